This is an optimization exercise on Yosys and OpenROAD, whose aim is a short achievable clock period and few clock cycles, not a production implementation.
At most, simulation tests tie the RTL to the original design; equivalence was not proved.
Order is by start time. A run may have started before the one above it ended, and the first run may already hold edits.
Not every run is shown, and edits may drop behaviour that the tests do not exercise.
The RTL of run 1 was laid out without a check of its function.
No activity file was given, so power comes from the tool's default toggle rates.

**flow/config.mk**
```make
export PLATFORM = sky130hd
export DESIGN_NAME = hart
export DESIGN_NICKNAME = hart
export VERILOG_FILES = /design/flow/design.v
export SDC_FILE = /design/flow/constraint.sdc
export NUM_CORES = 4
export LEC_CHECK = 0
export CAP_MARGIN = 20
export CORE_MARGIN = 2
export CORE_UTILIZATION = 40
export SLEW_MARGIN = 20
```
**flow/constraint.sdc**
```tcl
create_clock -name core_clock -period 10.0 [get_ports {i_clk}]
set_input_delay 2.0000 -clock core_clock [delete_from_list [all_inputs] [get_ports {i_clk}]]
set_output_delay 2.0000 -clock core_clock [all_outputs]
set_load 0.01 [all_outputs]
```
**flow/design.v**
```verilog
`default_nettype none
module Control (
    input wire [6:0] i_opcode,
    output wire jal,   
    output wire jalr,   
    output wire branch,   
    output wire MemRead,
    output wire MemWrite,
    output wire ALUsrc2,
    output wire ALUsrc1,
    output wire RegWrite,
    output wire [1:0] Data_sel,
    output wire [2:0] ALUOp
);
  localparam R_type = 7'b0110011;
  localparam I_type = 7'b0010011;
  localparam Load = 7'b0000011;
  localparam S_type = 7'b0100011;
  localparam B_type = 7'b1100011;
  localparam LUI = 7'b0110111;   
  localparam auipc = 7'b0010111;   
  localparam Jump = 7'b1101111;   
  localparam JumpR = 7'b1100111;   
  assign jal = (i_opcode == Jump);   
  assign jalr = (i_opcode == JumpR);   
  assign branch = (i_opcode == B_type);   
  assign MemRead = (i_opcode == Load);   
  assign MemWrite = (i_opcode == S_type);   
  assign ALUsrc1 = (i_opcode == auipc);   
  assign ALUsrc2 = (i_opcode == I_type) || (i_opcode == Load) || (i_opcode == S_type) || (i_opcode==auipc) || (i_opcode == JumpR);
  assign RegWrite = (i_opcode == R_type) ||   
      (i_opcode == I_type) ||   
      (i_opcode == Load) ||   
      (i_opcode == Jump) ||   
      (i_opcode == JumpR)  ||   
      (i_opcode == LUI) || (i_opcode == auipc);
  assign ALUOp    =    (i_opcode == R_type) ? 3'b000 : 
                     (i_opcode == I_type) ? 3'b001 : 
                     (i_opcode == Load)   ? 3'b111 :  
      (i_opcode == S_type) ? 3'b010 :
                     (i_opcode == B_type) ? 3'b011 :
                     (i_opcode == LUI)    ? 3'b100 :  
      (i_opcode == auipc) ? 3'b100 :   
      (i_opcode == Jump)   ? 3'b101 : 
                     (i_opcode == JumpR)  ? 3'b001 : 3'b000;   
  assign Data_sel    = (i_opcode == R_type) ? 2'b10 : 
                     (i_opcode == I_type) ? 2'b10 : 
                     (i_opcode == Load)   ? 2'b11 : 
                     (i_opcode == auipc)  ? 2'b10 :
                     (i_opcode == LUI)    ? 2'b01 :
                     (i_opcode == Jump)   ? 2'b00 : 
                     (i_opcode == JumpR)  ? 2'b00 : 2'b10;
endmodule
`default_nettype wire
`default_nettype none
module imm_format(
    input wire [6:0] opcode,
    output wire [5:0] i_format
);
localparam R_type = 7'b0110011;
localparam I_type = 7'b0010011;
localparam Load   = 7'b0000011; 
localparam S_type = 7'b0100011; 
localparam B_type = 7'b1100011; 
localparam LUI    = 7'b0110111;  
localparam auipc  = 7'b0010111;  
localparam Jump   = 7'b1101111;  
localparam JumpR  = 7'b1100111;  
    assign i_format = (opcode == R_type) ? 6'b000001 :  
                      (opcode == Load || opcode == I_type || opcode == JumpR) ? 6'b000010 :  
                      (opcode ==  S_type) ? 6'b000100 :  
                      (opcode ==  B_type) ? 6'b001000 :  
                      (opcode == LUI || opcode == auipc) ? 6'b010000 :  
                      (opcode == Jump) ? 6'b100000 :  
                      6'b000001;  
endmodule
`default_nettype wire
`default_nettype none
module imm (
    input  wire [31:0] i_inst,
    input  wire [ 5:0] i_format,
    output wire [31:0] o_immediate
);
    assign o_immediate = i_format[1] ? {{20{i_inst[31]}}, i_inst[31:20]} :  
                         i_format[2] ? {{20{i_inst[31]}}, i_inst[31:25], i_inst[11:7]} :  
                         i_format[3] ? {{20{i_inst[31]}}, i_inst[7], i_inst[30:25], i_inst[11:8], 1'b0} :  
                         i_format[4] ? {i_inst[31:12], 12'b0} :  
                                       {{12{i_inst[31]}}, i_inst[19:12], i_inst[20], i_inst[30:21], 1'b0};  
endmodule
`default_nettype wire
`default_nettype none
module ID (
    input wire rst,            
    input wire clk,            
    input wire [31:0] i_instruct,  
    input wire [31:0] i_currentPC,  
    input wire [31:0] i_regData1, 
    input wire [31:0] i_regData2, 
    output wire o_jal,
    output wire o_jalr,     
    output wire o_branch,   
    output wire o_MemRead,  
    output wire [1:0] o_Data_sel,  
    output wire o_MemWrite,        
    output wire [31:0] o_op1,        
    output wire [31:0] o_op2,       
    output wire [2:0] o_ALUop,     
    output wire [31:0] o_imm,      
    output wire [31:0] o_Rdata2,  
    output wire o_RegWrite,       
    output wire [3:0] func,
    output wire [2:0] func3
);
    wire ALUmux1; 
    wire ALUmux2;
    wire [5:0] OneHotDecode; 
  Control decoder(
      .i_opcode(i_instruct[6:0]),
      .jal(o_jal),
      .jalr(o_jalr),
      .branch(o_branch),
      .MemRead(o_MemRead),
      .MemWrite(o_MemWrite),
      .ALUsrc1(ALUmux1),
      .ALUsrc2(ALUmux2),
      .RegWrite(o_RegWrite),
      .Data_sel(o_Data_sel),
      .ALUOp(o_ALUop)
  );
 imm_format OneHot(
   .opcode(i_instruct[6:0]),
   .i_format(OneHotDecode)     
);
   imm imm_gen(
      .i_inst(i_instruct),       
      .i_format(OneHotDecode),   
      .o_immediate(o_imm)        
  ); 
  assign func3 = {i_instruct[14:12]}; 
  assign func = {i_instruct[30], i_instruct[14:12] }; 
  assign o_Rdata2 = i_regData2; 
  assign o_op1 = (ALUmux1)? i_currentPC : i_regData1;  
  assign o_op2 = (ALUmux2)? o_imm : i_regData2;
endmodule
`default_nettype wire
`default_nettype none
module IF(
  input wire IF_EN,
  input wire i_clk,            
  input wire i_rst,            
  input wire [31:0] i_NextPC,       
  output reg [31:0] o_PC,           
  output wire [31:0] o_inc_pc   
);
always @(posedge i_clk) begin
    if (i_rst) begin
        o_PC <= 32'h00000000;   
    end else if (IF_EN) begin
        o_PC <= i_NextPC;       
    end else begin
        o_PC <= o_PC;            
    end
end
  assign o_inc_pc = o_PC + 32'd4;
endmodule
`default_nettype wire
`default_nettype none
module rf #(
    parameter BYPASS_EN = 1
) (
    input  wire        i_clk,
    input  wire        i_rst,
    input  wire [ 4:0] i_rs1_raddr,
    output wire [31:0] o_rs1_rdata,
    input  wire [ 4:0] i_rs2_raddr,
    output wire [31:0] o_rs2_rdata,
    input  wire        i_rd_wen,
    input  wire [ 4:0] i_rd_waddr,
    input  wire [31:0] i_rd_wdata
);
  reg [31:0] mem[31:0];   
  integer i;   
  always @(posedge i_clk) begin
    if (i_rst) begin   
      for (i = 0; i < 32; i = i + 1) begin
        mem[i] <= 32'd0;
      end
    end else if (i_rd_wen && (i_rd_waddr != 5'd0)) begin   
      mem[i_rd_waddr] <= i_rd_wdata;
    end
  end
  assign o_rs1_rdata = (BYPASS_EN && i_rd_wen && (i_rd_waddr == i_rs1_raddr) && (i_rd_waddr != 5'd0)) ? i_rd_wdata : mem[i_rs1_raddr];  
  assign o_rs2_rdata = (BYPASS_EN && i_rd_wen && (i_rd_waddr == i_rs2_raddr) && (i_rd_waddr != 5'd0)) ? i_rd_wdata : mem[i_rs2_raddr];  
endmodule
`default_nettype wire
module hazard (
    input wire [4:0] IF_ID_RS1,
    input wire [4:0] IF_ID_RS2,
    input wire valid_inst, 
    input wire [4:0] ID_EX_WriteReg,
    input wire ID_EX_RegWrite,
    input wire [4:0] EX_MEM_WriteReg,
    input wire EX_MEM_RegWrite,
    output wire PC_En,
    output wire IF_ID_En,
    output wire Mux_sel
);
 wire hazard;
assign hazard = valid_inst && (
                   (ID_EX_RegWrite && (ID_EX_WriteReg != 5'd0) &&
                        ((ID_EX_WriteReg == IF_ID_RS1) || (ID_EX_WriteReg == IF_ID_RS2))) ||
                   (EX_MEM_RegWrite && (EX_MEM_WriteReg != 5'd0) &&
                        ((EX_MEM_WriteReg == IF_ID_RS1) || (EX_MEM_WriteReg == IF_ID_RS2)))
                 );
  assign PC_En = (~hazard);
  assign IF_ID_En = (~hazard);
  assign Mux_sel = (hazard);
endmodule
`default_nettype none
module alu_control (
    input wire [3:0] instruction_bits,
    input wire [2:0] alu_op,
    output wire o_unsigned,
    output wire o_sub,
    output wire o_arith,
    output wire [2:0] o_opsel
);
  wire [2:0] sbuj_type;   
  wire [2:0] func3;
  assign func3 = instruction_bits[2:0];   
  assign o_arith = instruction_bits[3] && (alu_op == 3'b000 || alu_op == 3'b001);
  assign o_unsigned = (alu_op == 3'b000 && func3 == 3'b011) || 
                      (alu_op == 3'b001 && func3 == 3'b011) ||
                      (alu_op == 3'b011 && func3 == 3'b110) ||
                      (alu_op == 3'b011 && func3 == 3'b111);
  assign o_sub = instruction_bits[3] && (alu_op == 3'b000);
  assign sbuj_type = 3'b000;
  assign o_opsel =(alu_op==3'b111)?3'b000:((alu_op == 3'b000 || alu_op == 3'b001) ? func3 : sbuj_type);
endmodule
`default_nettype wire
`default_nettype none
module alu (
    input  wire [ 2:0] i_opsel,
    input  wire        i_sub,
    input  wire        i_unsigned,
    input  wire        i_arith,
    input  wire [31:0] i_op1,
    input  wire [31:0] i_op2,
    output wire [31:0] o_result,
    output wire        o_eq,
    output wire        o_slt
);
  assign o_eq = (i_op1 == i_op2);
  wire signed [31:0] signed_op1 = i_op1;
  wire signed [31:0] signed_op2 = i_op2;
  wire slt_signed = (signed_op1 < signed_op2);
  wire slt_unsigned = (i_op1 < i_op2);
  assign o_slt = i_unsigned ? slt_unsigned : slt_signed;
  wire [31:0] op2_mux = i_sub ? ~i_op2 + 1 : i_op2;
  wire [31:0] add_sub_result = i_op1 + op2_mux;
  wire [31:0] and_result = i_op1 & i_op2;
  wire [31:0] or_result = i_op1 | i_op2;
  wire [31:0] xor_result = i_op1 ^ i_op2;
  wire [31:0] shift_result;
  wire shift_left;
  assign shift_left = (i_opsel == 3'b001) ? 1'b1 : 1'b0;
  barrel_shifter shifter (
      .i_value(i_op1),
      .i_shift_amt(i_op2[4:0]),
      .i_left(shift_left),
      .i_arith(i_arith),
      .o_result(shift_result)
  );
  wire is_shift;
  assign is_shift = (i_opsel == 3'b001) | (i_opsel == 3'b101);
  assign o_result = (i_opsel == 3'b000) ? add_sub_result :   
      (i_opsel == 3'b111) ? and_result :   
      (i_opsel == 3'b110) ? or_result :   
      (i_opsel == 3'b100) ? xor_result :   
      (is_shift) ? shift_result :   
      {{31'b0}, o_slt};   
endmodule
module barrel_shifter (
    input wire [31:0] i_value,
    input wire [4:0] i_shift_amt,
    input wire i_left,
    input wire i_arith,
    output wire [31:0] o_result
);
  wire [31:0] stage[4:0];
  assign stage[0] = i_shift_amt[0] ? (i_left ? {i_value[30:0], 1'b0} :   
      (i_arith ? {i_value[31], i_value[31:1]} :   
      {1'b0, i_value[31:1]}))   
      : i_value;
  assign stage[1] = i_shift_amt[1] ? (i_left ? {stage[0][29:0], 2'b0} :   
      (i_arith) ? {{2{stage[0][31]}}, stage[0][31:2]} :   
      {2'b0, stage[0][31:2]}) :   
      stage[0];
  assign stage[2] = i_shift_amt[2] ? (i_left ? {stage[1][27:0], 4'b0} :   
      (i_arith ? {{4{stage[1][31]}}, stage[1][31:4]} :   
      {4'b0, stage[1][31:4]})) :   
      stage[1];
  assign stage[3] = i_shift_amt[3] ? (i_left ? {stage[2][23:0], 8'b0} :   
      (i_arith ? {{8{stage[2][31]}}, stage[2][31:8]} :   
      {8'b0, stage[2][31:8]})) :   
      stage[2];
  assign stage[4] = i_shift_amt[4] ? (i_left ? {stage[3][15:0], 16'b0} :   
      (i_arith ? {{16{stage[3][31]}}, stage[3][31:16]} :   
      {16'b0, stage[3][31:16]})) :   
      stage[3];
  assign o_result = stage[4];
endmodule
`default_nettype wire
`default_nettype none
module branch (
    input wire [2:0] func3,
    input wire jal,
    input wire jalr,
    input wire branch,
    input wire eq,
    input wire slt,
    output wire [1:0] out
);
  assign out=
    (jal)?(2'b11):
    (jalr)?(2'b01):  
    (branch & func3==3'b000)? (eq?  2'b11: 2'b00):
    (branch & func3==3'b001)? (~eq ? 2'b11: 2'b00):
    (branch & func3==3'b100)? (slt ? 2'b11: 2'b00):
    (branch & func3==3'b101)? ((~slt || eq) ? 2'b11:2'b00):
    (branch & func3==3'b110)? (slt ? 2'b11 : 2'b00) :
    (branch & func3==3'b111)? ((~slt||eq) ? 2'b11:2'b00):
    2'b00;
endmodule
`default_nettype wire
`default_nettype none
module EX (
    input wire[31:0] i_pc,     
    input wire [2:0] func3,   
    input wire i_jal,   
    input wire i_jalr,   
    input wire i_branch,   
    input wire [2:0] i_ALUOp,   
    input wire [31:0] i_op1,   
    input wire [31:0] i_op2,   
    input wire[31:0] i_imm, 
    input wire [3:0] func,   
    output wire [31:0] o_result,   
    output wire [1:0] o_PC_Select,   
    output wire [31:0] o_inc_pc   
);
  wire o_sub;
  wire o_unsigned;
  wire o_arith;
  wire [2:0] o_opsel;
  wire o_eq;   
  wire o_slt;   
  alu_control ALU_cntrl (
      .instruction_bits(func),
      .alu_op(i_ALUOp),
      .o_sub(o_sub),
      .o_unsigned(o_unsigned),
      .o_arith(o_arith),
      .o_opsel(o_opsel)
  );
  alu ALU (
      .i_opsel(o_opsel),
      .i_sub(o_sub),
      .i_unsigned(o_unsigned),
      .i_arith(o_arith),
      .i_op1(i_op1),
      .i_op2(i_op2),
      .o_result(o_result),
      .o_eq(o_eq),
      .o_slt(o_slt)
  );
  branch BRANCH (
      .func3(func3),
      .jal(i_jal),
      .jalr(i_jalr),
      .branch(i_branch),
      .eq(o_eq),
      .slt(o_slt),
      .out(o_PC_Select)
  );
  assign o_inc_pc = i_pc + i_imm; 
endmodule
`default_nettype wire
`default_nettype none
module S_extend(
  input wire [3:0] i_mask,         
  input wire i_unsign,
  input wire [3:0] i_old_mask,
  input wire i_old_unsign,
  input wire [31:0] i_Rs2Data,    
  output wire[31:0] o_Memdata,    
  input wire [31:0] i_WB,
  output wire [31:0] o_regData
);
assign o_Memdata = (i_mask == 4'b1111)?  i_Rs2Data :
                   (i_mask == 4'b1100)? { i_Rs2Data[15:0] , 16'h0}:
                   (i_mask == 4'b0011)? { {16{i_Rs2Data[15]}} ,i_Rs2Data[15:0] }:
                   (i_mask == 4'b0001)? { {24{i_Rs2Data[7]}} ,i_Rs2Data[7:0]  }:
                   (i_mask == 4'b0010)? { {16{i_Rs2Data[7]}} ,i_Rs2Data[7:0] , 8'h0 }:
                   (i_mask == 4'b0100)? { {8{i_Rs2Data[7]}} ,i_Rs2Data[7:0] , 16'h0 }:
                   (i_mask == 4'b1000)? { i_Rs2Data[7:0], 24'h0 }:
                   i_Rs2Data; 
wire [15:0] ld_half = i_old_mask[2] ? i_WB[31:16] : i_WB[15:0];
wire [7:0]  ld_byte = i_old_mask[3] ? i_WB[31:24] :
                      i_old_mask[2] ? i_WB[23:16] :
                      i_old_mask[1] ? i_WB[15:8]  : i_WB[7:0];
assign o_regData = ((i_old_mask == 4'b0011) || (i_old_mask == 4'b1100)) ?
                     {{16{~i_old_unsign & ld_half[15]}}, ld_half} :
                   ((i_old_mask == 4'b0001) || (i_old_mask == 4'b0010) ||
                    (i_old_mask == 4'b0100) || (i_old_mask == 4'b1000)) ?
                     {{24{~i_old_unsign & ld_byte[7]}}, ld_byte} :
                   i_WB; 
endmodule
`default_nettype wire
module mask_gen (
    input wire [31:0] address,
    input wire [2:0] func3,
    input wire [6:0] opcode,
    output wire [31:0] aligned_address,
    output wire o_unsigned,
    output wire [3:0] mask
);
  wire[1:0] lsb;
  assign lsb = address[1:0];
  assign aligned_address = {address[31:2], 2'b0};
  assign mask = (opcode==7'b0000011 || opcode==7'b0100011)?((func3 == 3'b000 || func3 == 3'b100) ?   
      (lsb == 2'b00 ? 4'b0001 :
         lsb == 2'b01 ? 4'b0010 :
         lsb == 2'b10 ? 4'b0100 :
                        4'b1000 ) :
    (func3 == 3'b001 || func3 == 3'b101) ?   
      (lsb[1] == 1'b1 ? 4'b1100 : 4'b0011) : 4'b1111) : 4'b1111;   
  assign o_unsigned = (func3 == 3'b100 || func3 == 3'b101);
endmodule
`default_nettype none
module WB(
  input wire[31:0] i_MemData,   
  input wire[31:0] i_AluRslt,    
  input wire[31:0] i_imm,         
  input wire[31:0] i_PC4,        
  input wire [1:0] i_MUXsel,     
  output wire [31:0] o_dataSel  
  );
  assign o_dataSel = 
   (i_MUXsel == 2'b00) ? i_PC4 
  :(i_MUXsel == 2'b01) ? i_imm
  :(i_MUXsel == 2'b10) ? i_AluRslt : i_MemData;
endmodule
`default_nettype wire
`default_nettype none
module hart #(
    parameter RESET_ADDR = 32'h00000000
) (
    input  wire        i_clk,
    input  wire        i_rst,
    output wire [31:0] o_imem_raddr,
    input  wire [31:0] i_imem_rdata,
    output wire [31:0] o_dmem_addr,
    output wire        o_dmem_ren,
    output wire        o_dmem_wen,
    output wire [31:0] o_dmem_wdata,
    output wire [ 3:0] o_dmem_mask,
    input  wire [31:0] i_dmem_rdata,
    output wire        o_retire_valid,
    output wire [31:0] o_retire_inst,
    output wire        o_retire_trap,
    output wire        o_retire_halt,
    output wire [ 4:0] o_retire_rs1_raddr,
    output wire [ 4:0] o_retire_rs2_raddr,
    output wire [31:0] o_retire_rs1_rdata,
    output wire [31:0] o_retire_rs2_rdata,
    output wire [ 4:0] o_retire_rd_waddr,
    output wire [31:0] o_retire_rd_wdata,
    output wire [31:0] o_retire_dmem_addr,
    output wire [ 3:0] o_retire_dmem_mask,
    output wire        o_retire_dmem_ren,
    output wire        o_retire_dmem_wen,
    output wire [31:0] o_retire_dmem_rdata,
    output wire [31:0] o_retire_dmem_wdata,
    output wire [31:0] o_retire_pc,
    output wire [31:0] o_retire_next_pc
);
  wire [31:0] JB_PC;
  wire [31:0] current_PC;   
  wire [31:0] next_PC;   
  wire [31:0] PC_plus4;   
  wire        jal_C;   
  wire        jalr_C;   
  wire        branch_C;   
  wire        MemRead_C;   
  wire        MemWrite_C;   
  wire [ 1:0] Data_sel_C;   
  wire [ 2:0] ALUop_C;   
  wire [31:0] ALU_operand1;   
  wire [31:0] ALU_operand2;   
  wire [31:0] immediate_val;   
  wire [31:0] Mem_WD;   
  wire [ 2:0] func3_val;   
  wire [ 3:0] func_val;   
  wire [31:0] ALU_result;   
  wire [ 1:0] PC_MUX_SEL;   
  wire [31:0] PC_offset;   
  wire [31:0] MEM_DATA;   
  wire [31:0] WB_DATA;   
  wire IF_ID_En;  
  reg reg2_regWrite;
  reg [31:0] reg3_curr_instruct;
  assign next_PC = (PC_MUX_SEL[0]) ? JB_PC : PC_plus4;
  wire taken = PC_MUX_SEL[0];
  reg  taken_d;
  always @(posedge i_clk) begin
    if (i_rst)
      taken_d <= 1'b0;
    else
      taken_d <= taken;
  end
  wire[31:0] current_PC_w;
  IF fetch_inst (
      .IF_EN(IF_ID_En | taken),
      .i_clk   (i_clk),    
      .i_rst   (i_rst),    
      .i_NextPC(next_PC),  
      .o_PC(current_PC_w),             
      .o_inc_pc(PC_plus4)   
  );
  assign current_PC=(IF_ID_En)?(current_PC_w):(current_PC_w-32'd4);
  assign o_imem_raddr = current_PC;   
  reg[31:0] PC_plus4_flop;
  reg rst_reg;
  always@(posedge i_clk)begin
    if(i_rst)
      rst_reg<=1'b1;
    else
      rst_reg<=1'b0;
  end
reg [31:0] flopped_current_PC;
  always @(posedge i_clk) begin
    if (i_rst || rst_reg)begin
      flopped_current_PC      <= 32'd0;
    PC_plus4_flop<=32'd4;
  end
  else if (IF_ID_En)begin
      flopped_current_PC      <= current_PC;
    PC_plus4_flop<=PC_plus4;
  end
  else begin
      flopped_current_PC      <= flopped_current_PC; 
      PC_plus4_flop<=PC_plus4_flop;
    end
  end
  reg [31:0] reg0_PC_plus4;
  reg [31:0] reg0_current_PC;
  reg [31:0] reg0_curr_instruct;
  reg reg0_retire_valid; 
  always @(posedge i_clk) begin
    if (i_rst || rst_reg || taken || taken_d) begin
      reg0_PC_plus4      <= 32'd0;
      reg0_current_PC    <= 32'd0;
      reg0_curr_instruct <= 32'd0;
      reg0_retire_valid  <= 1'd0; 
    end else if (IF_ID_En) begin
      reg0_PC_plus4      <= PC_plus4_flop;
      reg0_current_PC    <= flopped_current_PC;
      reg0_curr_instruct <= i_imem_rdata;
      reg0_retire_valid  <= 1'd1;
    end else begin 
      reg0_PC_plus4      <= reg0_PC_plus4;
      reg0_current_PC    <= reg0_current_PC;
      reg0_curr_instruct <= reg0_curr_instruct;
      reg0_retire_valid  <= reg0_retire_valid; 
    end
  end
  wire [4:0] IF_ID_RS1;
  wire [4:0] IF_ID_RS2;
  wire [4:0] ID_EX_WriteReg;
  wire ID_EX_RegWrite;
  wire [4:0] EX_MEM_WriteReg;
  wire EX_MEM_RegWrite;
  reg reg0_regWrite;
  reg [31:0] reg1_curr_instruct;
  reg [31:0] reg2_curr_instruct;
  reg reg1_regWrite; 
  wire PC_En;
  wire Mux_sel;
  hazard haz (
      .IF_ID_RS1(reg0_curr_instruct[19:15]),
      .IF_ID_RS2(reg0_curr_instruct[24:20]),
      .ID_EX_RegWrite(reg0_regWrite),
      .EX_MEM_RegWrite(reg1_regWrite), 
      .ID_EX_WriteReg(reg1_curr_instruct[11:7]),
      .EX_MEM_WriteReg(reg2_curr_instruct[11:7]),
      .valid_inst(reg0_retire_valid),
      .PC_En(PC_En),
      .IF_ID_En(IF_ID_En),
      .Mux_sel(Mux_sel)
  );
  wire [31:0] regData1;
  wire [31:0] regData2;
  wire regWrite;
  ID decode_I (
      .rst        (i_rst),                
      .clk        (i_clk),                
      .i_instruct (reg0_curr_instruct),   
      .i_currentPC(reg0_current_PC),      
      .o_RegWrite (regWrite),
      .i_regData1 (regData1),
      .i_regData2 (regData2),
      .o_jal     (jal_C),           
      .o_jalr    (jalr_C),          
      .o_branch  (branch_C),        
      .o_MemRead (MemRead_C),       
      .o_Data_sel(Data_sel_C),      
      .o_MemWrite(MemWrite_C),      
      .o_op1     (ALU_operand1),    
      .o_op2     (ALU_operand2),    
      .o_ALUop   (ALUop_C),         
      .o_imm     (immediate_val),   
      .o_Rdata2  (Mem_WD),          
      .func      (func_val),        
      .func3     (func3_val)        
  );
  wire [4:0] rf_writeAddress;
  assign rf_writeAddress = (reg2_regWrite) ? reg3_curr_instruct[11:7] : 5'b00000;
  wire [31:0] WriteDataReg;
  rf rf (
      .i_clk(i_clk),
      .i_rst(i_rst),
      .i_rs1_raddr(reg0_curr_instruct[19:15]),
      .i_rs2_raddr(reg0_curr_instruct[24:20]),
      .o_rs1_rdata(regData1),
      .o_rs2_rdata(regData2),
      .i_rd_waddr(rf_writeAddress),
      .i_rd_wen  (reg2_regWrite),
      .i_rd_wdata(WriteDataReg)
  );
  reg [31:0] reg1_PC_plus4;
  reg [31:0] reg1_current_PC;
  reg [31:0] reg0_immediate_val;
  reg [2:0] reg0_func3_val;
  reg reg0_jal_C;
  reg reg0_jalr_C;
  reg reg0_branch_C;
  reg reg0_MemRead_C;
  reg [1:0] reg0_Data_sel_C;
  reg reg0_MemWrite_C;
  reg [31:0] reg0_ALU_operand1;
  reg [31:0] reg0_ALU_operand2;
  reg [31:0] reg0_Mem_WD;
  reg [2:0] reg0_ALUop_C;
  reg [3:0] reg0_func_val;
  reg [6:0] reg0_OP;
  reg reg1_retire_valid; 
reg [31:0] reg0_regData1;
reg [31:0] reg0_regData2;
  always @(posedge i_clk) begin
    if (i_rst || Mux_sel || taken) begin
      reg1_current_PC    <= 32'd0;
      reg1_PC_plus4      <= 32'd0;
      reg0_immediate_val <= 32'd0;
      reg0_func3_val     <= 3'd0;
      reg0_jal_C         <= 1'd0;
      reg0_jalr_C        <= 1'd0;
      reg0_branch_C      <= 1'd0;
      reg0_regWrite      <= 1'd0;
      reg0_MemRead_C     <= 1'd0; 
      reg0_Data_sel_C    <= 2'd0; 
      reg0_MemWrite_C    <= 1'd0;
      reg0_ALU_operand1  <= 32'd0;
      reg0_ALU_operand2  <= 32'd0;
      reg0_Mem_WD        <= 32'd0;
      reg0_ALUop_C       <= 3'd0;
      reg0_func_val      <= 4'd0;
      reg0_OP            <= 7'd0;
      reg1_curr_instruct <= 32'd0;
      reg1_retire_valid  <= 1'd0;
      reg0_regData1      <= 32'd0;
      reg0_regData2      <=32'd0;
    end else begin
      reg1_current_PC    <= reg0_current_PC;
      reg1_PC_plus4      <= reg0_PC_plus4;
      reg0_immediate_val <= immediate_val;
      reg0_func3_val     <= func3_val;
      reg0_jal_C         <= jal_C;
      reg0_jalr_C        <= jalr_C;
      reg0_branch_C      <= branch_C;
      reg0_regWrite      <= regWrite;
      reg0_MemRead_C     <= MemRead_C;
      reg0_Data_sel_C    <= Data_sel_C;
      reg0_MemWrite_C    <= MemWrite_C;
      reg0_ALU_operand1  <= ALU_operand1;
      reg0_ALU_operand2  <= ALU_operand2;
      reg0_Mem_WD        <= Mem_WD;
      reg0_ALUop_C       <= ALUop_C;
      reg0_func_val      <= func_val;
      reg0_OP            <= reg0_curr_instruct[6:0];
      reg1_curr_instruct <= reg0_curr_instruct; 
      reg1_retire_valid  <= reg0_retire_valid;
      reg0_regData1      <= regData1;
      reg0_regData2      <= regData2;      
    end 
 end
  EX execute_I (
      .i_pc(reg1_current_PC),       
      .func3(reg0_func3_val),   
      .i_jal(reg0_jal_C),   
      .i_jalr(reg0_jalr_C),   
      .i_branch(reg0_branch_C),   
      .i_ALUOp(reg0_ALUop_C),   
      .i_op1(reg0_ALU_operand1),   
      .i_op2(reg0_ALU_operand2),   
      .i_imm(reg0_immediate_val),         
      .func(reg0_func_val),   
      .o_result(ALU_result),   
      .o_PC_Select(PC_MUX_SEL),      
      .o_inc_pc(PC_offset)           
  );
assign JB_PC = (PC_MUX_SEL[1]) ? PC_offset :  ALU_result;
wire byte_hw_unsigned;
wire [3:0] mask;
wire [31:0] WriteDataMem;
reg [3:0]  reg1_mask;
reg reg1_byte_hw_unsigned;
S_extend dataEXT(
  .i_mask(mask),         
  .i_unsign(byte_hw_unsigned),
  .i_old_mask(reg1_mask),
  .i_old_unsign(reg1_byte_hw_unsigned), 
  .i_Rs2Data(reg0_Mem_WD),             
  .o_Memdata(WriteDataMem),            
  .i_WB(WB_DATA),
  .o_regData(WriteDataReg)
);
wire [31:0] aligned_address;
  mask_gen mask_gen (
      .address(ALU_result),
      .func3(reg0_func3_val),
      .aligned_address(aligned_address),
      .o_unsigned(byte_hw_unsigned),
      .mask(mask),
      .opcode(reg0_OP)
  );
  reg [31:0] reg2_PC_plus4;
  reg [31:0] reg0_alu_result;
  reg [31:0] reg0_aligned_address; 
  reg [3:0] reg0_mask;
  reg reg0_byte_hw_unsigned;
  reg [31:0] reg0_ALU_result;
  reg [31:0] reg1_immediate_val; 
  reg reg1_MemRead_C;
  reg [1:0] reg1_Data_sel_C; 
  reg reg1_MemWrite_C; 
  reg [31:0] reg0_WriteDataMem; 
  reg reg2_retire_valid;
  reg [31:0] reg2_current_PC;
  reg [31:0] reg2_next_PC;
  reg [31:0] reg1_regData1;
  reg [31:0] reg1_regData2;
  always @(posedge i_clk) begin
    if (i_rst) begin
      reg2_PC_plus4 <= 32'b0;
      reg0_aligned_address <= 32'b0;
      reg0_mask <= 4'b0;
      reg0_byte_hw_unsigned <= 1'b0;
      reg0_ALU_result <= 32'b0;
      reg1_immediate_val <= 32'd0;
      reg1_regWrite <= 1'd0;
      reg1_MemRead_C <= 1'd0;
      reg1_Data_sel_C <= 2'd0;
      reg1_MemWrite_C <= 1'd0;
      reg0_WriteDataMem <= 32'd0;
      reg2_curr_instruct <= 32'd0;
      reg2_retire_valid  <= 1'd0;
      reg2_current_PC    <= 32'd0;
      reg2_next_PC       <= 32'd0;
      reg1_regData2     <= 32'd0;
      reg1_regData1     <= 32'd0;   
    end else begin
      reg2_PC_plus4 <= reg1_PC_plus4;
      reg0_aligned_address <= aligned_address;
      reg0_mask <= mask;
      reg0_byte_hw_unsigned <= byte_hw_unsigned;
      reg0_ALU_result <= ALU_result;
      reg1_immediate_val <= reg0_immediate_val;
      reg1_regWrite <= reg0_regWrite;
      reg1_MemRead_C <= reg0_MemRead_C;
      reg1_Data_sel_C <= reg0_Data_sel_C;
      reg1_MemWrite_C <= reg0_MemWrite_C;
      reg0_WriteDataMem <= WriteDataMem;
      reg2_curr_instruct <= reg1_curr_instruct;
      reg2_retire_valid  <= reg1_retire_valid;
      reg2_current_PC    <= reg1_current_PC;
      reg2_next_PC       <= taken ? JB_PC : reg1_PC_plus4;
      reg1_regData2     <= reg0_regData2;
      reg1_regData1     <= reg0_regData1;       
    end
  end
  assign o_dmem_addr = reg0_aligned_address;   
  assign o_dmem_ren  = reg1_MemRead_C;    
  assign o_dmem_wen  = reg1_MemWrite_C;   
  assign o_dmem_wdata = reg0_WriteDataMem;      
  assign MEM_DATA = i_dmem_rdata;     
reg [1:0]  reg2_Data_sel_C;
reg [31:0] reg0_MEM_DATA;
reg [31:0] reg1_ALU_result;
reg [31:0] reg2_immediate_val;
reg [31:0] reg3_PC_plus4; 
reg reg3_retire_valid;
reg [31:0] reg3_current_PC;
reg [31:0] reg3_next_PC;
reg [31:0] reg1_aligned_address;
reg reg2_MemRead_C;
reg reg2_MemWrite_C;
reg [31:0] reg1_WriteDataMem;
reg [31:0] reg2_regData1;
reg [31:0] reg2_regData2;
always @(posedge i_clk) begin
    if (i_rst)begin
      reg2_regWrite         <= 1'd0;
      reg2_Data_sel_C       <= 2'd0;
      reg0_MEM_DATA         <= 32'd0; 
      reg1_ALU_result       <= 32'd0;
      reg2_immediate_val    <= 32'd0;
      reg3_PC_plus4         <= 32'd0;
      reg1_mask             <= 4'd0;
      reg1_byte_hw_unsigned <= 1'd0;
      reg3_curr_instruct    <= 32'd0; 
      reg3_retire_valid     <= 1'd0;
      reg3_current_PC       <= 32'd0;  
      reg3_next_PC          <= 32'd0;
      reg1_aligned_address  <= 32'd0;
      reg2_MemRead_C        <= 1'd0; 
      reg2_MemWrite_C       <= 1'd0;
      reg1_WriteDataMem     <= 32'd0;
      reg2_regData1         <= 32'd0;
      reg2_regData2         <= 32'd0;   
    end else begin
      reg2_regWrite         <= reg1_regWrite;
      reg2_Data_sel_C       <= reg1_Data_sel_C; 
      reg0_MEM_DATA         <= MEM_DATA;
      reg1_ALU_result       <= reg0_ALU_result;
      reg2_immediate_val    <= reg1_immediate_val; 
      reg3_PC_plus4         <= reg2_PC_plus4;
      reg1_mask             <= reg0_mask;
      reg1_byte_hw_unsigned <= reg0_byte_hw_unsigned;
      reg3_curr_instruct    <= reg2_curr_instruct; 
      reg3_retire_valid     <= reg2_retire_valid;
      reg3_current_PC       <= reg2_current_PC;
      reg3_next_PC          <= reg2_next_PC;
      reg1_aligned_address  <= reg0_aligned_address;
      reg2_MemRead_C        <= reg1_MemRead_C;
      reg2_MemWrite_C       <= reg1_MemWrite_C;
      reg1_WriteDataMem     <= reg0_WriteDataMem; 
      reg2_regData1         <= reg1_regData1;
      reg2_regData2         <= reg1_regData2;
    end 
 end
  WB writeback (
      .i_MemData(MEM_DATA),   
      .i_AluRslt(reg1_ALU_result),   
      .i_imm(reg2_immediate_val),   
      .i_PC4(reg3_PC_plus4),   
      .i_MUXsel(reg2_Data_sel_C),   
      .o_dataSel(WB_DATA)         
  );
  assign o_dmem_mask = reg0_mask;  
  assign o_retire_valid = reg3_retire_valid &  ~i_rst;  
  assign o_retire_inst = reg3_curr_instruct;
  assign o_retire_trap = 1'b0;   
  assign o_retire_halt = (reg3_curr_instruct == 32'h00100073);   
  assign o_retire_rs1_raddr = reg3_curr_instruct[19:15];
  assign o_retire_rs2_raddr = reg3_curr_instruct[24:20];
  assign o_retire_rd_waddr = rf_writeAddress;
  assign o_retire_rs1_rdata = reg2_regData1;
  assign o_retire_rs2_rdata = reg2_regData2;
  assign o_retire_rd_wdata = WriteDataReg;
  assign o_retire_pc = reg3_current_PC;
  assign o_retire_next_pc = reg3_next_PC;
  assign o_retire_dmem_addr = reg1_aligned_address; 
  assign o_retire_dmem_ren = reg2_MemRead_C;
  assign o_retire_dmem_wen = reg2_MemWrite_C;
  assign o_retire_dmem_mask = reg1_mask; 
  assign o_retire_dmem_wdata = reg1_WriteDataMem; 
  assign o_retire_dmem_rdata = MEM_DATA; 
endmodule
`default_nettype wire
```
**flow/run.sh**
```bash
#!/bin/bash
# synth_recipe.tcl (not shown) runs the flow's synth.tcl, then flattens the netlist and writes it again
# the make line also repeats each setting of config.mk as NAME=value (left out here)
make -C /OpenROAD-flow-scripts/flow DESIGN_CONFIG=/design/flow/config.mk WORK_HOME=/design/flow/orfs CLKGATE_MAP_FILE= SYNTH_SCRIPT=/design/flow/synth_recipe.tcl finish
```
==> impl_results.md, run 1 <==
* Number of warnings reported in the yosys synthesis log at 4
* Internal reg-to-reg setup slack at roughly 3.5 ns
* Synthesized netlist cell count at between 8000 and 9000
* Global-route usage over all layers at 0.329
* Worst path buffer plus inverter count at 3
* Adder-cell share of the synthesized area at 0.0207
* Number of buffers added for setup after CTS at 0
* Final Setup Violations at 0
* Areal power density over the cells at between 150 and 200 nW/um^2
* Highest-count cells in the layout ignoring fill and taps: sky130_fd_sc_hd__nor2_1, sky130_fd_sc_hd__dfxtp_1, sky130_fd_sc_hd__edfxtp_1, sky130_fd_sc_hd__mux4_2, sky130_fd_sc_hd__nor2b_1
* Total die area at 252000 um^2
* Starting density of the core at 0.403
* Count of flip-flops with a built-in enable after synthesis at ~1000
* Async set-or-reset flop fraction in the synthesized netlist at 0
* Die Y at between 500 and 600 um
* Highest net fanout along the worst path at 33
* Half-perimeter wire length after detailed placement at 280 mm
* CTS Sinks at ~2100
* Syn_area_per_cell at roughly 12 um^2
* Worst Setup End Kind: output pin
* Transition at the pin with the smallest max-transition slack at between 1 and 1.5 ns
* Count of pins on the block boundary at 480
* Vias in the first global route at about 73000
* Drt total wl at about 420 mm
* Fraction of post-synthesis cell area in the top cell type by area at 0.310
* Input/output buffers at 474
* Path type of the worst min-delay path: reg -> reg
* Inserted Clock Buffers at 216
* Tcrit/Tclk final at 0.794
* Multiplexer area fraction after synthesis at 0.170
* Number of unique standard cell types used by synthesis at approximately 110
* Number of nets with antenna violations after routing at 0
* Count of instances resized after the clock tree is built at 0
* Met2 demand-to-capacity share in global routing at 0.509
* Overall power consumption at around 21 mW
* Number of hold violations in the final report at 0
* Number of iterations in the first detailed-routing pass at 8
* Layer carrying the most global-route usage: met2
* CTS root buffer: sky130_fd_sc_hd__clkbuf_16
* Initial DRC Count at 10900
* Largest family of logic cells by synthesized area: multiplexers
* Beginning of the worst hold path: reg0_regData1[5]
* Number of cell rows at roughly 180
* Worst hold path endpoint: reg1_regData1[5]
* Floorplan Core Area at 246000 um^2
* Critical path startpoint category: primary input
* Worst-path clk slew at around 0.06 ns
* Fraction of final layout cells with drive strength greater than 1 at 0.164
* #FFs+latches synth at 2082
* Largest net degree at the start of global routing at between 150 and 200
* Worst reg2reg path startpoint: reg0_ALU_operand2[1]
* Worst Hold Path Cells at 1
* Stage delay of the slowest cell on the critical path at ~0.95 ns
* Area of the mapped netlist at between 90000 and 100000 um^2
* Layout Skew at 0.0974 ns
* Routed wirelength normalized by instance count at between 30 and 40 um
* Arrival time reported for the critical path endpoint at around 5.9 ns
* Met1 GRT Util at 0.411
* Longest Clk Path Bufs at 3
* Number of max-slew violations in the final report at 0
* Unrepaired setup endpoints after global routing: no
* Antenna violations before repair at 30
* Reg-to-Reg End: fetch_inst.o_PC[31]
* Vias after detailed routing at roughly 76000
* Result of the run: complete, no violations
* Area share of and/or/nand/nor cells after synthesis at 0.143
* Register area share after synthesis at 0.524
* CTS tree: yes
* Final nets at 8888
* Maximum level of the CTS H-tree at 4
* Top flip-flop cell by instance count after synthesis: sky130_fd_sc_hd__dfxtp_1
* Most area-hungry cell type in the Yosys netlist: sky130_fd_sc_hd__edfxtp_1
* Total gr overflow at 0
* Required time of the critical path at about 8 ns
* Cell at the slowest stage of the critical path: sky130_fd_sc_hd__a211oi_4
* Cell repeated most along the worst path: sky130_fd_sc_hd__clkdlybuf4s50_1
* Sequence of cells on the critical path: clkdlybuf4s50_1 > mux4_2 > nand2_1 > a311o_1 > a211oi_4 > a211oi_1 > a31o_2 > inv_2 > clkdlybuf4s50_1
* Hold-fix buffers at CTS at 0
* Clock Latency Late Sink at ~0.92 ns
* Final min period at slightly below 8 ns
* Residual DRC count at 0
* Worst hold margin at 0.422 ns
* Compound-cell area share of the yosys netlist at 0.0843
* Die width at 502 um
* Largest cells by area after synthesis: sky130_fd_sc_hd__edfxtp_1, sky130_fd_sc_hd__dfxtp_1, sky130_fd_sc_hd__mux4_2
* Timing-limited maximum frequency at roughly 130 MHz
* Largest vdd supply drop at 0.194 mV
* Final TNS setup at 0 ns
* Wire length of the first global-routing pass at slightly below 600 mm
* Fraction of met3 tracks used by global routing at 0.0704
* Commonest non-fill, non-tap cell in the layout: sky130_fd_sc_hd__nor2_1
* Max FFs per register at just over 1000
* Post-Synth XOR/XNOR Area at 0.0162
* Depth of the most critical reg-to-reg path at 17
* Weighted congestion at the end of routability-driven global placement at 1.03
* Largest register by flop count: rf.mem
* Worst slew slack as a fraction of its limit at 0.150
* CP top delay family: compound AO/OA/AOI/OAI gates
* Reported max-cap violation count at 0
* Static leakage at around 40 nW
* Critical path start-end classification: in -> out
* Via density per instance at around 6.2
* Area growth, synth to finish at 15.3%
metrics by stage:
| stage | setup WS, ns | std cells | cell area [um^2] | utilization |
|---|---|---|---|---|
| final | 2.06 | 12200 | 114000 | 0.464 |
| after global routing | 1.92 | 12200 | 114000 | 0.464 |
| after CTS | 2.12 | 12200 | 114000 | 0.464 |
| after detailed placement | 2.15 | 11800 | 107000 | 0.434 |
| after global placement | 2.14 | 11800 | 107000 | 0.434 |
| after floorplan | 3.87 | 8591 | 99200 | - |
how the worst max path moves through the flow:
stage	cells past startpoint	startpoint	end
floorplan	10	i_dmem_rdata[7]	o_retire_rd_wdata[10]
global placement	9	i_dmem_rdata[7]	o_retire_rd_wdata[12]
detailed placement	9	i_dmem_rdata[7]	o_retire_rd_wdata[12]
CTS	9	i_dmem_rdata[23]	o_retire_rd_wdata[12]
global route	9	i_dmem_rdata[23]	o_retire_rd_wdata[13]
finish	9	i_dmem_rdata[7]	o_retire_rd_wdata[9]
where the power goes:
| part | leakage (nW) | internal [mW] | switching (mW) | total [mW] |
|---|---|---|---|---|
| logic | 17.0 | 0.972 | 1.75 | 2.72 |
| registers | 19.2 | 9.23 | 0.323 | 9.55 |
| clock network | 3.60 | 4.78 | 3.62 | 8.41 |
| total | 39.8 | 15.0 | 5.70 | 20.7 |
worst reg2reg max path, delay by kind of cell, from the launching register on:
family | cells | cell delay (ns)
AO/OA/AOI/OAI | 6 | 2.30
buffers and inverters | 2 | 0.97
adder cells (fa/ha/maj) | 2 | 0.68
flip-flops | 1 | 0.47
AND/OR/NAND/NOR | 6 | 1.80
XOR/XNOR | 1 | 0.24
cell usage after synthesis, drive strengths merged (31+ instances only):
cell and instances:
nor2 1443, dfxtp 1058, edfxtp 1024, mux4 678, clkbuf 560, nand2 548, nor2b 518, a21oi 343
buf 273, o21ai 215, ha 160, and2 150, inv 142, a211oi 125, xnor2 103, mux2i 99
nor3 98, nand3 89, xor2 80, a31oi 67, a21o 54, o211ai 50, mux2 48, o21a 45
a22oi 44, and3 32, nand2b 32, nor4 32, or3 31
logic make-up after synthesis:
group / count (synthesis)
other cells: 1
fa+ha+maj: 163
mux: 825
simple gates: 3073
flops: 2082
buf+inv: 980
xor+xnor: 183
compound gates: 1248
area by class of cell:
| type | count | area (um^2) |
|---|---|---|
| diodes | 13 | 32.5 |
| clock buffers | 292 | 6040 |
| clock inverters | 113 | 1380 |
| fillers | 22300 | 132000 |
| inverters | 147 | 553 |
| multi-input cells | 5529 | 43700 |
| flip-flops and latches | 2082 | 52000 |
| well taps | 3312 | 4140 |
| repair buffers | 684 | 6480 |
layer usage:
metal  wire length [um]  up-vias
met5                 80        -
met4              35300       12
met3              44200     1251
met2             190000     5351
met1             153000    38000
li1                   -    31000
==> run 2, diff against run 1 <==
==> flow/design.v (replaced) <==
`default_nettype none
module hart #(
    parameter RESET_ADDR = 32'h00000000
) (
    input  wire        i_clk,
    input  wire        i_rst,
    output wire [31:0] o_imem_raddr,
    input  wire [31:0] i_imem_rdata,
    output wire [31:0] o_dmem_addr,
    output wire        o_dmem_ren,
    output wire        o_dmem_wen,
    output wire [31:0] o_dmem_wdata,
    output wire [ 3:0] o_dmem_mask,
    input  wire [31:0] i_dmem_rdata,
    output wire        o_retire_valid,
    output wire [31:0] o_retire_inst,
    output wire        o_retire_trap,
    output wire        o_retire_halt,
    output wire [ 4:0] o_retire_rs1_raddr,
    output wire [ 4:0] o_retire_rs2_raddr,
    output wire [31:0] o_retire_rs1_rdata,
    output wire [31:0] o_retire_rs2_rdata,
    output wire [ 4:0] o_retire_rd_waddr,
    output wire [31:0] o_retire_rd_wdata,
    output wire [31:0] o_retire_dmem_addr,
    output wire [ 3:0] o_retire_dmem_mask,
    output wire        o_retire_dmem_ren,
    output wire        o_retire_dmem_wen,
    output wire [31:0] o_retire_dmem_rdata,
    output wire [31:0] o_retire_dmem_wdata,
    output wire [31:0] o_retire_pc,
    output wire [31:0] o_retire_next_pc
);
  reg [31:0] pc;   
  reg        d_valid;
  reg [31:0] d_pc;
  reg        d_pred;
  reg [31:0] d_pred_tgt;
  reg        e_valid;
  reg [31:0] e_inst;
  reg [31:0] e_pc;
  reg [31:0] e_pc4;
  reg        e_pred;
  reg [31:0] e_opa, e_opb, e_ops;
  reg        e_am, e_bm, e_sm;   
  reg [31:0] e_opbx;             
  reg        e_pp, e_mp, e_pm, e_mm;   
  reg        e_spp, e_smp, e_spma, e_spms, e_smma;   
  reg        e_rpp, e_rmp, e_rpma, e_rpms, e_rmma;   
  reg [31:0] e_brimm;        
  reg        e_tgt_ok;       
  reg [31:0] e_passval;  
  reg        e_pass;
  reg        e_sub, e_arith, e_ltu;
  reg        e_sel_add, e_sel_sll, e_sel_slt, e_sel_xor, e_sel_sr, e_sel_or, e_sel_and;   
  reg        e_j_add, e_j_sll, e_j_slt, e_j_xor, e_j_sr, e_j_or, e_j_and;   
  reg        e_br_eq, e_br_ne, e_br_lt, e_br_ge, e_jal, e_jalr, e_br;
  reg        e_ld, e_st;
  reg [4:0]  e_rdw;      
  reg        e_isld;
  reg        m_valid;
  reg [31:0] m_inst, m_pc, m_npc, m_res;
  reg [4:0]  m_rdw;
  reg        m_ld, m_st;
  reg [31:0] m_addr, m_wdata;
  reg [3:0]  m_mask;
  reg        m_uns;
  reg        w_valid;
  reg [31:0] w_inst, w_pc, w_npc, w_res;
  reg [4:0]  w_rdw;
  reg        w_ld, w_st;
  reg [31:0] w_addr, w_wdata;
  reg [3:0]  w_mask;
  reg        w_uns;
  reg        r_valid;
  reg [31:0] r_inst, r_pc, r_npc, r_wdata;
  reg [4:0]  r_rdw;
  reg [31:0] r_rs1v, r_rs2v;
  reg        r_ld, r_st;
  reg [31:0] r_addr, r_mdata, r_mrdata;
  reg [3:0]  r_mask;
  reg        r_halt;
  reg [31:0] rf [0:31];
  reg [31:0] btb_v;
  reg [6:0]  btb_tag [0:31];
  reg [11:0] btb_tgt [0:31];
  reg        bw_en, bw_v, bw_data;
  reg [4:0]  bw_idx;
  reg [6:0]  bw_tag;
  reg [11:0] bw_tgt;
  wire [6:0]  f_tag = {pc[11:7], pc[1:0]};
  reg         f_hit;
  reg  [11:0] f_tgt;
  integer k;
  always @(*) begin
    f_hit = 1'b0;
    f_tgt = 12'd0;
    for (k = 0; k < 32; k = k + 1) begin
      if (btb_v[k] && (pc[6:2] == k[4:0]) && (btb_tag[k] == f_tag)) begin
        f_hit = 1'b1;
        f_tgt = f_tgt | btb_tgt[k];
      end
    end
  end
  wire [31:0] inst = i_imem_rdata;
  wire [6:0]  op   = inst[6:0];
  wire [2:0]  f3   = inst[14:12];
  wire [4:0]  rd   = inst[11:7];
  wire [4:0]  rs1  = inst[19:15];
  wire [4:0]  rs2  = inst[24:20];
  wire is_r     = (op == 7'b0110011);
  wire is_i     = (op == 7'b0010011);
  wire is_ld    = (op == 7'b0000011);
  wire is_st    = (op == 7'b0100011);
  wire is_br    = (op == 7'b1100011);
  wire is_lui   = (op == 7'b0110111);
  wire is_auipc = (op == 7'b0010111);
  wire is_jal   = (op == 7'b1101111);
  wire is_jalr  = (op == 7'b1100111);
  wire regwrite = is_r | is_i | is_ld | is_jal | is_jalr | is_lui | is_auipc;
  wire [4:0] d_rdw = regwrite ? rd : 5'd0;
  wire use1 = is_r | is_i | is_ld | is_st | is_br | is_jalr;
  wire use2 = is_r | is_st | is_br;
  wire [31:0] imm_i = {{20{inst[31]}}, inst[31:20]};
  wire [31:0] imm_s = {{20{inst[31]}}, inst[31:25], inst[11:7]};
  wire [31:0] imm_b = {{20{inst[31]}}, inst[7], inst[30:25], inst[11:8], 1'b0};
  wire [31:0] imm_u = {inst[31:12], 12'b0};
  wire [31:0] imm_j = {{12{inst[31]}}, inst[19:12], inst[20], inst[30:21], 1'b0};
  wire [31:0] d_imm = is_st ? imm_s : is_auipc ? imm_u : imm_i;
  wire b_imm = is_i | is_ld | is_st | is_auipc | is_jalr;
  wire f3op  = is_r | is_i | is_jalr;
  wire d_sel_add = ~(is_lui | is_jal | is_jalr) & (~f3op | (f3 == 3'b000));
  wire [4:0] e_rdq = e_valid ? e_rdw : 5'd0;
  wire [4:0] m_rdq = m_valid ? m_rdw : 5'd0;
  wire [4:0] w_rdq = w_valid ? w_rdw : 5'd0;
  wire [4:0] e_ldq = (e_valid & e_isld) ? e_rdw : 5'd0;
  wire [4:0] m_ldq = (m_valid & m_ld) ? m_rdw : 5'd0;
  wire haz1 = use1 & (rs1 != 5'd0) & ((rs1 == e_ldq) | (rs1 == m_ldq));
  wire haz2 = use2 & (rs2 != 5'd0) & ((rs2 == e_ldq) | (rs2 == m_ldq));
  wire d_stall = d_valid & (haz1 | haz2);
  wire [31:0] d_pred_off = d_pred_tgt - d_pc;
  wire d_tgt_ok = (is_br | is_jal) & (d_pred_off == (is_jal ? imm_j : imm_b));
  wire a_m = (rs1 != 5'd0) & (rs1 == e_rdq);
  wire a_w = (rs1 != 5'd0) & (rs1 == m_rdq) & ~a_m;
  wire a_r = (rs1 != 5'd0) & (rs1 == w_rdq) & ~a_m & ~a_w;
  wire a_f = ~a_m & ~a_w & ~a_r;
  wire b_m = (rs2 != 5'd0) & (rs2 == e_rdq);
  wire b_w = (rs2 != 5'd0) & (rs2 == m_rdq) & ~b_m;
  wire b_r = (rs2 != 5'd0) & (rs2 == w_rdq) & ~b_m & ~b_w;
  wire [31:0] w_wb;
  wire [31:0] rf1 = rf[rs1];
  wire [31:0] rf2 = rf[rs2];
  wire [31:0] d_opa = is_auipc ? d_pc : a_w ? m_res : a_r ? w_wb : rf1;
  wire [31:0] d_opb = b_imm ? d_imm : b_w ? m_res : b_r ? w_wb : rf2;
  wire [31:0] d_ops = b_w ? m_res : b_r ? w_wb : rf2;
  wire [31:0] ea = e_am ? m_res : e_opa;
  wire [31:0] eb = e_bm ? m_res : e_opb;
  wire [31:0] es = e_sm ? m_res : e_ops;
  wire [31:0] sum_pp  = e_opa + e_opbx + {31'd0, e_sub};
  wire [31:0] sum_mp  = m_res + e_opbx + {31'd0, e_sub};
  wire [31:0] sum_pma = e_opa + m_res;
  wire [31:0] sum_pms = e_opa - m_res;
  wire [31:0] sum_mma = {m_res[30:0], 1'b0};
  wire [31:0] sum = ({32{e_spp}} & sum_pp) | ({32{e_smp}} & sum_mp) |
                    ({32{e_spma}} & sum_pma) | ({32{e_spms}} & sum_pms) |
                    ({32{e_smma}} & sum_mma);
  wire        eq_pp = (e_opa == e_opb);
  wire        eq_mp = (m_res == e_opb);
  wire        eq_pm = (e_opa == m_res);
  wire [31:0] ca = {e_opa[31] ^ ~e_ltu, e_opa[30:0]};
  wire [31:0] cb = {e_opb[31] ^ ~e_ltu, e_opb[30:0]};
  wire [31:0] cm = {m_res[31] ^ ~e_ltu, m_res[30:0]};
  wire        lt_pp = (ca < cb);
  wire        lt_mp = (cm < cb);
  wire        lt_pm = (ca < cm);
  wire        lt  = (e_pp & lt_pp) | (e_mp & lt_mp) | (e_pm & lt_pm);
  wire [31:0] sll = ea << eb[4:0];
  wire signed [32:0] sr_in = {e_arith & ea[31], ea};
  wire signed [32:0] sr  = sr_in >>> eb[4:0];
  wire [31:0] res_other = ({32{e_sel_sll}} & sll) |
                      ({32{e_sel_slt}} & {31'd0, lt}) | ({32{e_sel_xor}} & (ea ^ eb)) |
                      ({32{e_sel_sr}} & sr[31:0]) | ({32{e_sel_or}} & (ea | eb)) |
                      ({32{e_sel_and}} & (ea & eb)) | ({32{e_pass}} & e_passval);
  wire [31:0] e_res = ({32{e_rpp}} & sum_pp) | ({32{e_rmp}} & sum_mp) |
                      ({32{e_rpma}} & sum_pma) | ({32{e_rpms}} & sum_pms) |
                      ({32{e_rmma}} & sum_mma) | res_other;
  wire [31:0] e_pcimm = e_pc + e_brimm;
  wire [31:0] tgt_other = ({32{e_j_sll}} & sll) |
                      ({32{e_j_slt}} & {31'd0, lt}) | ({32{e_j_xor}} & (ea ^ eb)) |
                      ({32{e_j_sr}} & sr[31:0]) | ({32{e_j_or}} & (ea | eb)) |
                      ({32{e_j_and}} & (ea & eb)) | ({32{~e_jalr}} & e_pcimm);
  wire [31:0] tgt = ({32{e_j_add}} & sum) | tgt_other;
  wire jmp = e_jal | e_jalr;
  wire tk_pp = jmp | (e_br_eq & eq_pp) | (e_br_ne & ~eq_pp) | (e_br_lt & lt_pp) | (e_br_ge & ~lt_pp);
  wire tk_mp = jmp | (e_br_eq & eq_mp) | (e_br_ne & ~eq_mp) | (e_br_lt & lt_mp) | (e_br_ge & ~lt_mp);
  wire tk_pm = jmp | (e_br_eq & eq_pm) | (e_br_ne & ~eq_pm) | (e_br_lt & lt_pm) | (e_br_ge & ~lt_pm);
  wire tk_mm = jmp | e_br_eq | e_br_ge;
  wire taken = (e_pp & tk_pp) | (e_mp & tk_mp) | (e_pm & tk_pm) | (e_mm & tk_mm);
  wire [31:0] e_npc = taken ? tgt : e_pc4;
  wire pred_ok = e_pred ? (taken & e_tgt_ok) : ~taken;
  wire redirect = e_valid & ~pred_ok;
  wire [1:0] lsb = sum[1:0];
  wire [2:0] ef3 = e_inst[14:12];
  wire [3:0] e_mask = (ef3[1:0] == 2'b00) ? (4'b0001 << lsb) :
                      (ef3[1:0] == 2'b01) ? (lsb[1] ? 4'b1100 : 4'b0011) : 4'b1111;
  wire [31:0] e_mdata = (ef3[1:0] == 2'b00) ? {4{es[7:0]}} :
                        (ef3[1:0] == 2'b01) ? {2{es[15:0]}} : es;
  wire [31:0] ld = i_dmem_rdata;
  wire [15:0] ld_half = w_mask[2] ? ld[31:16] : ld[15:0];
  wire [7:0]  ld_byte = w_mask[3] ? ld[31:24] : w_mask[2] ? ld[23:16] : w_mask[1] ? ld[15:8] : ld[7:0];
  wire [31:0] ld_ext = ((w_mask == 4'b0011) || (w_mask == 4'b1100)) ? {{16{~w_uns & ld_half[15]}}, ld_half} :
                       ((w_mask == 4'b0001) || (w_mask == 4'b0010) || (w_mask == 4'b0100) || (w_mask == 4'b1000)) ?
                         {{24{~w_uns & ld_byte[7]}}, ld_byte} : ld;
  wire [4:0] w_rs1 = w_inst[19:15];
  wire [4:0] w_rs2 = w_inst[24:20];
  assign w_wb = w_ld ? ld_ext : w_res;
  integer i;
  always @(posedge i_clk) begin
    if (i_rst) begin
      pc      <= RESET_ADDR;
      d_valid <= 1'b0;
    end else if (redirect) begin
      pc      <= e_npc;
      d_valid <= 1'b0;
    end else if (d_stall) begin
      pc      <= d_pc;
      d_valid <= 1'b0;
    end else begin
      pc      <= f_hit ? {pc[31:12], f_tgt} : pc + 32'd4;
      d_valid <= 1'b1;
    end
    d_pc       <= pc;
    d_pred     <= f_hit;
    d_pred_tgt <= {pc[31:12], f_tgt};
    e_valid    <= ~i_rst & d_valid & ~d_stall & ~redirect;
    e_inst     <= inst;
    e_pc       <= d_pc;
    e_pc4      <= d_pc + 32'd4;
    e_pred     <= d_pred;
    e_tgt_ok   <= d_tgt_ok;
    e_opa      <= d_opa;
    e_opb      <= d_opb;
    e_ops      <= d_ops;
    e_am       <= ~is_auipc & a_m;
    e_bm       <= ~b_imm & b_m;
    e_opbx     <= (is_r & inst[30]) ? ~d_opb : d_opb;
    e_pp       <= ~(~is_auipc & a_m) & ~(~b_imm & b_m);
    e_mp       <=  (~is_auipc & a_m) & ~(~b_imm & b_m);
    e_pm       <= ~(~is_auipc & a_m) &  (~b_imm & b_m);
    e_mm       <=  (~is_auipc & a_m) &  (~b_imm & b_m);
    e_spp      <= ~(~is_auipc & a_m) & ~(~b_imm & b_m);
    e_smp      <=  (~is_auipc & a_m) & ~(~b_imm & b_m);
    e_spma     <= ~(~is_auipc & a_m) &  (~b_imm & b_m) & ~(is_r & inst[30]);
    e_spms     <= ~(~is_auipc & a_m) &  (~b_imm & b_m) &  (is_r & inst[30]);
    e_smma     <=  (~is_auipc & a_m) &  (~b_imm & b_m) & ~(is_r & inst[30]);
    e_rpp      <= d_sel_add & ~(~is_auipc & a_m) & ~(~b_imm & b_m);
    e_rmp      <= d_sel_add &  (~is_auipc & a_m) & ~(~b_imm & b_m);
    e_rpma     <= d_sel_add & ~(~is_auipc & a_m) &  (~b_imm & b_m) & ~(is_r & inst[30]);
    e_rpms     <= d_sel_add & ~(~is_auipc & a_m) &  (~b_imm & b_m) &  (is_r & inst[30]);
    e_rmma     <= d_sel_add &  (~is_auipc & a_m) &  (~b_imm & b_m) & ~(is_r & inst[30]);
    e_sm       <= b_m;
    e_brimm    <= is_jal ? imm_j : imm_b;
    e_passval  <= is_lui ? imm_u : d_pc + 32'd4;
    e_pass     <= is_lui | is_jal | is_jalr;
    e_sub      <= is_r & inst[30];
    e_arith    <= inst[30];
    e_ltu      <= is_br ? f3[1] : f3[0];
    e_sel_add  <= d_sel_add;
    e_sel_sll  <= (is_r | is_i) & (f3 == 3'b001);
    e_sel_slt  <= (is_r | is_i) & (f3[2:1] == 2'b01);
    e_sel_xor  <= (is_r | is_i) & (f3 == 3'b100);
    e_sel_sr   <= (is_r | is_i) & (f3 == 3'b101);
    e_sel_or   <= (is_r | is_i) & (f3 == 3'b110);
    e_sel_and  <= (is_r | is_i) & (f3 == 3'b111);
    e_j_add    <= is_jalr & (f3 == 3'b000);
    e_j_sll    <= is_jalr & (f3 == 3'b001);
    e_j_slt    <= is_jalr & (f3[2:1] == 2'b01);
    e_j_xor    <= is_jalr & (f3 == 3'b100);
    e_j_sr     <= is_jalr & (f3 == 3'b101);
    e_j_or     <= is_jalr & (f3 == 3'b110);
    e_j_and    <= is_jalr & (f3 == 3'b111);
    e_br_eq    <= is_br & (f3 == 3'b000);
    e_br_ne    <= is_br & (f3 == 3'b001);
    e_br_lt    <= is_br & ((f3 == 3'b100) | (f3 == 3'b110));
    e_br_ge    <= is_br & ((f3 == 3'b101) | (f3 == 3'b111));
    e_br       <= is_br;
    e_jal      <= is_jal;
    e_jalr     <= is_jalr;
    e_ld       <= is_ld;
    e_st       <= is_st;
    e_isld     <= is_ld;
    e_rdw      <= d_rdw;
    m_valid <= ~i_rst & e_valid;
    m_inst  <= e_inst;
    m_pc    <= e_pc;
    m_npc   <= e_npc;
    m_res   <= e_res;
    m_rdw   <= e_rdw;
    m_ld    <= ~i_rst & e_valid & e_ld;
    m_st    <= ~i_rst & e_valid & e_st;
    m_addr  <= {sum[31:2], 2'b00};
    m_mask  <= (e_ld | e_st) ? e_mask : 4'b1111;
    m_wdata <= e_mdata;
    m_uns   <= ef3[2];
    w_valid <= ~i_rst & m_valid;
    w_inst  <= m_inst;
    w_pc    <= m_pc;
    w_npc   <= m_npc;
    w_res   <= m_res;
    w_rdw   <= m_rdw;
    w_ld    <= m_ld;
    w_st    <= m_st;
    w_addr  <= m_addr;
    w_mask  <= m_mask;
    w_wdata <= m_wdata;
    w_uns   <= m_uns;
    r_valid  <= ~i_rst & w_valid;
    r_inst   <= w_inst;
    r_halt   <= (w_inst == 32'h00100073);
    r_pc     <= w_pc;
    r_npc    <= w_npc;
    r_wdata  <= w_wb;
    r_rdw    <= w_rdw;
    r_ld     <= w_ld;
    r_st     <= w_st;
    r_addr   <= w_addr;
    r_mask   <= w_mask;
    r_mdata  <= w_wdata;
    r_mrdata <= ld;
    r_rs1v   <= rf[w_rs1];
    r_rs2v   <= rf[w_rs2];
    if (i_rst) begin
      for (i = 0; i < 32; i = i + 1) rf[i] <= 32'd0;
    end else if (w_valid && (w_rdw != 5'd0)) begin
      rf[w_rdw] <= w_wb;
    end
    bw_en   <= ~i_rst & e_valid & (e_br | e_jal | e_pred);
    bw_v    <= (e_br | e_jal) & taken;
    bw_data <= e_valid & (e_br | e_jal);
    bw_idx  <= e_pc[6:2];
    bw_tag  <= {e_pc[11:7], e_pc[1:0]};
    bw_tgt  <= e_pcimm[11:0];
    if (i_rst) begin
      btb_v <= 32'd0;
    end else if (bw_en) begin
      btb_v[bw_idx] <= bw_v;
    end
    if (bw_data) begin
      btb_tag[bw_idx] <= bw_tag;
      btb_tgt[bw_idx] <= bw_tgt;
    end
  end
  assign o_imem_raddr = pc;
  assign o_dmem_addr  = m_addr;
  assign o_dmem_ren   = m_ld;
  assign o_dmem_wen   = m_st;
  assign o_dmem_wdata = m_wdata;
  assign o_dmem_mask  = m_mask;
  assign o_retire_valid      = r_valid;
  assign o_retire_inst       = r_inst;
  assign o_retire_trap       = 1'b0;
  assign o_retire_halt       = r_halt;
  assign o_retire_rs1_raddr  = r_inst[19:15];
  assign o_retire_rs2_raddr  = r_inst[24:20];
  assign o_retire_rs1_rdata  = r_rs1v;
  assign o_retire_rs2_rdata  = r_rs2v;
  assign o_retire_rd_waddr   = r_rdw;
  assign o_retire_rd_wdata   = r_wdata;
  assign o_retire_dmem_addr  = r_addr;
  assign o_retire_dmem_mask  = r_mask;
  assign o_retire_dmem_ren   = r_ld;
  assign o_retire_dmem_wen   = r_st;
  assign o_retire_dmem_rdata = r_mrdata;
  assign o_retire_dmem_wdata = r_mdata;
  assign o_retire_pc         = r_pc;
  assign o_retire_next_pc    = r_npc;
endmodule
`default_nettype wire
==> flow/flow/run.sh (new file) <==
#!/bin/bash
# The standard layout, with timing repair aimed below the clock period: the
# clock, its period and the constraints are the standard flow's; only the repair margin
# differs from the standard flow.
set -uo pipefail
export SETUP_SLACK_MARGIN=7
bash standard.sh > standard.log 2>&1
==> flow/standard.sh (new file) <==
#!/bin/bash
# synth_recipe.tcl (not shown) runs the flow's synth.tcl, then flattens the netlist and writes it again
# the make line also repeats each setting of config.mk as NAME=value (left out here)
make -C /OpenROAD-flow-scripts/flow DESIGN_CONFIG=/design/flow/config.mk WORK_HOME=/design/flow/orfs CLKGATE_MAP_FILE= SYNTH_SCRIPT=/design/flow/synth_recipe.tcl "${@:-finish}"
--- a/flow/config.mk
+++ b/flow/config.mk
@@ -6,6 +6,8 @@
 export NUM_CORES = 4
 export LEC_CHECK = 0
+export ABC_CLOCK_PERIOD_IN_PS = 2500
 export CAP_MARGIN = 20
 export CORE_MARGIN = 2
-export CORE_UTILIZATION = 40
+export CORE_UTILIZATION = 35
+export PLACE_DENSITY = 0.45
 export SLEW_MARGIN = 20
removed: flow/run.sh
==> impl_results.md, run 2 <==
* Arrival time reported for the critical path endpoint at 4.97 ns (-0.97 ns)
* Largest registers: rf: 1024 flops, btb_tgt: 352 flops, btb_tag: 224 flops
* Largest register by flop count: rf
* Largest net degree at the start of global routing at 96 (-40%)
* Inserted Clock Buffers at 327 (+51%)
* Vias after detailed routing at 121000 (+60%)
* Total gr overflow at 0 (unchanged)
* Highest-count cells in the layout ignoring fill and taps: sky130_fd_sc_hd__edfxtp_1, sky130_fd_sc_hd__mux4_2, sky130_fd_sc_hd__nor2_1, sky130_fd_sc_hd__buf_4, sky130_fd_sc_hd__dfxtp_1
* Maximum level of the CTS H-tree at 5 (+1)
* #FFs+latches synth at 2742 (+32%)
* Longest Clk Path Bufs at 4 (+1)
* CTS Sinks at 2742 (+32%)
* Most frequent cells after synthesis: sky130_fd_sc_hd__edfxtp_1, sky130_fd_sc_hd__nor2_1, sky130_fd_sc_hd__mux4_2
* Initial DRC Count at 19100 (+76%)
* Number of unique standard cell types used by synthesis at 94 (-11%)
* Starting density of the core at 0.352 (-0.0505)
* Synthesized netlist cell count at 11100 (+30%)
* P_int at 27.0 mW (+80%)
* Area growth, synth to finish at 39.2%
* Input/output buffers at 474 (unchanged)
* Transition at the pin with the smallest max-transition slack at 1.24 ns (+0.000833 ns)
* Global-route usage over all layers at 0.388 (+0.0588)
* Number of cell rows at 233 (+28%)
* Clock Power Share at 0.288 (-0.118)
* Weighted congestion at the end of routability-driven global placement at 1.02 (-0.23%)
* Required time of the critical path at 10.87 ns (+2.87 ns)
* Static leakage at 71.8 nW (+80%)
* Total die area at 411000 um^2 (+63%)
* Reported max-cap violation count at 0 (unchanged)
* CP top delay family: compound AO/OA/AOI/OAI gates
* Via density per instance at 6.56 (+5.7%)
* Most area-hungry cell type in the Yosys netlist: sky130_fd_sc_hd__edfxtp_1
* Number of warnings reported in the yosys synthesis log at 1 (-3)
* Most common cell in the netlist: sky130_fd_sc_hd__edfxtp_1
* Share of total power consumed by net switching at 0.375 (+0.0995)
* Wire length of the first global-routing pass at 1070 mm (+84%)
* Final min period at 4.11 ns (-3.83 ns)
* Drt total wl at 825 mm (+95%)
* Register area share after synthesis at 0.499 (-0.0249)
* Fraction of final layout cells with drive strength greater than 1 at 0.463 (+0.300)
* Cell at the slowest stage of the critical path: sky130_fd_sc_hd__o41ai_4
* CTS tree: yes
* Tcrit/Tclk final at 0.411 (-0.383)
* Worst path buffer plus inverter count at 2 (-1)
* Min setup slack post-route at 5.89 ns (+3.83 ns)
* Combinational share of power at 0.389 (+0.257)
* Unrepaired setup endpoints after global routing: yes
* Final TNS setup at 0 ns (unchanged)
* Worst Hold Path Cells at 0 (-1)
* Critical path startpoint category: flop
* Top flip-flop cell by instance count after synthesis: sky130_fd_sc_hd__edfxtp_1
* Highest net fanout along the worst path at 11 (-67%)
* Floorplan Core Area at 403000 um^2 (+64%)
* Final Setup Violations at 0 (unchanged)
* Syn_area_per_cell at 12.8 um^2 (+11%)
* Vias in the first global route at 113000 (+55%)
* Area of the mapped netlist at 142000 um^2 (+43%)
* Number of nets with antenna violations after routing at 0 (unchanged)
* Count of flip-flops with a built-in enable after synthesis at 1600 (+56%)
* Fraction of post-synthesis cell area in the top cell type by area at 0.338 (+0.0279)
* Routed wirelength normalized by instance count at 44.8 um (+29%)
* Depth of the most critical reg-to-reg path at 13 (-4)
* Max FFs per register at 1024 (unchanged)
* Path type of the worst min-delay path: reg -> reg
* Layout Skew at 0.0703 ns (-0.0271 ns)
* Post-placement setup slack at 3.37 ns (+1.22 ns)
* Die width at 641 um (+28%)
* Worst slew slack as a fraction of its limit at 0.171 (+0.0203)
* Timing-limited maximum frequency at 244 MHz (+93%)
* Worst Setup End Kind: flop
* Residual DRC count at 0 (unchanged)
* Worst-path clk slew at 0.06 ns (about the same)
* Commonest non-fill, non-tap cell in the layout: sky130_fd_sc_hd__edfxtp_1
* Largest vdd supply drop at 0.144 mV (-26%)
* Critical path start-end classification: reg -> reg
* Sequential power share at 0.323 (-0.139)
* Die Y at 641 um (+28%)
* Result of the run: complete, no violations
* Clock Latency Late Sink at 1.00 ns (+0.08 ns)
* Antenna violations before repair at 83 (+180%)
* Areal power density over the cells at 218 nW/um^2 (+21%)
* Number of max-slew violations in the final report at 0 (unchanged)
* Logic depth of the worst path, buffers included at 13 (+4)
* Number of iterations in the first detailed-routing pass at 7 (-1)
* Count of pins on the block boundary at 480 (unchanged)
* Overall power consumption at 43.2 mW (+110%)
* Sequence of cells on the critical path: buf_4 > buf_12 > ha_2 > a21oi_4 > o21bai_1 > a21oi_1 > o31ai_4 > xor2_2 > a221o_1 > o41ai_4 > a41oi_4 > nand2_1 > o21ai_1
* Number of hold violations in the final report at 0 (unchanged)
* CTS root buffer: sky130_fd_sc_hd__clkbuf_16
* Stage delay of the slowest cell on the critical path at 0.78 ns (-0.17 ns)
* Largest cells by area after synthesis: sky130_fd_sc_hd__edfxtp_1, sky130_fd_sc_hd__mux4_2, sky130_fd_sc_hd__dfxtp_1
* Switching component of the power at 16.2 mW (+180%)
* Half-perimeter wire length after detailed placement at 462 mm (+65%)
* Final nets at 13100 (+47%)
* Async set-or-reset flop fraction in the synthesized netlist at 0 (unchanged)
run 2: changes by cell type in the layout (fill, tap and decap cells not counted), moves of 275 or more:
cell and delta:
sky130_fd_sc_hd__buf_12 +363, sky130_fd_sc_hd__buf_4 +570, sky130_fd_sc_hd__buf_6 +572, sky130_fd_sc_hd__clkdlybuf4s50_1 -452
sky130_fd_sc_hd__dfxtp_1 -302, sky130_fd_sc_hd__dfxtp_2 +275, sky130_fd_sc_hd__edfxtp_1 +576, sky130_fd_sc_hd__mux4_2 +613
sky130_fd_sc_hd__nor2_1 -390, sky130_fd_sc_hd__nor2_4 +327, sky130_fd_sc_hd__nor2b_1 -493, sky130_fd_sc_hd__xnor2_1 +286
run 2: what timing repair did:
item | CTS | global route
setup buffers | 897 | 251
resized for setup | 4502 | 1122
pin swaps | 392 | 272
hold buffers | 0 | 0
gates cloned | 216 | 27
setup endpoints to repair | 2892 | 2179
run 2: final timing paths:
path,startpoint,end,slack (ns)
min,w_wdata[17],r_mdata[17],0.31
max reg2reg,m_res[23],pc[26],5.89
min reg2reg,w_wdata[17],r_mdata[17],0.31
max,m_res[23],pc[26],5.89
run 2: stage by stage:
stage / instances / utilization / hold WS, ns / area (um^2)
floorplan: 11100 / - / 0.310 / 147000
global placement: 16400 / 0.384 / 0.311 / 155000
detailed placement: 16400 / 0.384 / 0.312 / 155000
CTS: 18100 / 0.472 / 0.290 / 190000
global route: 18400 / 0.490 / 0.281 / 198000
finish: 18400 / 0.490 / 0.307 / 198000
run 2: area by class of cell:
| class | count | area (um^2) |
|---|---|---|
| antenna | 41 | 103 |
| clock buffer | 433 | 9140 |
| clock inverter | 164 | 1830 |
| fill | 34900 | 206000 |
| inverter | 320 | 1390 |
| multi-input combinational | 7171 | 78400 |
| sequential | 2742 | 71700 |
| tap | 5405 | 6760 |
| timing repair buffer | 2158 | 28300 |
| timing repair inverter | 1 | 8.76 |
run 2: per-layer routing:
| layer | global-route usage | up-vias | wire (um) |
|---|---|---|---|
| met5 | 0.000473 | - | 552 |
| li1 | - | 46200 | - |
| met2 | 0.556 | 9958 | 344000 |
| met3 | 0.138 | 2559 | 111000 |
| met1 | 0.482 | 62200 | 296000 |
| met4 | 0.280 | 54 | 74300 |
run 2: cell families after synthesis:
family / share of synthesized area
AND/OR/NAND/NOR: 0.0869
flip-flops: 0.499
AO/OA/AOI/OAI: 0.0856
multiplexers: 0.236
buffers and inverters: 0.0355
XOR/XNOR: 0.0293
adder cells (fa/ha/maj): 0.0279
other: 0.0000264
run 2: power by group through the flow:
stage	logic, mW	registers, mW	clock network [mW]
6_report	16.8	13.9	12.4
5_1_grt	17.0	14.0	12.9
4_1_cts	14.9	13.9	12.5
3_5_place_dp	10.6	14.0	0
3_3_place_gp	10.6	14.0	0
2_1_floorplan	6.32	13.6	0
Testbench counts for the RTL of run 2, summed over its fixed seeds: cycles 62,966.
==> run 3, diff against run 2 <==
--- a/flow/design.v
+++ b/flow/design.v
@@ -44,13 +44,12 @@
   reg [31:0] e_opa, e_opb, e_ops;
   reg        e_am, e_bm, e_sm;   
-  reg [31:0] e_opbx;             
   reg        e_pp, e_mp, e_pm, e_mm;   
   reg        e_spp, e_smp, e_spma, e_spms, e_smma;   
-  reg        e_rpp, e_rmp, e_rpma, e_rpms, e_rmma;   
+  reg        e_rppa, e_rpps, e_rmpa, e_rmps, e_rpma, e_rpms, e_rmma;   
   reg [31:0] e_brimm;        
   reg        e_tgt_ok;       
   reg [31:0] e_passval;  
   reg        e_pass;
-  reg        e_sub, e_arith, e_ltu;
+  reg        e_arith, e_ltu;
   reg        e_sel_add, e_sel_sll, e_sel_slt, e_sel_xor, e_sel_sr, e_sel_or, e_sel_and;   
   reg        e_j_add, e_j_sll, e_j_slt, e_j_xor, e_j_sr, e_j_or, e_j_and;   
@@ -60,5 +59,8 @@
   reg        e_isld;
   reg        m_valid;
-  reg [31:0] m_inst, m_pc, m_npc, m_res;
+  reg [31:0] m_inst, m_pc, m_res;
+  reg        m_taken;            
+  reg        m_jr;               
+  reg [31:0] m_tgt, m_pc4;
   reg [4:0]  m_rdw;
   reg        m_ld, m_st;
@@ -131,4 +133,5 @@
   wire f3op  = is_r | is_i | is_jalr;
   wire d_sel_add = ~(is_lui | is_jal | is_jalr) & (~f3op | (f3 == 3'b000));
+  wire       ev = e_valid & ~m_jr;
   wire [4:0] e_rdq = e_valid ? e_rdw : 5'd0;
   wire [4:0] m_rdq = m_valid ? m_rdw : 5'd0;
@@ -151,18 +154,22 @@
   wire [31:0] rf1 = rf[rs1];
   wire [31:0] rf2 = rf[rs2];
-  wire [31:0] d_opa = is_auipc ? d_pc : a_w ? m_res : a_r ? w_wb : rf1;
-  wire [31:0] d_opb = b_imm ? d_imm : b_w ? m_res : b_r ? w_wb : rf2;
-  wire [31:0] d_ops = b_w ? m_res : b_r ? w_wb : rf2;
+  wire [31:0] d_opa_o = is_auipc ? d_pc : a_w ? m_res : w_wb;
+  wire [31:0] d_opb_o = b_imm ? d_imm : b_w ? m_res : w_wb;
+  wire [31:0] d_ops_o = b_w ? m_res : w_wb;
+  wire [31:0] d_opa = (~is_auipc & ~a_w & ~a_r) ? rf1 : d_opa_o;
+  wire [31:0] d_opb = (~b_imm & ~b_w & ~b_r) ? rf2 : d_opb_o;
+  wire [31:0] d_ops = (~b_w & ~b_r) ? rf2 : d_ops_o;
   wire [31:0] ea = e_am ? m_res : e_opa;
   wire [31:0] eb = e_bm ? m_res : e_opb;
   wire [31:0] es = e_sm ? m_res : e_ops;
-  wire [31:0] sum_pp  = e_opa + e_opbx + {31'd0, e_sub};
-  wire [31:0] sum_mp  = m_res + e_opbx + {31'd0, e_sub};
+  wire [31:0] sum_ppa = e_opa + e_opb;
+  wire [31:0] sum_pps = e_opa - e_opb;
+  wire [31:0] sum_mpa = m_res + e_opb;
+  wire [31:0] sum_mps = m_res - e_opb;
   wire [31:0] sum_pma = e_opa + m_res;
   wire [31:0] sum_pms = e_opa - m_res;
   wire [31:0] sum_mma = {m_res[30:0], 1'b0};
-  wire [31:0] sum = ({32{e_spp}} & sum_pp) | ({32{e_smp}} & sum_mp) |
-                    ({32{e_spma}} & sum_pma) | ({32{e_spms}} & sum_pms) |
-                    ({32{e_smma}} & sum_mma);
+  wire [31:0] sum = ({32{e_spp}} & sum_ppa) | ({32{e_smp}} & sum_mpa) |
+                    ({32{e_spma}} & sum_pma) | ({32{e_smma}} & sum_mma);
   wire        eq_pp = (e_opa == e_opb);
   wire        eq_mp = (m_res == e_opb);
@@ -182,5 +189,6 @@
                       ({32{e_sel_sr}} & sr[31:0]) | ({32{e_sel_or}} & (ea | eb)) |
                       ({32{e_sel_and}} & (ea & eb)) | ({32{e_pass}} & e_passval);
-  wire [31:0] e_res = ({32{e_rpp}} & sum_pp) | ({32{e_rmp}} & sum_mp) |
+  wire [31:0] e_res = ({32{e_rppa}} & sum_ppa) | ({32{e_rpps}} & sum_pps) |
+                      ({32{e_rmpa}} & sum_mpa) | ({32{e_rmps}} & sum_mps) |
                       ({32{e_rpma}} & sum_pma) | ({32{e_rpms}} & sum_pms) |
                       ({32{e_rmma}} & sum_mma) | res_other;
@@ -197,7 +205,12 @@
   wire tk_mm = jmp | e_br_eq | e_br_ge;
   wire taken = (e_pp & tk_pp) | (e_mp & tk_mp) | (e_pm & tk_pm) | (e_mm & tk_mm);
-  wire [31:0] e_npc = taken ? tgt : e_pc4;
   wire pred_ok = e_pred ? (taken & e_tgt_ok) : ~taken;
-  wire redirect = e_valid & ~pred_ok;
+  wire redirect = ev & ~e_jalr & ~pred_ok;
+  wire [31:0] pc_seq  = d_stall ? d_pc : f_hit ? {pc[31:12], f_tgt} : pc + 32'd4;
+  wire        rd_t    = ev & ~e_jalr & ~(e_pred & e_tgt_ok);   
+  wire        rd_n    = ev & ~e_jalr & e_pred;                 
+  wire [31:0] pc_if_t = rd_t ? e_pcimm : pc_seq;
+  wire [31:0] pc_if_n = rd_n ? e_pc4 : pc_seq;
+  wire [31:0] pc_next = m_jr ? m_tgt : taken ? pc_if_t : pc_if_n;
   wire [1:0] lsb = sum[1:0];
   wire [2:0] ef3 = e_inst[14:12];
@@ -217,21 +230,11 @@
   integer i;
   always @(posedge i_clk) begin
-    if (i_rst) begin
-      pc      <= RESET_ADDR;
-      d_valid <= 1'b0;
-    end else if (redirect) begin
-      pc      <= e_npc;
-      d_valid <= 1'b0;
-    end else if (d_stall) begin
-      pc      <= d_pc;
-      d_valid <= 1'b0;
-    end else begin
-      pc      <= f_hit ? {pc[31:12], f_tgt} : pc + 32'd4;
-      d_valid <= 1'b1;
-    end
+    if (i_rst) pc <= RESET_ADDR;
+    else       pc <= pc_next;
+    d_valid <= ~i_rst & ~redirect & ~d_stall & ~m_jr;
     d_pc       <= pc;
     d_pred     <= f_hit;
     d_pred_tgt <= {pc[31:12], f_tgt};
-    e_valid    <= ~i_rst & d_valid & ~d_stall & ~redirect;
+    e_valid    <= ~i_rst & d_valid & ~d_stall & ~redirect & ~m_jr;
     e_inst     <= inst;
     e_pc       <= d_pc;
@@ -244,5 +247,4 @@
     e_am       <= ~is_auipc & a_m;
     e_bm       <= ~b_imm & b_m;
-    e_opbx     <= (is_r & inst[30]) ? ~d_opb : d_opb;
     e_pp       <= ~(~is_auipc & a_m) & ~(~b_imm & b_m);
     e_mp       <=  (~is_auipc & a_m) & ~(~b_imm & b_m);
@@ -254,6 +256,8 @@
     e_spms     <= ~(~is_auipc & a_m) &  (~b_imm & b_m) &  (is_r & inst[30]);
     e_smma     <=  (~is_auipc & a_m) &  (~b_imm & b_m) & ~(is_r & inst[30]);
-    e_rpp      <= d_sel_add & ~(~is_auipc & a_m) & ~(~b_imm & b_m);
-    e_rmp      <= d_sel_add &  (~is_auipc & a_m) & ~(~b_imm & b_m);
+    e_rppa     <= d_sel_add & ~(~is_auipc & a_m) & ~(~b_imm & b_m) & ~(is_r & inst[30]);
+    e_rpps     <= d_sel_add & ~(~is_auipc & a_m) & ~(~b_imm & b_m) &  (is_r & inst[30]);
+    e_rmpa     <= d_sel_add &  (~is_auipc & a_m) & ~(~b_imm & b_m) & ~(is_r & inst[30]);
+    e_rmps     <= d_sel_add &  (~is_auipc & a_m) & ~(~b_imm & b_m) &  (is_r & inst[30]);
     e_rpma     <= d_sel_add & ~(~is_auipc & a_m) &  (~b_imm & b_m) & ~(is_r & inst[30]);
     e_rpms     <= d_sel_add & ~(~is_auipc & a_m) &  (~b_imm & b_m) &  (is_r & inst[30]);
@@ -263,5 +267,4 @@
     e_passval  <= is_lui ? imm_u : d_pc + 32'd4;
     e_pass     <= is_lui | is_jal | is_jalr;
-    e_sub      <= is_r & inst[30];
     e_arith    <= inst[30];
     e_ltu      <= is_br ? f3[1] : f3[0];
@@ -291,12 +294,15 @@
     e_isld     <= is_ld;
     e_rdw      <= d_rdw;
-    m_valid <= ~i_rst & e_valid;
+    m_valid <= ~i_rst & ev;
+    m_jr    <= ~i_rst & ev & e_jalr;
     m_inst  <= e_inst;
     m_pc    <= e_pc;
-    m_npc   <= e_npc;
+    m_taken <= taken;
+    m_tgt   <= tgt;
+    m_pc4   <= e_pc4;
     m_res   <= e_res;
     m_rdw   <= e_rdw;
-    m_ld    <= ~i_rst & e_valid & e_ld;
-    m_st    <= ~i_rst & e_valid & e_st;
+    m_ld    <= ~i_rst & ev & e_ld;
+    m_st    <= ~i_rst & ev & e_st;
     m_addr  <= {sum[31:2], 2'b00};
     m_mask  <= (e_ld | e_st) ? e_mask : 4'b1111;
@@ -306,5 +312,5 @@
     w_inst  <= m_inst;
     w_pc    <= m_pc;
-    w_npc   <= m_npc;
+    w_npc   <= m_taken ? m_tgt : m_pc4;
     w_res   <= m_res;
     w_rdw   <= m_rdw;
@@ -335,7 +341,7 @@
       rf[w_rdw] <= w_wb;
     end
-    bw_en   <= ~i_rst & e_valid & (e_br | e_jal | e_pred);
+    bw_en   <= ~i_rst & ev & (e_br | e_jal | e_pred);
     bw_v    <= (e_br | e_jal) & taken;
-    bw_data <= e_valid & (e_br | e_jal);
+    bw_data <= ev & (e_br | e_jal);
     bw_idx  <= e_pc[6:2];
     bw_tag  <= {e_pc[11:7], e_pc[1:0]};
==> impl_results.md, run 3 <==
* Result of the run: complete, no violations
* Count of flip-flops with a built-in enable after synthesis at 1600 (unchanged)
* Total die area at 418000 um^2 (+1.7%)
* Critical path startpoint category: flop
* Critical path start-end classification: reg -> reg
* Area growth, synth to finish at 39.9%
* Reg-to-Reg End: pc[10]
* Areal power density over the cells at 219 nW/um^2 (+0.38%)
* Top flip-flop cell by instance count after synthesis: sky130_fd_sc_hd__edfxtp_1
* Tcrit/Tclk final at 0.400 (-0.0105)
* Clock Latency Late Sink at 1.02 ns (+0.02 ns)
* Die width at 647 um (+0.86%)
* Final Setup Violations at 0 (unchanged)
* Area of the mapped netlist at 145000 um^2 (+1.7%)
* Worst slew slack as a fraction of its limit at 0.0997 (-0.0710)
* Wire length of the first global-routing pass at 1060 mm (-0.64%)
* Most common cell in the netlist: sky130_fd_sc_hd__edfxtp_1
* Input/output buffers at 474 (unchanged)
* Initial DRC Count at 19200 (+0.69%)
* Number of hold violations in the final report at 0 (unchanged)
* Required time of the critical path at 10.88 ns (about the same)
* Placed Instances at 17000 (+3.3%)
* Worst Setup End Kind: flop
* Largest register by flop count: rf
* Hold-fix buffers at CTS at 0 (unchanged)
* First element of the critical path: m_res[24]
* Post-placement setup slack at 3.71 ns (+0.347 ns)
* Synthesized netlist cell count at 11600 (+4.7%)
* Transition at the pin with the smallest max-transition slack at 1.35 ns (+0.111 ns)
* Inserted Clock Buffers at 325 (-0.61%)
* Half-perimeter wire length after detailed placement at 473 mm (+2.3%)
* Utilization after layout at 0.493 (+0.00272)
* Async set-or-reset flop fraction in the synthesized netlist at 0 (unchanged)
* Layout Skew at 0.0999 ns (+0.0296 ns)
* Number of cells in the finished layout apart from fillers at 19000 (+3.1%)
* Reported max-cap violation count at 0 (unchanged)
* #FFs+latches synth at 2742 (unchanged)
* Total gr overflow at 0 (unchanged)
* Routed wirelength normalized by instance count at 43.5 um (-2.8%)
* Arrival time reported for the critical path endpoint at 4.88 ns (-0.09 ns)
* Most frequent cells after synthesis: sky130_fd_sc_hd__edfxtp_1, sky130_fd_sc_hd__nor2_1, sky130_fd_sc_hd__mux4_2
* Depth of the most critical reg-to-reg path at 17 (+4)
* Most area-hungry cell type in the Yosys netlist: sky130_fd_sc_hd__edfxtp_1
* Fraction of post-synthesis cell area in the top cell type by area at 0.332 (-0.00578)
* Weighted congestion at the end of routability-driven global placement at 0.996 (-2.8%)
* Min setup slack post-route at 6.00 ns (+0.105 ns)
* Largest registers: rf: 1024 flops, btb_tgt: 352 flops, btb_tag: 224 flops
* Highest-count cells in the layout ignoring fill and taps: sky130_fd_sc_hd__edfxtp_1, sky130_fd_sc_hd__mux4_2, sky130_fd_sc_hd__nor2_1, sky130_fd_sc_hd__buf_4, sky130_fd_sc_hd__dfxtp_1
* CTS Sinks at 2742 (unchanged)
* Beginning of the worst hold path: m_inst[15]
* Timing-limited maximum frequency at 250 MHz (+2.6%)
* CTS tree: yes
* Number of max-slew violations in the final report at 0 (unchanged)
* Vias after detailed routing at 124000 (+2.7%)
* Drt total wl at 827 mm (+0.20%)
* Number of nets with antenna violations after routing at 0 (unchanged)
* Largest cells by area after synthesis: sky130_fd_sc_hd__edfxtp_1, sky130_fd_sc_hd__mux4_2, sky130_fd_sc_hd__dfxtp_1
* Largest net degree at the start of global routing at 112 (+17%)
* Number of cell rows at 235 (+0.86%)
* Residual DRC count at 0 (unchanged)
* Count of pins on the block boundary at 480 (unchanged)
* Via density per instance at 6.54 (-0.38%)
* Internal reg-to-reg setup slack at 6.00 ns (+0.11 ns)
* Global-route usage over all layers at 0.374 (-0.0134)
* Worst-path clk slew at 0.07 ns (about the same)
* Max FFs per register at 1024 (unchanged)
* Longest Clk Path Bufs at 4 (unchanged)
* Worst hold path endpoint: w_inst[15]
* Starting density of the core at 0.352 (about the same)
* Unrepaired setup endpoints after global routing: yes
* Fraction of final layout cells with drive strength greater than 1 at 0.471 (+0.00796)
* Worst reg2reg path startpoint: m_res[24]
* Path type of the worst min-delay path: reg -> reg
* Static leakage at 74.5 nW (+3.8%)
* Final TNS setup at 0 ns (unchanged)
* Final min period at 4.00 ns (-0.105 ns)
* Worst Hold Path Cells at 0 (unchanged)
* Final nets at 13600 (+4.1%)
* Number of iterations in the first detailed-routing pass at 10 (+3)
* Die Y at 647 um (+0.86%)
* Number of unique standard cell types used by synthesis at 104 (+11%)
* Highest net fanout along the worst path at 11 (unchanged)
* Floorplan Core Area at 410000 um^2 (+1.7%)
* Number of warnings reported in the yosys synthesis log at 1 (unchanged)
* Maximum level of the CTS H-tree at 5 (unchanged)
* Commonest non-fill, non-tap cell in the layout: sky130_fd_sc_hd__edfxtp_1
* Syn_area_per_cell at 12.5 um^2 (-2.8%)
* Vias in the first global route at 116000 (+2.9%)
* Register area share after synthesis at 0.491 (-0.00853)
* CTS root buffer: sky130_fd_sc_hd__clkbuf_16
* Largest vdd supply drop at 0.151 mV (+5.0%)
* Antenna violations before repair at 78 (-6.0%)
-- run 3: changes by cell type after synthesis, sizes merged, moves of 38 or more --
cell / previous run / this run
clkbuf: 644 / 717
mux2i: 299 / 261
xnor2: 408 / 245
nand2b: 31 / 98
a22oi: 263 / 195
xor2: 68 / 235
nand2: 582 / 666
buf: 294 / 243
a21oi: 368 / 449
o21ai: 255 / 383
mux2: 120 / 158
and3: 43 / 100
nor2: 1493 / 1598
nand3: 203 / 123
-- run 3: cell type report --
| class | count | area [um^2] |
|---|---|---|
| Multi-Input combinational cell | 7607 | 81600 |
| Sequential cell | 2742 | 71700 |
| Clock inverter | 159 | 1930 |
| Tap cell | 5451 | 6820 |
| Antenna cell | 37 | 92.6 |
| Timing Repair Buffer | 2221 | 29600 |
| Fill cell | 35400 | 208000 |
| Clock buffer | 442 | 8990 |
| Timing Repair inverter | 1 | 11.3 |
| Inverter | 353 | 1540 |
-- run 3: worst max-delay path by stage --
stage          slack [ns]  cells past startpoint   endpoint
6_report             6.00                     17     pc[10]
5_1_grt              6.02                     17     pc[31]
4_1_cts              6.13                     13  m_tgt[29]
3_5_place_dp         3.71                     10   e_opb[4]
3_3_place_gp         3.72                     10   e_opb[4]
2_1_floorplan        5.80                      9  e_opb[15]
-- run 3: repair_timing --
| item | 4_1_cts | 5_1_grt |
|---|---|---|
| cloned | 211 | 67 |
| endpoints found under the hold margin | 0 | 0 |
| pin swaps | 385 | 342 |
| endpoints found under the setup margin | 2822 | 2108 |
| buffers inserted | 786 | 361 |
| gates resized for setup | 4756 | 1547 |
-- run 3: where the power goes --
part / internal, mW / total (mW) / switching, mW
registers: 12.9 / 14.0 / 1.10
clock network: 7.12 / 12.4 / 5.30
logic: 7.65 / 17.9 / 10.3
total: 27.7 / 44.3 / 16.7
-- run 3: metrics by stage --
step / hold WS [ns] / area [um^2] / power (mW)
finish: 0.265 / 202000 / 44.3
global route: 0.269 / 202000 / 45.2
CTS: 0.256 / 191000 / 41.8
detailed placement: 0.312 / 157000 / 24.8
global placement: 0.310 / 157000 / 24.8
floorplan: 0.310 / 149000 / 20.2
-- run 3: critical path: stages, from the launching register on --
cell and delay [ns]:
sky130_fd_sc_hd__dfxtp_1 0.32, sky130_fd_sc_hd__buf_6 0.21, sky130_fd_sc_hd__inv_1 0.20, sky130_fd_sc_hd__ha_4 0.39, sky130_fd_sc_hd__and3_1 0.20, sky130_fd_sc_hd__and4_2 0.30, sky130_fd_sc_hd__and3_2 0.26, sky130_fd_sc_hd__nand4_1 0.23
sky130_fd_sc_hd__mux2_2 0.32, sky130_fd_sc_hd__o221ai_2 0.09, sky130_fd_sc_hd__a221o_2 0.40, sky130_fd_sc_hd__buf_12 0.17, sky130_fd_sc_hd__buf_16 0.14, sky130_fd_sc_hd__nand2_8 0.12, sky130_fd_sc_hd__buf_12 0.13, sky130_fd_sc_hd__buf_16 0.11
sky130_fd_sc_hd__a21oi_1 0.05, sky130_fd_sc_hd__a211o_1 0.25
-- run 3: cells by family (layout without fill, tap and decap cells) --
group / Yosys count / in the layout / synth area share
multiplexers: 1700 / 1701 / 0.230
flip-flops: 2742 / 2742 / 0.491
AND/OR/NAND/NOR: 3121 / 3130 / 0.0953
XOR/XNOR: 480 / 480 / 0.0291
AO/OA/AOI/OAI: 1929 / 1946 / 0.0910
other: 1 / 74 / 0.0000259
buffers and inverters: 1313 / 3176 / 0.0364
adder cells (fa/ha/maj): 313 / 313 / 0.0276
-- run 3: metal layers --
layer | track usage | vias to the layer above | wire (um)
met5 | 0 | - | 530
met4 | 0.249 | 42 | 71900
met3 | 0.118 | 2377 | 113000
met2 | 0.546 | 10000 | 347000
met1 | 0.475 | 64000 | 295000
li1 | - | 47900 | -
Testbench counts for the RTL of run 3, summed over its fixed seeds: cycles 63,212.
==> run 4, diff against run 3 <==
--- a/flow/config.mk
+++ b/flow/config.mk
@@ -9,5 +9,5 @@
 export CAP_MARGIN = 20
 export CORE_MARGIN = 2
-export CORE_UTILIZATION = 35
-export PLACE_DENSITY = 0.45
+export CORE_UTILIZATION = 40
+export PLACE_DENSITY = 0.5
 export SLEW_MARGIN = 20
==> impl_results.md, run 4 <==
* Number of cell rows at 220 (-6.4%)
* Most area-hungry cell type in the Yosys netlist: sky130_fd_sc_hd__edfxtp_1
* Maximum level of the CTS H-tree at 5 (unchanged)
* Number of iterations in the first detailed-routing pass at 10 (unchanged)
* Antenna violations before repair at 84 (+7.7%)
* Number of filler cells placed in the layout at 29300 (-17%)
* Commonest non-fill, non-tap cell in the layout: sky130_fd_sc_hd__edfxtp_1
* Most common cell in the netlist: sky130_fd_sc_hd__edfxtp_1
* Transition at the pin with the smallest max-transition slack at 1.31 ns (-0.0434 ns)
* Initial DRC Count at 21900 (+14%)
* Area growth, synth to finish at 38.7%
* Stage delay of the slowest cell on the critical path at 0.51 ns (+0.11 ns)
* Number of warnings reported in the yosys synthesis log at 1 (unchanged)
* CTS tree: yes
* Reported max-cap violation count at 0 (unchanged)
* Final TNS setup at 0 ns (unchanged)
* Wire length of the first global-routing pass at 1070 mm (+1.1%)
* Fraction of post-synthesis cell area in the top cell type by area at 0.332 (unchanged)
* Final Setup Violations at 0 (unchanged)
* Die width at 605 um (-6.4%)
* Half-perimeter wire length after detailed placement at 480 mm (+1.5%)
* Layout Skew at 0.0563 ns (-0.0436 ns)
* Syn_area_per_cell at 12.5 um^2 (unchanged)
* Count of flip-flops with a built-in enable after synthesis at 1600 (unchanged)
* Highest net fanout along the worst path at 6 (-5)
* Worst slew slack as a fraction of its limit at 0.126 (+0.0268)
* Required time of the critical path at 10.85 ns (-0.03 ns)
* Routed wirelength normalized by instance count at 45.6 um (+4.8%)
* Die Y at 605 um (-6.4%)
* Cell at the slowest stage of the critical path: sky130_fd_sc_hd__mux4_2
* Critical path startpoint category: primary input
* Beginning of the worst hold path: w_addr[29]
* Unrepaired setup endpoints after global routing: yes
* Drt total wl at 833 mm (+0.69%)
* Number of unique standard cell types used by synthesis at 104 (unchanged)
* CTS root buffer: sky130_fd_sc_hd__clkbuf_16
* Weighted congestion at the end of routability-driven global placement at 0.984 (-1.2%)
* Vias in the first global route at 118000 (+1.3%)
* Path type of the worst min-delay path: reg -> reg
* Result of the run: complete, no violations
* Fraction of final layout cells with drive strength greater than 1 at 0.470 (-0.00127)
* Worst Setup End Kind: flop
* CTS Sinks at 2742 (unchanged)
* Inserted Clock Buffers at 318 (-2.2%)
* Vias after detailed routing at 127000 (+1.9%)
* Areal power density over the cells at 221 nW/um^2 (+0.73%)
* Largest register by flop count: rf
* Highest-count cells in the layout ignoring fill and taps: sky130_fd_sc_hd__edfxtp_1, sky130_fd_sc_hd__mux4_2, sky130_fd_sc_hd__nor2_1, sky130_fd_sc_hd__buf_4, sky130_fd_sc_hd__dfxtp_1
* Number of nets with antenna violations after routing at 0 (unchanged)
* Count of pins on the block boundary at 480 (unchanged)
* Synthesized netlist cell count at 11600 (unchanged)
* Input/output buffers at 474 (unchanged)
* Static leakage at 74.1 nW (-0.61%)
* Longest Clk Path Bufs at 4 (unchanged)
* Global-route usage over all layers at 0.434 (+0.0602)
* Largest net degree at the start of global routing at 80 (-29%)
* Area of the mapped netlist at 145000 um^2 (unchanged)
* Largest vdd supply drop at 0.151 mV (+0.13%)
* Register area share after synthesis at 0.491 (unchanged)
* Async set-or-reset flop fraction in the synthesized netlist at 0 (unchanged)
* Sequence of cells on the critical path: buf_16 > buf_12 > buf_6 > buf_8 > buf_16 > buf_12 > mux4_2 > mux4_2 > mux2i_4 > nor2_4 > a21oi_2 > o21ai_2 > mux2_4
* Largest cells by area after synthesis: sky130_fd_sc_hd__edfxtp_1, sky130_fd_sc_hd__mux4_2, sky130_fd_sc_hd__dfxtp_1
* Total die area at 366000 um^2 (-12%)
* #FFs+latches synth at 2742 (unchanged)
* Floorplan Core Area at 359000 um^2 (-12%)
* Total gr overflow at 0 (unchanged)
* Number of hold violations in the final report at 0 (unchanged)
* Max FFs per register at 1024 (unchanged)
* First element of the critical path: i_imem_rdata[20]
* Utilization after layout at 0.558 (+0.0650)
* Worst hold margin at 0.310 ns (+0.0450 ns)
* Starting density of the core at 0.402 (+0.0499)
* Top flip-flop cell by instance count after synthesis: sky130_fd_sc_hd__edfxtp_1
* Clock Latency Late Sink at 0.96 ns (-0.06 ns)
* Number of max-slew violations in the final report at 0 (unchanged)
* Tcrit/Tclk final at 0.406 (+0.00571)
* Final min period at 4.06 ns (+0.0571 ns)
* Critical path start-end classification: in -> reg
* Most frequent cells after synthesis: sky130_fd_sc_hd__edfxtp_1, sky130_fd_sc_hd__nor2_1, sky130_fd_sc_hd__mux4_2
* Residual DRC count at 0 (unchanged)
* Worst-path clk slew at 0.06 ns (about the same)
* Final Instance Area at 201000 um^2 (-0.86%)
* Arrival time reported for the critical path endpoint at 4.91 ns (+0.03 ns)
* Final nets at 13600 (-0.46%)
* Timing-limited maximum frequency at 246 MHz (-1.4%)
* Via density per instance at 6.93 (+6.1%)
* Worst reg2reg path startpoint: m_res[24]
* Largest registers: rf: 1024 flops, btb_tgt: 352 flops, btb_tag: 224 flops
* Total cell area at the placement stage at 156000 um^2 (-0.53%)
==> run 4: worst paths after layout <==
kind,cells after the start,slack [ns],end
setup / recovery,13,5.94,e_opb[2]
hold / removal,0,0.31,r_addr[29]
setup reg to reg,16,5.97,pc[21]
hold reg to reg,0,0.31,r_addr[29]
==> run 4: report_power, final <==
group | internal (mW) | switching, mW
Combinational | 7.72 | 10.3
Sequential | 12.9 | 1.20
Clock | 6.87 | 5.25
Total | 27.5 | 16.8
==> run 4: logic make-up after synthesis <==
| family | count (synthesis) | synth area share |
|---|---|---|
| AO/OA/AOI/OAI | 1929 | 0.0910 |
| multiplexers | 1700 | 0.230 |
| AND/OR/NAND/NOR | 3121 | 0.0953 |
| XOR/XNOR | 480 | 0.0291 |
| other | 1 | 0.0000259 |
| adder cells (fa/ha/maj) | 313 | 0.0276 |
| flip-flops | 2742 | 0.491 |
| buffers and inverters | 1313 | 0.0364 |
==> run 4: critical path: cells and delay by family <==
kind / cells / cell delay, ns
compound gates: 2 / 0.26
buf+inv: 6 / 0.84
mux: 4 / 1.66
simple gates: 1 / 0.11
==> run 4: cell type report <==
cell class                      count  area, um^2  area share
Multi-Input combinational cell   7615       81400       0.406
Sequential cell                  2742       71800       0.358
Timing Repair Buffer             2158       29100       0.145
Clock buffer                      431        9010      0.0449
Tap cell                         4773        5970      0.0298
Clock inverter                    152        1550     0.00775
Inverter                          353        1510     0.00751
Antenna cell                       47         118    0.000587
==> run 4: metrics by stage <==
step                total power, mW  std cells  setup slack (ns)
floorplan                      20.2      11600              5.80
global placement               24.8      16300              3.55
detailed placement             24.9      16300              3.56
CTS                            41.5      17800              6.06
global route                   45.0      18200              5.94
finish                         44.3      18300              5.94
==> run 4: layer usage <==
metal,wire length (um),up-vias,global-route usage
met1,287000,64600,0.535
met3,127000,2870,0.174
met2,343000,11400,0.620
li1,-,47800,-
met4,74700,70,0.305
met5,1370,-,0
==> run 4: repair_timing <==
action                                   CTS  global route
hold buffers                               0             0
cloned                                   216            55
resized for setup                       4634          1628
pin swaps                                324           399
buffers inserted                         763           333
endpoints found under the setup margin  2815          2192
==> run 5, diff against run 4 <==
--- a/flow/flow/run.sh
+++ b/flow/flow/run.sh
@@ -4,4 +4,4 @@
 # differs from the standard flow.
 set -uo pipefail
-export SETUP_SLACK_MARGIN=7
+export SETUP_SLACK_MARGIN=6
 bash standard.sh > standard.log 2>&1
--- a/flow/config.mk
+++ b/flow/config.mk
@@ -9,5 +9,5 @@
 export CAP_MARGIN = 20
 export CORE_MARGIN = 2
-export CORE_UTILIZATION = 40
-export PLACE_DENSITY = 0.5
+export CORE_UTILIZATION = 35
+export PLACE_DENSITY = 0.45
 export SLEW_MARGIN = 20
==> impl_results.md, run 5 <==
* Result of the run: complete, no violations
* Highest net fanout along the worst path at 6 (unchanged)
* Number of unique standard cell types used by synthesis at 104 (unchanged)
* Floorplan Core Area at 410000 um^2 (+14%)
* Via density per instance at 6.42 (-7.4%)
* Critical path start-end classification: reg -> reg
* Combinational share of power at 0.327 (-0.081)
* Number of nets with antenna violations after routing at 0 (unchanged)
* Tcrit/Tclk final at 0.412 (+0.00592)
* Layout Skew at 0.0975 ns (+0.0412 ns)
* CTS tree: yes
* Final TNS setup at 0 ns (unchanged)
* Input/output buffers at 474 (unchanged)
* Switching component of the power at 14.3 mW (-15%)
* CTS Sinks at 2742 (unchanged)
* Unrepaired setup endpoints after global routing: yes
* Starting density of the core at 0.352 (-0.0499)
* Area of the mapped netlist at 145000 um^2 (unchanged)
* Commonest non-fill, non-tap cell in the layout: sky130_fd_sc_hd__edfxtp_1
* Most area-hungry cell type in the Yosys netlist: sky130_fd_sc_hd__edfxtp_1
* Routed wirelength normalized by instance count at 41.6 um (-8.7%)
* Number of warnings reported in the yosys synthesis log at 1 (unchanged)
* Clock Power Share at 0.317 (+0.043)
* Maximum level of the CTS H-tree at 5 (unchanged)
* Number of cell rows at 235 (+6.8%)
* Total die area at 418000 um^2 (+14%)
* Path type of the worst min-delay path: reg -> reg
* Min setup slack post-route at 5.88 ns (-0.0592 ns)
* Final min period at 4.12 ns (+0.0592 ns)
* Largest register by flop count: rf
* Most common cell in the netlist: sky130_fd_sc_hd__edfxtp_1
* Required time of the critical path at 10.88 ns (+0.03 ns)
* Share of total power consumed by net switching at 0.365 (-0.0143)
* Transition at the pin with the smallest max-transition slack at 1.30 ns (-0.00630 ns)
* Largest net degree at the start of global routing at 109 (+36%)
* Overall power consumption at 39.1 mW (-12%)
* Worst-path clk slew at 0.06 ns (about the same)
* Largest registers: rf: 1024 flops, btb_tgt: 352 flops, btb_tag: 224 flops
* Fraction of final layout cells with drive strength greater than 1 at 0.279 (-0.192)
* Hold-fix buffers at CTS at 0 (unchanged)
* Areal power density over the cells at 222 nW/um^2 (+0.40%)
* Placed Instances at 16900 (+4.1%)
* Final Instance Area at 176000 um^2 (-12%)
* Final Setup Violations at 0 (unchanged)
* Half-perimeter wire length after detailed placement at 468 mm (-2.6%)
* Longest Clk Path Bufs at 4 (unchanged)
* CTS root buffer: sky130_fd_sc_hd__clkbuf_16
* Utilization after layout at 0.429 (-0.128)
* Top flip-flop cell by instance count after synthesis: sky130_fd_sc_hd__edfxtp_1
* Die Y at 647 um (+6.9%)
* Max FFs per register at 1024 (unchanged)
* Final nets at 12500 (-7.6%)
* P_int at 24.8 mW (-9.7%)
* Number of hold violations in the final report at 0 (unchanged)
* Residual DRC count at 0 (unchanged)
* Worst Setup End Kind: flop
* Antenna violations before repair at 88 (+4.8%)
* Number of filler cells placed in the layout at 37900 (+29%)
* Register area share after synthesis at 0.491 (unchanged)
* Global-route usage over all layers at 0.345 (-0.0892)
* Inserted Clock Buffers at 325 (+2.2%)
* Number of cells in the finished layout apart from fillers at 18000 (-1.4%)
* Largest vdd supply drop at 0.153 mV (+1.4%)
* Worst hold margin at 0.312 ns (+0.00153 ns)
* Post-placement setup slack at 3.74 ns (+0.179 ns)
* Arrival time reported for the critical path endpoint at 5.00 ns (+0.09 ns)
* Weighted congestion at the end of routability-driven global placement at 0.984 (about the same)
* Wire length of the first global-routing pass at 984 mm (-8.1%)
* Syn_area_per_cell at 12.5 um^2 (unchanged)
* Most frequent cells after synthesis: sky130_fd_sc_hd__edfxtp_1, sky130_fd_sc_hd__nor2_1, sky130_fd_sc_hd__mux4_2
* Reported max-cap violation count at 0 (unchanged)
* Critical path startpoint category: flop
* Total cell area at the placement stage at 156000 um^2 (about the same)
* Vias after detailed routing at 116000 (-8.7%)
* Fraction of post-synthesis cell area in the top cell type by area at 0.332 (unchanged)
* Count of flip-flops with a built-in enable after synthesis at 1600 (unchanged)
* Total gr overflow at 0 (unchanged)
* #FFs+latches synth at 2742 (unchanged)
* Count of pins on the block boundary at 480 (unchanged)
* Static leakage at 64.8 nW (-12%)
* Worst slew slack as a fraction of its limit at 0.132 (+0.00558)
* Area growth, synth to finish at 21.9%
* Vias in the first global route at 110000 (-6.8%)
* Largest cells by area after synthesis: sky130_fd_sc_hd__edfxtp_1, sky130_fd_sc_hd__mux4_2, sky130_fd_sc_hd__dfxtp_1
* Sequential power share at 0.356 (+0.038)
* Drt total wl at 750 mm (-10%)
* Clock Latency Late Sink at 1.00 ns (+0.04 ns)
* Synthesized netlist cell count at 11600 (unchanged)
* Initial DRC Count at 17200 (-22%)
* Number of iterations in the first detailed-routing pass at 9 (-1)
* Highest-count cells in the layout ignoring fill and taps: sky130_fd_sc_hd__edfxtp_1, sky130_fd_sc_hd__nor2_1, sky130_fd_sc_hd__mux4_2, sky130_fd_sc_hd__dfxtp_1, sky130_fd_sc_hd__nand2_1
* Async set-or-reset flop fraction in the synthesized netlist at 0 (unchanged)
* Timing-limited maximum frequency at 243 MHz (-1.4%)
* Die width at 647 um (+6.9%)
* Number of max-slew violations in the final report at 0 (unchanged)
## run 5: cell types whose count changed in the layout (fill, tap and decap cells not counted), moves of 86 or more
cell and change:
sky130_fd_sc_hd__nor2_1 +568, sky130_fd_sc_hd__buf_6 -466, sky130_fd_sc_hd__buf_16 -190, sky130_fd_sc_hd__buf_12 -261
sky130_fd_sc_hd__clkdlybuf4s50_1 +366, sky130_fd_sc_hd__buf_2 -103, sky130_fd_sc_hd__diode_2 +95, sky130_fd_sc_hd__o21ai_0 +147
sky130_fd_sc_hd__buf_4 -340, sky130_fd_sc_hd__nor2_2 -86, sky130_fd_sc_hd__a21oi_1 +100, sky130_fd_sc_hd__nor2_4 -482
sky130_fd_sc_hd__dfxtp_1 +280, sky130_fd_sc_hd__dfxtp_2 -220
## run 5: worst max-delay path, stage by stage, from the launching register on
cell	delay [ns]
sky130_fd_sc_hd__dfxtp_4	0.35
sky130_fd_sc_hd__buf_12	0.15
sky130_fd_sc_hd__clkinvlp_4	0.19
sky130_fd_sc_hd__ha_4	0.33
sky130_fd_sc_hd__nand4_1	0.18
sky130_fd_sc_hd__nor2_2	0.19
sky130_fd_sc_hd__and3_4	0.26
sky130_fd_sc_hd__nand4_1	0.51
sky130_fd_sc_hd__mux2_4	0.49
sky130_fd_sc_hd__o221ai_1	0.18
sky130_fd_sc_hd__a221o_2	0.26
sky130_fd_sc_hd__buf_12	0.17
sky130_fd_sc_hd__buf_4	0.12
sky130_fd_sc_hd__nor2_4	0.05
sky130_fd_sc_hd__buf_6	0.14
sky130_fd_sc_hd__nand2_2	0.06
sky130_fd_sc_hd__a21oi_2	0.04
sky130_fd_sc_hd__a2111oi_1	0.36
## run 5: power by group through the flow
stage / clock (mW) / sequential, mW / combinational (mW)
after global placement: 0 / 13.9 / 10.6
final: 12.4 / 13.9 / 12.8
after detailed placement: 0 / 14.0 / 10.7
after global routing: 12.9 / 13.9 / 13.2
after CTS: 12.5 / 13.9 / 11.7
after floorplan: 0 / 13.6 / 5.91
## run 5: cell type report
type,count,area [um^2],share of cell area
multi-input combinational,7603,73000,0.414
inverter,353,1420,0.00808
clock buffer,444,9270,0.0526
antenna,142,355,0.00202
sequential,2742,71300,0.404
timing repair buffer,1126,12400,0.0702
tap,5451,6820,0.0387
clock inverter,148,1670,0.00949
## run 5: cells by family after synthesis
kind of cell / after synthesis / share of synthesized area
adders and majority gates: 313 / 0.0276
xor gates and xnor gates: 480 / 0.0291
muxes: 1700 / 0.230
buffers and inverters: 1313 / 0.0364
AOI/OAI and AO/OA: 1929 / 0.0910
and+or+nand+nor: 3121 / 0.0953
DFF: 2742 / 0.491
other: 1 / 0.0000259
## run 5: what timing repair did
item	CTS	global route
buffers inserted	122	135
cloned	52	24
pin swaps	71	119
endpoints found under the setup margin	1523	799
endpoints found under the hold margin	0	0
resized for setup	891	406
## run 5: final timing paths
path | startpoint | endpoint | slack [ns] | cells past startpoint
setup / recovery | m_res[20] | pc[13] | 5.88 | 17
hold / removal | e_inst[18] | m_inst[18] | 0.31 | 0
setup reg to reg | m_res[20] | pc[13] | 5.88 | 17
hold reg to reg | e_inst[18] | m_inst[18] | 0.31 | 0
## run 5: metal layers
layer	vias to the layer above	GRT usage	wire length, um
li1	45600	-	-
met1	59300	0.435	278000
met2	8648	0.514	323000
met3	2046	0.105	89600
met4	42	0.224	58500
met5	-	0.000231	343

==> afterwards: timing with drivers on the ports <==
Ports are ideal in the flow. The routed layouts listed here were re-timed in OpenROAD. Step 1 sets driving cells, clkbuf_16 on the clock port and buf_2 on the other inputs (assumed; they add their load-dependent delay and slew). Step 2 times the ports against the registers' clock, not the clock port: input delays grow and output delays shrink by t, the midpoint of the rising clock arrivals with the driver on. Three values: no drivers, after step 1, after step 2; two values: the first two.
run	shift t [ns]	setup WS [ns]	slew at the worst register clock pin (ns)
run 1	0.980	2.063 / 1.964 / 1.964	0.07 / 0.07
run 2	1.087	5.895 / 5.468 / 4.381	0.07 / 0.07
run 3	1.099	6.000 / 5.719 / 4.620	0.07 / 0.07
run 4	1.050	5.942 / 5.595 / 4.545	0.07 / 0.07
run 5	1.063	5.883 / 5.737 / 4.674	0.07 / 0.07
After both steps setup and hold are still met in every run listed. For run 2, which loses most, drivers alone change the setup slack by -0.427 ns; drivers and shift together by -1.514 ns.
